This is an optimization exercise on Yosys and OpenROAD, whose aim is small area, a short achievable clock period and few clock cycles, not a production implementation.
Only simulation tests tie the RTL to the original design; equivalence was not proved.
Order is by start time. A run may have started before the one above it ended, and the first run may already hold edits.
Not every run is shown, and edits may drop behaviour that the tests do not exercise.

### flow/config.mk
export PLATFORM = sky130hd
export DESIGN_NAME = riscv_core_top
export DESIGN_NICKNAME = riscv_core_top
export VERILOG_FILES = /design/flow/design.v
export SDC_FILE = /design/flow/constraint.sdc
export NUM_CORES = 4
export LEC_CHECK = 0
export CAP_MARGIN = 20
export CORE_MARGIN = 2
export CORE_UTILIZATION = 45
export PLACE_DENSITY = 0.6
export SLEW_MARGIN = 20
### flow/constraint.sdc
create_clock -name core_clock -period 8.0 [get_ports {clk}]
set_input_delay 1.6000 -clock core_clock [delete_from_list [all_inputs] [get_ports {clk}]]
set_output_delay 1.6000 -clock core_clock [all_outputs]
set_load 0.01 [all_outputs]
### flow/design.v
`timescale 1ns/1ps
module alu (
    input      [31:0] op_a,
    input      [31:0] op_b,
    input      [3:0]  alu_ctrl,
    output reg [31:0] result,
    output            zero
);
    localparam ALU_ADD  = 4'b0000;
    localparam ALU_SUB  = 4'b0001;
    localparam ALU_AND  = 4'b0010;
    localparam ALU_OR   = 4'b0011;
    localparam ALU_XOR  = 4'b0100;
    localparam ALU_SLT  = 4'b0101;
    localparam ALU_SLTU = 4'b0110;
    localparam ALU_SLL  = 4'b0111;
    localparam ALU_SRL  = 4'b1000;
    localparam ALU_SRA  = 4'b1001;
    always @(*) begin
        case (alu_ctrl)
            ALU_ADD:  result = op_a + op_b;
            ALU_SUB:  result = op_a - op_b;
            ALU_AND:  result = op_a & op_b;
            ALU_OR:   result = op_a | op_b;
            ALU_XOR:  result = op_a ^ op_b;
            ALU_SLT:  result = ($signed(op_a) < $signed(op_b)) ? 32'h1 : 32'h0;
            ALU_SLTU: result = (op_a < op_b) ? 32'h1 : 32'h0;
            ALU_SLL:  result = op_a << op_b[4:0];
            ALU_SRL:  result = op_a >> op_b[4:0];
            ALU_SRA:  result = $signed(op_a) >>> op_b[4:0];
            default:  result = 32'h0;
        endcase
    end
    assign zero = (result == 32'h0);
endmodule
`timescale 1ns/1ps
module alu_control (
    input      [1:0] alu_op,
    input      [2:0] funct3,
    input      [6:0] funct7,
    output reg [3:0] alu_ctrl
);
    localparam ALU_ADD  = 4'b0000;
    localparam ALU_SUB  = 4'b0001;
    localparam ALU_AND  = 4'b0010;
    localparam ALU_OR   = 4'b0011;
    localparam ALU_XOR  = 4'b0100;
    localparam ALU_SLT  = 4'b0101;
    localparam ALU_SLTU = 4'b0110;
    localparam ALU_SLL  = 4'b0111;
    localparam ALU_SRL  = 4'b1000;
    localparam ALU_SRA  = 4'b1001;
    always @(*) begin
        case (alu_op)
            2'b00: alu_ctrl = ALU_ADD;
            2'b01: alu_ctrl = ALU_SUB;
            2'b10: begin
                case (funct3)
                    3'b000: begin
                        if (funct7[5])
                            alu_ctrl = ALU_SUB;
                        else
                            alu_ctrl = ALU_ADD;
                    end
                    3'b111: alu_ctrl = ALU_AND;
                    3'b110: alu_ctrl = ALU_OR;
                    3'b100: alu_ctrl = ALU_XOR;
                    3'b010: alu_ctrl = ALU_SLT;
                    3'b011: alu_ctrl = ALU_SLTU;
                    3'b001: alu_ctrl = ALU_SLL;
                    3'b101: begin
                        if (funct7[5])
                            alu_ctrl = ALU_SRA;
                        else
                            alu_ctrl = ALU_SRL;
                    end
                    default: alu_ctrl = ALU_ADD;
                endcase
            end
            2'b11: begin
                case (funct3)
                    3'b000: alu_ctrl = ALU_ADD;
                    3'b111: alu_ctrl = ALU_AND;
                    3'b110: alu_ctrl = ALU_OR;
                    3'b100: alu_ctrl = ALU_XOR;
                    3'b010: alu_ctrl = ALU_SLT;
                    3'b011: alu_ctrl = ALU_SLTU;
                    3'b001: alu_ctrl = ALU_SLL;
                    3'b101: begin
                        if (funct7[5])
                            alu_ctrl = ALU_SRA;
                        else
                            alu_ctrl = ALU_SRL;
                    end
                    default: alu_ctrl = ALU_ADD;
                endcase
            end
            default: alu_ctrl = ALU_ADD;
        endcase
    end
endmodule
`timescale 1ns/1ps
module branch_unit (
    input             branch_en,
    input      [2:0]  funct3,
    input      [31:0] op_a,
    input      [31:0] op_b,
    output reg        branch_taken
);
    localparam F3_BEQ = 3'b000;
    localparam F3_BNE = 3'b001;
    localparam F3_BLT = 3'b100;
    localparam F3_BGE = 3'b101;
    localparam F3_BLTU = 3'b110;
    localparam F3_BGEU = 3'b111;
    always @(*) begin
        if (!branch_en) begin
            branch_taken = 1'b0;
        end else begin
            case (funct3)
                F3_BEQ: branch_taken = (op_a == op_b);
                F3_BNE: branch_taken = (op_a != op_b);
                F3_BLT: branch_taken = ($signed(op_a) < $signed(op_b));
                F3_BGE: branch_taken = ($signed(op_a) >= $signed(op_b));
                F3_BLTU: branch_taken = (op_a < op_b);
                F3_BGEU: branch_taken = (op_a >= op_b);
                default: branch_taken = 1'b0;
            endcase
        end
    end
endmodule
`timescale 1ns/1ps
module control_unit (
    input      [6:0] opcode,
    output reg        reg_write,
    output reg        mem_read,
    output reg        mem_write,
    output reg        mem_to_reg,
    output reg        alu_src,
    output reg        branch,
    output reg        jump,
    output reg        jump_reg,
    output reg        lui,
    output reg        auipc,
    output reg [1:0]  alu_op
);
    localparam OPCODE_RTYPE  = 7'b0110011;
    localparam OPCODE_ITYPE  = 7'b0010011;
    localparam OPCODE_LOAD   = 7'b0000011;
    localparam OPCODE_STORE  = 7'b0100011;
    localparam OPCODE_BRANCH = 7'b1100011;
    localparam OPCODE_JAL    = 7'b1101111;
    localparam OPCODE_JALR   = 7'b1100111;
    localparam OPCODE_LUI    = 7'b0110111;
    localparam OPCODE_AUIPC  = 7'b0010111;
    always @(*) begin
        reg_write = 1'b0;
        mem_read  = 1'b0;
        mem_write = 1'b0;
        mem_to_reg = 1'b0;
        alu_src   = 1'b0;
        branch    = 1'b0;
        jump      = 1'b0;
        jump_reg  = 1'b0;
        lui       = 1'b0;
        auipc     = 1'b0;
        alu_op    = 2'b00;
        case (opcode)
            OPCODE_RTYPE: begin
                reg_write = 1'b1;
                alu_src   = 1'b0;
                alu_op    = 2'b10;
            end
            OPCODE_ITYPE: begin
                reg_write = 1'b1;
                alu_src   = 1'b1;
                alu_op    = 2'b11;
            end
            OPCODE_LOAD: begin
                reg_write = 1'b1;
                mem_read  = 1'b1;
                mem_to_reg = 1'b1;
                alu_src   = 1'b1;
                alu_op    = 2'b00;
            end
            OPCODE_STORE: begin
                mem_write = 1'b1;
                alu_src   = 1'b1;
                alu_op    = 2'b00;
            end
            OPCODE_BRANCH: begin
                branch    = 1'b1;
                alu_op    = 2'b01;
            end
            OPCODE_JAL: begin
                reg_write = 1'b1;
                jump      = 1'b1;
                alu_op    = 2'b00;
            end
            OPCODE_JALR: begin
                reg_write = 1'b1;
                jump_reg  = 1'b1;
                alu_src   = 1'b1;
                alu_op    = 2'b00;
            end
            OPCODE_LUI: begin
                reg_write = 1'b1;
                lui       = 1'b1;
                alu_src   = 1'b1;
                alu_op    = 2'b00;
            end
            OPCODE_AUIPC: begin
                reg_write = 1'b1;
                auipc     = 1'b1;
                alu_src   = 1'b1;
                alu_op    = 2'b00;
            end
            default: begin
            end
        endcase
    end
endmodule
`timescale 1ns/1ps
module ex_mem_reg (
    input             clk,
    input             rst_n,
    input             reg_write_in,
    input             mem_read_in,
    input             mem_write_in,
    input             mem_to_reg_in,
    input             jump_in,
    input      [31:0] alu_result_in,
    input      [31:0] rs2_data_in,
    input      [31:0] pc_plus4_in,
    input      [4:0]  rd_in,
    output reg        reg_write_out,
    output reg        mem_read_out,
    output reg        mem_write_out,
    output reg        mem_to_reg_out,
    output reg        jump_out,
    output reg [31:0] alu_result_out,
    output reg [31:0] rs2_data_out,
    output reg [31:0] pc_plus4_out,
    output reg [4:0]  rd_out
);
    always @(posedge clk) begin
        if (!rst_n) begin
            reg_write_out  <= 1'b0;
            mem_read_out   <= 1'b0;
            mem_write_out  <= 1'b0;
            mem_to_reg_out <= 1'b0;
            jump_out       <= 1'b0;
            alu_result_out <= 32'h0000_0000;
            rs2_data_out   <= 32'h0000_0000;
            pc_plus4_out   <= 32'h0000_0000;
            rd_out         <= 5'd0;
        end else begin
            reg_write_out  <= reg_write_in;
            mem_read_out   <= mem_read_in;
            mem_write_out  <= mem_write_in;
            mem_to_reg_out <= mem_to_reg_in;
            jump_out       <= jump_in;
            alu_result_out <= alu_result_in;
            rs2_data_out   <= rs2_data_in;
            pc_plus4_out   <= pc_plus4_in;
            rd_out         <= rd_in;
        end
    end
endmodule
`timescale 1ns/1ps
module forwarding_unit (
    input        ex_mem_reg_write,
    input  [4:0] ex_mem_rd,
    input        mem_wb_reg_write,
    input  [4:0] mem_wb_rd,
    input  [4:0] id_ex_rs1,
    input  [4:0] id_ex_rs2,
    output reg [1:0] forward_a,
    output reg [1:0] forward_b
);
    always @(*) begin
        forward_a = 2'b00;
        forward_b = 2'b00;
        if (ex_mem_reg_write && (ex_mem_rd != 5'd0) && (ex_mem_rd == id_ex_rs1)) begin
            forward_a = 2'b10;
        end else if (mem_wb_reg_write && (mem_wb_rd != 5'd0) && (mem_wb_rd == id_ex_rs1)) begin
            forward_a = 2'b01;
        end
        if (ex_mem_reg_write && (ex_mem_rd != 5'd0) && (ex_mem_rd == id_ex_rs2)) begin
            forward_b = 2'b10;
        end else if (mem_wb_reg_write && (mem_wb_rd != 5'd0) && (mem_wb_rd == id_ex_rs2)) begin
            forward_b = 2'b01;
        end
    end
endmodule
`timescale 1ns/1ps
module hazard_unit (
    input        id_ex_mem_read,
    input  [4:0] id_ex_rd,
    input  [4:0] if_id_rs1,
    input  [4:0] if_id_rs2,
    output reg   pc_write_en,
    output reg   if_id_write_en,
    output reg   id_ex_flush
);
    always @(*) begin
        if (id_ex_mem_read && (id_ex_rd != 5'd0) &&
            ((id_ex_rd == if_id_rs1) || (id_ex_rd == if_id_rs2))) begin
            pc_write_en   = 1'b0;
            if_id_write_en = 1'b0;
            id_ex_flush   = 1'b1;
        end else begin
            pc_write_en   = 1'b1;
            if_id_write_en = 1'b1;
            id_ex_flush   = 1'b0;
        end
    end
endmodule
`timescale 1ns/1ps
module id_ex_reg (
    input             clk,
    input             rst_n,
    input             flush,
    input             reg_write_in,
    input             mem_read_in,
    input             mem_write_in,
    input             mem_to_reg_in,
    input             alu_src_in,
    input             branch_in,
    input             jump_in,
    input             jump_reg_in,
    input             lui_in,
    input             auipc_in,
    input      [1:0]  alu_op_in,
    input      [31:0] pc_in,
    input      [31:0] rs1_data_in,
    input      [31:0] rs2_data_in,
    input      [31:0] imm_i_in,
    input      [31:0] imm_s_in,
    input      [31:0] imm_b_in,
    input      [31:0] imm_u_in,
    input      [31:0] imm_j_in,
    input      [4:0]  rs1_in,
    input      [4:0]  rs2_in,
    input      [4:0]  rd_in,
    input      [2:0]  funct3_in,
    input      [6:0]  funct7_in,
    output reg        reg_write_out,
    output reg        mem_read_out,
    output reg        mem_write_out,
    output reg        mem_to_reg_out,
    output reg        alu_src_out,
    output reg        branch_out,
    output reg        jump_out,
    output reg        jump_reg_out,
    output reg        lui_out,
    output reg        auipc_out,
    output reg [1:0]  alu_op_out,
    output reg [31:0] pc_out,
    output reg [31:0] rs1_data_out,
    output reg [31:0] rs2_data_out,
    output reg [31:0] imm_i_out,
    output reg [31:0] imm_s_out,
    output reg [31:0] imm_b_out,
    output reg [31:0] imm_u_out,
    output reg [31:0] imm_j_out,
    output reg [4:0]  rs1_out,
    output reg [4:0]  rs2_out,
    output reg [4:0]  rd_out,
    output reg [2:0]  funct3_out,
    output reg [6:0]  funct7_out
);
    always @(posedge clk) begin
        if (!rst_n || flush) begin
            reg_write_out <= 1'b0;
            mem_read_out  <= 1'b0;
            mem_write_out <= 1'b0;
            mem_to_reg_out <= 1'b0;
            alu_src_out   <= 1'b0;
            branch_out    <= 1'b0;
            jump_out      <= 1'b0;
            jump_reg_out  <= 1'b0;
            lui_out       <= 1'b0;
            auipc_out     <= 1'b0;
            alu_op_out    <= 2'b00;
            pc_out        <= 32'h0000_0000;
            rs1_data_out  <= 32'h0000_0000;
            rs2_data_out  <= 32'h0000_0000;
            imm_i_out     <= 32'h0000_0000;
            imm_s_out     <= 32'h0000_0000;
            imm_b_out     <= 32'h0000_0000;
            imm_u_out     <= 32'h0000_0000;
            imm_j_out     <= 32'h0000_0000;
            rs1_out       <= 5'd0;
            rs2_out       <= 5'd0;
            rd_out        <= 5'd0;
            funct3_out    <= 3'd0;
            funct7_out    <= 7'd0;
        end else begin
            reg_write_out <= reg_write_in;
            mem_read_out  <= mem_read_in;
            mem_write_out <= mem_write_in;
            mem_to_reg_out <= mem_to_reg_in;
            alu_src_out   <= alu_src_in;
            branch_out    <= branch_in;
            jump_out      <= jump_in;
            jump_reg_out  <= jump_reg_in;
            lui_out       <= lui_in;
            auipc_out     <= auipc_in;
            alu_op_out    <= alu_op_in;
            pc_out        <= pc_in;
            rs1_data_out  <= rs1_data_in;
            rs2_data_out  <= rs2_data_in;
            imm_i_out     <= imm_i_in;
            imm_s_out     <= imm_s_in;
            imm_b_out     <= imm_b_in;
            imm_u_out     <= imm_u_in;
            imm_j_out     <= imm_j_in;
            rs1_out       <= rs1_in;
            rs2_out       <= rs2_in;
            rd_out        <= rd_in;
            funct3_out    <= funct3_in;
            funct7_out    <= funct7_in;
        end
    end
endmodule
`timescale 1ns/1ps
module if_id_reg (
    input             clk,
    input             rst_n,
    input             write_en,
    input             flush,
    input      [31:0] pc_in,
    input      [31:0] instr_in,
    output reg [31:0] pc_out,
    output reg [31:0] instr_out
);
    localparam NOP = 32'h0000_0013;  
    always @(posedge clk) begin
        if (!rst_n) begin
            pc_out    <= 32'h0000_0000;
            instr_out <= NOP;
        end else if (flush) begin
            pc_out    <= 32'h0000_0000;
            instr_out <= NOP;
        end else if (write_en) begin
            pc_out    <= pc_in;
            instr_out <= instr_in;
        end
    end
endmodule
`timescale 1ns/1ps
module immediate_generator (
    input      [31:0] instr,
    output reg [31:0] imm_i,
    output reg [31:0] imm_s,
    output reg [31:0] imm_b,
    output reg [31:0] imm_u,
    output reg [31:0] imm_j
);
    always @(*) begin
        imm_i = {{20{instr[31]}}, instr[31:20]};
        imm_s = {{20{instr[31]}}, instr[31:25], instr[11:7]};
        imm_b = {{19{instr[31]}}, instr[31], instr[7], instr[30:25], instr[11:8], 1'b0};
        imm_u = {instr[31:12], 12'b0};
        imm_j = {{11{instr[31]}}, instr[31], instr[19:12], instr[20], instr[30:21], 1'b0};
    end
endmodule
`timescale 1ns/1ps
module mem_wb_reg (
    input             clk,
    input             rst_n,
    input             reg_write_in,
    input             mem_to_reg_in,
    input             jump_in,
    input      [31:0] alu_result_in,
    input      [31:0] mem_data_in,
    input      [31:0] pc_plus4_in,
    input      [4:0]  rd_in,
    output reg        reg_write_out,
    output reg        mem_to_reg_out,
    output reg        jump_out,
    output reg [31:0] alu_result_out,
    output reg [31:0] mem_data_out,
    output reg [31:0] pc_plus4_out,
    output reg [4:0]  rd_out
);
    always @(posedge clk) begin
        if (!rst_n) begin
            reg_write_out  <= 1'b0;
            mem_to_reg_out <= 1'b0;
            jump_out       <= 1'b0;
            alu_result_out <= 32'h0000_0000;
            mem_data_out   <= 32'h0000_0000;
            pc_plus4_out   <= 32'h0000_0000;
            rd_out         <= 5'd0;
        end else begin
            reg_write_out  <= reg_write_in;
            mem_to_reg_out <= mem_to_reg_in;
            jump_out       <= jump_in;
            alu_result_out <= alu_result_in;
            mem_data_out   <= mem_data_in;
            pc_plus4_out   <= pc_plus4_in;
            rd_out         <= rd_in;
        end
    end
endmodule
`timescale 1ns/1ps
module program_counter (
    input              clk,
    input              rst_n,
    input              pc_write_en,
    input      [31:0]  pc_next,
    output reg [31:0]  pc_current
);
    always @(posedge clk) begin
        if (!rst_n) begin
            pc_current <= 32'h0000_0000;
        end else if (pc_write_en) begin
            pc_current <= pc_next;
        end
    end
endmodule
`timescale 1ns/1ps
module register_file (
    input             clk,
    input             rst_n,
    input             reg_write_en,
    input      [4:0]  rs1_addr,
    input      [4:0]  rs2_addr,
    input      [4:0]  rd_addr,
    input      [31:0] rd_data,
    output     [31:0] rs1_data,
    output     [31:0] rs2_data
);
    reg [31:0] regs [0:31];
    integer i;
    always @(posedge clk) begin
        if (!rst_n) begin
            for (i = 0; i < 32; i = i + 1) begin
                regs[i] <= 32'h0000_0000;
            end
        end else if (reg_write_en && (rd_addr != 5'd0)) begin
            regs[rd_addr] <= rd_data;
        end
    end
    assign rs1_data = (rs1_addr == 5'd0) ? 32'h0000_0000 :
                      (reg_write_en && (rd_addr == rs1_addr)) ? rd_data : regs[rs1_addr];
    assign rs2_data = (rs2_addr == 5'd0) ? 32'h0000_0000 :
                      (reg_write_en && (rd_addr == rs2_addr)) ? rd_data : regs[rs2_addr];
endmodule
`timescale 1ns/1ps
module riscv_core_top (
    input         clk,
    input         rst_n,
    output [31:0] imem_addr,
    input  [31:0] imem_rdata,
    output        dmem_read,
    output        dmem_write,
    output [31:0] dmem_addr,
    output [31:0] dmem_wdata,
    input  [31:0] dmem_rdata
);
    wire [31:0] pc_current;
    wire [31:0] pc_next;
    wire [31:0] pc_plus4 = pc_current + 32'd4;
    wire [31:0] instr;
    wire [31:0] if_id_pc;
    wire [31:0] if_id_instr;
    wire [6:0] opcode = if_id_instr[6:0];
    wire [4:0] rs1 = if_id_instr[19:15];
    wire [4:0] rs2 = if_id_instr[24:20];
    wire [4:0] rd  = if_id_instr[11:7];
    wire [2:0] funct3 = if_id_instr[14:12];
    wire [6:0] funct7 = if_id_instr[31:25];
    wire [31:0] rs1_data;
    wire [31:0] rs2_data;
    wire [31:0] imm_i;
    wire [31:0] imm_s;
    wire [31:0] imm_b;
    wire [31:0] imm_u;
    wire [31:0] imm_j;
    wire        reg_write;
    wire        mem_read;
    wire        mem_write;
    wire        mem_to_reg;
    wire        alu_src;
    wire        branch;
    wire        jump;
    wire        jump_reg;
    wire        lui;
    wire        auipc;
    wire [1:0]  alu_op;
    wire pc_write_en;
    wire if_id_write_en;
    wire id_ex_flush;
    wire        id_ex_reg_write;
    wire        id_ex_mem_read;
    wire        id_ex_mem_write;
    wire        id_ex_mem_to_reg;
    wire        id_ex_alu_src;
    wire        id_ex_branch;
    wire        id_ex_jump;
    wire        id_ex_jump_reg;
    wire        id_ex_lui;
    wire        id_ex_auipc;
    wire [1:0]  id_ex_alu_op;
    wire [31:0] id_ex_pc;
    wire [31:0] id_ex_rs1_data;
    wire [31:0] id_ex_rs2_data;
    wire [31:0] id_ex_imm_i;
    wire [31:0] id_ex_imm_s;
    wire [31:0] id_ex_imm_b;
    wire [31:0] id_ex_imm_u;
    wire [31:0] id_ex_imm_j;
    wire [4:0]  id_ex_rs1;
    wire [4:0]  id_ex_rs2;
    wire [4:0]  id_ex_rd;
    wire [2:0]  id_ex_funct3;
    wire [6:0]  id_ex_funct7;
    wire [1:0] forward_a;
    wire [1:0] forward_b;
    wire [3:0] alu_ctrl;
    wire [31:0] alu_result;
    wire alu_zero;
    wire [31:0] wb_write_data;
    wire [31:0] ex_rs1_forward = (forward_a == 2'b10) ? ex_mem_alu_result :
                                 (forward_a == 2'b01) ? wb_write_data :
                                 id_ex_rs1_data;
    wire [31:0] ex_rs2_forward = (forward_b == 2'b10) ? ex_mem_alu_result :
                                 (forward_b == 2'b01) ? wb_write_data :
                                 id_ex_rs2_data;
    wire [31:0] imm_alu = (id_ex_lui || id_ex_auipc) ? id_ex_imm_u :
                          (id_ex_mem_write) ? id_ex_imm_s :
                          id_ex_imm_i;
    wire [31:0] alu_in1 = (id_ex_auipc) ? id_ex_pc :
                          (id_ex_lui)   ? 32'h0000_0000 :
                          ex_rs1_forward;
    wire [31:0] alu_in2 = (id_ex_alu_src) ? imm_alu : ex_rs2_forward;
    wire [31:0] ex_pc_plus4 = id_ex_pc + 32'd4;
    wire branch_taken;
    wire [31:0] branch_target = id_ex_pc + id_ex_imm_b;
    wire [31:0] jal_target    = id_ex_pc + id_ex_imm_j;
    wire [31:0] jalr_target   = (ex_rs1_forward + id_ex_imm_i) & 32'hFFFF_FFFE;
    wire take_branch = (id_ex_branch && branch_taken) || id_ex_jump || id_ex_jump_reg;
    wire [31:0] pc_target = id_ex_jump_reg ? jalr_target :
                            id_ex_jump     ? jal_target  :
                            branch_target;
    wire        ex_mem_reg_write;
    wire        ex_mem_mem_read;
    wire        ex_mem_mem_write;
    wire        ex_mem_mem_to_reg;
    wire        ex_mem_jump;
    wire [31:0] ex_mem_alu_result;
    wire [31:0] ex_mem_rs2_data;
    wire [31:0] ex_mem_pc_plus4;
    wire [4:0]  ex_mem_rd;
    wire [31:0] mem_read_data;
    wire        mem_wb_reg_write;
    wire        mem_wb_mem_to_reg;
    wire        mem_wb_jump;
    wire [31:0] mem_wb_alu_result;
    wire [31:0] mem_wb_mem_data;
    wire [31:0] mem_wb_pc_plus4;
    wire [4:0]  mem_wb_rd;
    wire if_id_flush = take_branch;
    wire id_ex_flush_ctl = take_branch;
    program_counter pc_u (
        .clk(clk),
        .rst_n(rst_n),
        .pc_write_en(pc_write_en),
        .pc_next(pc_next),
        .pc_current(pc_current)
    );
    assign imem_addr = pc_current;
    assign instr     = imem_rdata;
    if_id_reg if_id_u (
        .clk(clk),
        .rst_n(rst_n),
        .write_en(if_id_write_en),
        .flush(if_id_flush),
        .pc_in(pc_current),
        .instr_in(instr),
        .pc_out(if_id_pc),
        .instr_out(if_id_instr)
    );
    register_file rf_u (
        .clk(clk),
        .rst_n(rst_n),
        .reg_write_en(mem_wb_reg_write),
        .rs1_addr(rs1),
        .rs2_addr(rs2),
        .rd_addr(mem_wb_rd),
        .rd_data(wb_write_data),
        .rs1_data(rs1_data),
        .rs2_data(rs2_data)
    );
    immediate_generator imm_gen_u (
        .instr(if_id_instr),
        .imm_i(imm_i),
        .imm_s(imm_s),
        .imm_b(imm_b),
        .imm_u(imm_u),
        .imm_j(imm_j)
    );
    control_unit ctrl_u (
        .opcode(opcode),
        .reg_write(reg_write),
        .mem_read(mem_read),
        .mem_write(mem_write),
        .mem_to_reg(mem_to_reg),
        .alu_src(alu_src),
        .branch(branch),
        .jump(jump),
        .jump_reg(jump_reg),
        .lui(lui),
        .auipc(auipc),
        .alu_op(alu_op)
    );
    hazard_unit hazard_u (
        .id_ex_mem_read(id_ex_mem_read),
        .id_ex_rd(id_ex_rd),
        .if_id_rs1(rs1),
        .if_id_rs2(rs2),
        .pc_write_en(pc_write_en),
        .if_id_write_en(if_id_write_en),
        .id_ex_flush(id_ex_flush)
    );
    id_ex_reg id_ex_u (
        .clk(clk),
        .rst_n(rst_n),
        .flush(id_ex_flush || id_ex_flush_ctl),
        .reg_write_in(reg_write),
        .mem_read_in(mem_read),
        .mem_write_in(mem_write),
        .mem_to_reg_in(mem_to_reg),
        .alu_src_in(alu_src),
        .branch_in(branch),
        .jump_in(jump),
        .jump_reg_in(jump_reg),
        .lui_in(lui),
        .auipc_in(auipc),
        .alu_op_in(alu_op),
        .pc_in(if_id_pc),
        .rs1_data_in(rs1_data),
        .rs2_data_in(rs2_data),
        .imm_i_in(imm_i),
        .imm_s_in(imm_s),
        .imm_b_in(imm_b),
        .imm_u_in(imm_u),
        .imm_j_in(imm_j),
        .rs1_in(rs1),
        .rs2_in(rs2),
        .rd_in(rd),
        .funct3_in(funct3),
        .funct7_in(funct7),
        .reg_write_out(id_ex_reg_write),
        .mem_read_out(id_ex_mem_read),
        .mem_write_out(id_ex_mem_write),
        .mem_to_reg_out(id_ex_mem_to_reg),
        .alu_src_out(id_ex_alu_src),
        .branch_out(id_ex_branch),
        .jump_out(id_ex_jump),
        .jump_reg_out(id_ex_jump_reg),
        .lui_out(id_ex_lui),
        .auipc_out(id_ex_auipc),
        .alu_op_out(id_ex_alu_op),
        .pc_out(id_ex_pc),
        .rs1_data_out(id_ex_rs1_data),
        .rs2_data_out(id_ex_rs2_data),
        .imm_i_out(id_ex_imm_i),
        .imm_s_out(id_ex_imm_s),
        .imm_b_out(id_ex_imm_b),
        .imm_u_out(id_ex_imm_u),
        .imm_j_out(id_ex_imm_j),
        .rs1_out(id_ex_rs1),
        .rs2_out(id_ex_rs2),
        .rd_out(id_ex_rd),
        .funct3_out(id_ex_funct3),
        .funct7_out(id_ex_funct7)
    );
    forwarding_unit fwd_u (
        .ex_mem_reg_write(ex_mem_reg_write),
        .ex_mem_rd(ex_mem_rd),
        .mem_wb_reg_write(mem_wb_reg_write),
        .mem_wb_rd(mem_wb_rd),
        .id_ex_rs1(id_ex_rs1),
        .id_ex_rs2(id_ex_rs2),
        .forward_a(forward_a),
        .forward_b(forward_b)
    );
    alu_control alu_ctrl_u (
        .alu_op(id_ex_alu_op),
        .funct3(id_ex_funct3),
        .funct7(id_ex_funct7),
        .alu_ctrl(alu_ctrl)
    );
    alu alu_u (
        .op_a(alu_in1),
        .op_b(alu_in2),
        .alu_ctrl(alu_ctrl),
        .result(alu_result),
        .zero(alu_zero)
    );
    branch_unit br_u (
        .branch_en(id_ex_branch),
        .funct3(id_ex_funct3),
        .op_a(ex_rs1_forward),
        .op_b(ex_rs2_forward),
        .branch_taken(branch_taken)
    );
    assign pc_next = take_branch ? pc_target : pc_plus4;
    ex_mem_reg ex_mem_u (
        .clk(clk),
        .rst_n(rst_n),
        .reg_write_in(id_ex_reg_write),
        .mem_read_in(id_ex_mem_read),
        .mem_write_in(id_ex_mem_write),
        .mem_to_reg_in(id_ex_mem_to_reg),
        .jump_in(id_ex_jump || id_ex_jump_reg),
        .alu_result_in(alu_result),
        .rs2_data_in(ex_rs2_forward),
        .pc_plus4_in(ex_pc_plus4),
        .rd_in(id_ex_rd),
        .reg_write_out(ex_mem_reg_write),
        .mem_read_out(ex_mem_mem_read),
        .mem_write_out(ex_mem_mem_write),
        .mem_to_reg_out(ex_mem_mem_to_reg),
        .jump_out(ex_mem_jump),
        .alu_result_out(ex_mem_alu_result),
        .rs2_data_out(ex_mem_rs2_data),
        .pc_plus4_out(ex_mem_pc_plus4),
        .rd_out(ex_mem_rd)
    );
    assign dmem_read     = ex_mem_mem_read;
    assign dmem_write    = ex_mem_mem_write;
    assign dmem_addr     = ex_mem_alu_result;
    assign dmem_wdata    = ex_mem_rs2_data;
    assign mem_read_data = ex_mem_mem_read ? dmem_rdata : 32'h0000_0000;
    mem_wb_reg mem_wb_u (
        .clk(clk),
        .rst_n(rst_n),
        .reg_write_in(ex_mem_reg_write),
        .mem_to_reg_in(ex_mem_mem_to_reg),
        .jump_in(ex_mem_jump),
        .alu_result_in(ex_mem_alu_result),
        .mem_data_in(mem_read_data),
        .pc_plus4_in(ex_mem_pc_plus4),
        .rd_in(ex_mem_rd),
        .reg_write_out(mem_wb_reg_write),
        .mem_to_reg_out(mem_wb_mem_to_reg),
        .jump_out(mem_wb_jump),
        .alu_result_out(mem_wb_alu_result),
        .mem_data_out(mem_wb_mem_data),
        .pc_plus4_out(mem_wb_pc_plus4),
        .rd_out(mem_wb_rd)
    );
    assign wb_write_data = mem_wb_jump ? mem_wb_pc_plus4 :
                           mem_wb_mem_to_reg ? mem_wb_mem_data :
                           mem_wb_alu_result;
endmodule
### flow/run.sh
#!/bin/bash
# synth_recipe.tcl (not shown) runs the flow's synth.tcl, then flattens the netlist and writes it again
# the make line also repeats each setting of config.mk as NAME=value (left out here)
make -C /OpenROAD-flow-scripts/flow DESIGN_CONFIG=/design/flow/config.mk WORK_HOME=/design/flow/orfs CLKGATE_MAP_FILE= SYNTH_SCRIPT=/design/flow/synth_recipe.tcl finish
==> results.yml, run 1 <==
outcome:
  status: "complete, no violations"
synth:
  yosys.area_share.xor_xnor_pct: 1.477
  synth_seq_cells: 1461
  synth_cells: 7344
  synth_compound_area_share_pct: 10.47
  synth_mux_area_share_pct: 19.97
  synth_flop_cell: "edfxtp_1"
  synth_edf_count: 1024
  synth-simple-area-share_pct: 13.34
  synth_fa_ha_area_share_pct: 2.997
  yosys_warnings: 13
  synth_top_family_by_area: "multiplexers"
  async_flop_share_pct: 0
  syn_area_per_cell_sq_um: 11.22
  synth.cell_area_sq_um: 82420
  yosysUniqueCellTypes: 99
  ys_seq_area_share_pct: 47.92
drt:
  ant_nets: 0
  dr.pass1.iters: 8
  vias: 65380
  avgRoutedWirePerCell_um: 34.68
  viasPerCell: 6.668
  wirelength_um: 340100
  post-route-drc-count: 0
  drtIter0Drc: 9894
clock_network:
  cts_setup_buffers: 0
  cts_resized: 0
  root_buffer: "clkbuf_16"
  cts_buffer_depth: 3
  worstSkewPairLatency_ns: 0.83
  cts_hold_buf: 0
  cts_buffers: 158
  cts_tree: "yes"
  htreeDepth: 4
  clock_sinks: 1461
  clk_pin_slew_ns: 0.06
cells_and_area:
  area_delta_synth_final_pct: 12.00
  final_common_cell: "nor2_1"
  nets: 7546
  layout_common_cells: "1,421 x nor2_1, 1,024 x edfxtp_1, 558 x mux4_2"
  drive_gt1_share_pct: 17.64
sta:
  final_hold_viol_count: 0
  fin_worst_skew_ns: 0.05362
  finalCritPeriodShare_pct: 91.55
  slew_headroom_pct: 16.83
  tightestPinTransition_ns: 1.248
  max_freq_ghz: 0.1365
  period_needed_ns: 7.324
  setup_tns_ns: 0
  setup_violations: 0
  rsz0062_at_grt: "no"
  report.final.slew_viol_count: 0
global_route:
  track_usage_pct: 35.87
  gr-usage-met2_pct: 54.51
  grt_pass1_wl_um: 472800
  gr-usage-met1_pct: 45.66
  antenna_found_initial: 14
  grt_max_degree: 143
  grt_overflow_total: 0
  met3_usage_pct: 8.314
  busiest_layer: "met2"
  grt_pass1_vias: 62560
floorplanning:
  num_rows: 157
  dieArea_sq_um: 186600
  start_util_pct: 45.16
  io_pins: 164
  die_h_um: 432.0
  core_area_sq_um: 182500
  fp.dieW_um: 432.0
worst_setup_path:
  cp_max_fo: 39
  cp-start-kind: "flip-flop"
  crit_path_end_kind: "flip-flop"
  worstPathRequired_ns: 8.62
  crit_type: "flip-flop to flip-flop"
  worstPathArrival_ns: 7.95
run:
  max-cap-violations: 0
worst_hold_path:
  min_path_type: "flip-flop to flip-flop"
placement:
  io_buffers: 163
  gp_congestion: 1.041
  dp_hpwl_um: 224400
## logic make-up (layout without fill, tap and decap cells)
group	Yosys count	after routing
AOI/OAI and AO/OA	1287	1287
other	1	37
adders and majority gates	195	195
xor gates and xnor gates	139	139
and+or+nand+nor	2534	2534
muxes	936	936
DFF	1461	1461
buffers and inverters	791	831
## registers in the layout, summed over array words and instances, names as in the netlist, 32 cells and up
register                 cells
rf_u.regs                 1024
ex_mem_u.alu_result_out     32
ex_mem_u.pc_plus4_out       32
ex_mem_u.rs2_data_out       32
id_ex_u.pc_out              32
id_ex_u.rs1_data_out        32
id_ex_u.rs2_data_out        32
if_id_u.instr_out           32
if_id_u.pc_out              32
mem_wb_u.alu_result_out     32
mem_wb_u.mem_data_out       32
mem_wb_u.pc_plus4_out       32
pc_u.pc_current             32
## critical path, stage by stage (launching register included)
cell,delay [ns]
dfxtp_1,0.47
or3_4,0.49
o311ai_2,0.27
or2_2,0.73
buf_4,0.38
nor2_1,0.08
a21oi_1,0.15
nor2_1,0.05
a21oi_1,0.28
ha_1,0.33
nand4_1,0.23
nor4_1,0.68
nand2_1,0.12
a31oi_1,0.23
nor4_1,0.08
a311oi_1,0.31
a22o_2,0.64
and3_2,0.52
o21ai_2,0.09
buf_4,0.28
a211oi_1,0.68
## routing by layer
| metal | vias to the layer above | wire length [um] |
|---|---|---|
| met5 | - | 113 |
| met4 | 4 | 28120 |
| met3 | 1006 | 38510 |
| met2 | 4680 | 150600 |
| met1 | 32600 | 122800 |
| li1 | 27090 | - |
## Yosys cell counts (139+ instances only)
master / number / area [sq um]
a21oi_1: 434 / 2172
and2_1: 155 / 969.7
clkbuf_1: 497 / 1866
dfxtp_1: 437 / 8748
edfxtp_1: 1024 / 30750
ha_1: 191 / 2390
inv_1: 139 / 521.8
mux2i_1: 289 / 2893
mux4_2: 558 / 12570
nand2_1: 543 / 2038
nor2_1: 1421 / 5334
o21ai_0: 187 / 935.9
## stage by stage
stage                     hold slack, ns  utilization [%]  area, sq um  instances  setup slack (ns)
after floorplan                   0.4119                -        82540       7375             2.943
after global placement            0.4125            47.68        87020       9505             1.105
after detailed placement          0.4178            47.71        87070       9509            0.9228
after CTS                         0.4236            50.57        92280       9799            0.9128
after global routing              0.4455            50.58        92300       9801            0.4437
final                             0.4147            50.59        92310       9805            0.6762
## worst paths after layout
kind	cells past startpoint	slack, ns	end	from
setup / recovery	20	0.68	id_ex_u.rs2_data_out[16]$_SDFF_PP0_	mem_wb_u.rd_out[4]$_SDFF_PN0_
hold / removal	1	0.41	mem_wb_u.pc_plus4_out[16]$_SDFF_PN0_	ex_mem_u.pc_plus4_out[16]$_SDFF_PN0_
setup reg to reg	20	0.68	id_ex_u.rs2_data_out[16]$_SDFF_PP0_	mem_wb_u.rd_out[4]$_SDFF_PN0_
hold reg to reg	1	0.41	mem_wb_u.pc_plus4_out[16]$_SDFF_PN0_	ex_mem_u.pc_plus4_out[16]$_SDFF_PN0_
## area by class of cell
class                      instances  area [sq um]
inverter                         143         546.8
antenna                            5         12.51
clock buffer                     202          4264
clock inverter                    88         944.7
fill                           15990         90180
tap                             2385          2984
multi-input combinational       5123         40470
sequential                      1461         39540
timing repair buffer             398          3551
Testbench counts, summed over its fixed seeds: cycles 158,676.
Power of run 1 is not shown: the default activity estimate is doubtful for this run.
==> inputs of run 2 (changes only) <==
==> flow/design.v (replaced) <==
`timescale 1ns/1ps
module register_file (
    input             clk,
    input             rst_n,
    input             we,
    input      [4:0]  waddr,
    input      [31:0] wdata,
    input      [4:0]  raddr1,
    input      [4:0]  raddr2,
    output     [31:0] rdata1,
    output     [31:0] rdata2
);
    reg [31:0] regs [1:31];
    reg [31:1] valid;
    always @(posedge clk) begin
        if (we && waddr != 5'd0)
            regs[waddr] <= wdata;
    end
    always @(posedge clk) begin
        if (!rst_n)
            valid <= 31'd0;
        else if (we && waddr != 5'd0)
            valid[waddr] <= 1'b1;
    end
    wire [31:0] v = {valid, 1'b0};
    wire [31:0] r1 = regs[raddr1];
    wire [31:0] r2 = regs[raddr2];
    assign rdata1 = r1 & {32{v[raddr1]}};
    assign rdata2 = r2 & {32{v[raddr2]}};
endmodule
`timescale 1ns/1ps
module riscv_core_top (
    input         clk,
    input         rst_n,
    output [31:0] imem_addr,
    input  [31:0] imem_rdata,
    output        dmem_read,
    output        dmem_write,
    output [31:0] dmem_addr,
    output [31:0] dmem_wdata,
    input  [31:0] dmem_rdata
);
    reg [31:0] e_pc;       
    reg [31:0] e_a;        
    reg [31:0] e_b;        
    reg [31:0] e_x;        
    reg [4:0]  e_rd;
    reg        e_cin;      
    reg        e_wen;      
    reg        e_load;
    reg        e_store;
    reg        e_br;       
    reg        e_br_lt;    
    reg        e_br_inv;   
    reg        e_jal;
    reg        e_jalr;
    reg        e_r_sum, e_r_lt, e_r_and, e_r_or, e_r_xor, e_r_sll, e_r_sr, e_r_pc4, e_r_tgt;
    reg        e_sra;
    wire [32:0] sum_full = {1'b0, e_a} + {1'b0, e_b} + {32'd0, e_cin};
    wire [31:0] sum = sum_full[31:0];
    wire        lt  = ~sum_full[32];           
    wire        eq  = &(e_a ^ e_b);            
    wire [31:0] pc4 = e_pc + 32'd4;
    wire [31:0] tgt = e_pc + e_x;
    wire cond  = (e_br_lt ? lt : eq) ^ e_br_inv;
    wire taken = e_jal | (e_br & cond);
    wire [31:0] npc = e_jalr ? {sum[31:1], 1'b0} :
                      taken  ? tgt : pc4;
    wire [4:0]  shamt = e_b[4:0];
    wire [31:0] sll = e_a << shamt;
    wire [31:0] sr  = $signed({e_sra & e_a[31], e_a}) >>> shamt;
    wire [31:0] alu_res = ({32{e_r_sum}} & sum) |
                          ({32{e_r_lt}}  & {31'd0, lt}) |
                          ({32{e_r_and}} & (e_a & e_b)) |
                          ({32{e_r_or}}  & (e_a | e_b)) |
                          ({32{e_r_xor}} & (e_a ^ e_b)) |
                          ({32{e_r_sll}} & sll) |
                          ({32{e_r_sr}}  & sr) |
                          ({32{e_r_pc4}} & pc4) |
                          ({32{e_r_tgt}} & tgt);
    wire [31:0] result = e_load ? dmem_rdata : alu_res;
    assign imem_addr  = npc;
    assign dmem_read  = e_load;
    assign dmem_write = e_store;
    assign dmem_addr  = sum;
    assign dmem_wdata = e_x;
    wire [31:0] ins    = imem_rdata;
    wire [6:0]  opcode = ins[6:0];
    wire [4:0]  rd     = ins[11:7];
    wire [2:0]  f3     = ins[14:12];
    wire [4:0]  rs1    = ins[19:15];
    wire [4:0]  rs2    = ins[24:20];
    wire op_r     = (opcode == 7'b0110011);
    wire op_i     = (opcode == 7'b0010011);
    wire op_load  = (opcode == 7'b0000011);
    wire op_store = (opcode == 7'b0100011);
    wire op_br    = (opcode == 7'b1100011);
    wire op_jal   = (opcode == 7'b1101111);
    wire op_jalr  = (opcode == 7'b1100111);
    wire op_lui   = (opcode == 7'b0110111);
    wire op_auipc = (opcode == 7'b0010111);
    wire [31:0] imm_i = {{20{ins[31]}}, ins[31:20]};
    wire [31:0] imm_s = {{20{ins[31]}}, ins[31:25], ins[11:7]};
    wire [31:0] imm_b = {{19{ins[31]}}, ins[31], ins[7], ins[30:25], ins[11:8], 1'b0};
    wire [31:0] imm_u = {ins[31:12], 12'b0};
    wire [31:0] imm_j = {{11{ins[31]}}, ins[31], ins[19:12], ins[20], ins[30:21], 1'b0};
    wire alu_op = op_r | op_i;
    wire f_sub  = op_r & (f3 == 3'b000) & ins[30];
    wire f_slt  = alu_op & (f3 == 3'b010);
    wire f_sltu = alu_op & (f3 == 3'b011);
    wire f_br   = op_br & (f3[2:1] != 2'b01);
    wire f_cmp_signed = f_slt | (f_br & f3[2] & ~f3[1]);
    wire f_inv_b = f_sub | f_slt | f_sltu | f_br;
    wire [31:0] rf1, rf2;
    register_file rf_u (
        .clk(clk), .rst_n(rst_n),
        .we(e_wen), .waddr(e_rd), .wdata(result),
        .raddr1(rs1), .raddr2(rs2),
        .rdata1(rf1), .rdata2(rf2)
    );
    wire [31:0] rs1_val = (e_wen && e_rd == rs1) ? result : rf1;
    wire [31:0] rs2_val = (e_wen && e_rd == rs2) ? result : rf2;
    wire        b_imm = op_i | op_load | op_store | op_jalr | op_lui;
    wire [31:0] b_imm_val = op_store ? imm_s : op_lui ? imm_u : imm_i;
    wire [31:0] b_val = b_imm ? b_imm_val : rs2_val;
    wire [31:0] a_next = (op_lui ? 32'd0 : rs1_val) ^ {f_cmp_signed, 31'd0};
    wire [31:0] b_next = (b_val ^ {f_cmp_signed, 31'd0}) ^ {32{f_inv_b}};
    wire [31:0] x_next = op_store ? rs2_val :
                         op_jal   ? imm_j :
                         op_auipc ? imm_u : imm_b;
    wire f_wen = (rd != 5'd0) & (alu_op | op_load | op_jal | op_jalr | op_lui | op_auipc);
    always @(posedge clk) begin
        e_a  <= a_next;
        e_b  <= b_next;
        e_x  <= x_next;
        e_rd <= rd;
        e_cin <= f_inv_b;
        e_br_lt  <= f3[2];
        e_br_inv <= f3[0];
        e_sra    <= ins[30];
        e_r_sum <= (alu_op & (f3 == 3'b000)) | op_lui;
        e_r_lt  <= f_slt | f_sltu;
        e_r_and <= alu_op & (f3 == 3'b111);
        e_r_or  <= alu_op & (f3 == 3'b110);
        e_r_xor <= alu_op & (f3 == 3'b100);
        e_r_sll <= alu_op & (f3 == 3'b001);
        e_r_sr  <= alu_op & (f3 == 3'b101);
        e_r_pc4 <= op_jal | op_jalr;
        e_r_tgt <= op_auipc;
        if (!rst_n) begin
            e_pc    <= 32'hFFFF_FFFC;
            e_wen   <= 1'b0;
            e_load  <= 1'b0;
            e_store <= 1'b0;
            e_br    <= 1'b0;
            e_jal   <= 1'b0;
            e_jalr  <= 1'b0;
        end else begin
            e_pc    <= npc;
            e_wen   <= f_wen;
            e_load  <= op_load;
            e_store <= op_store;
            e_br    <= f_br;
            e_jal   <= op_jal;
            e_jalr  <= op_jalr;
        end
    end
endmodule
==> run 2 against run 1 <==
- register-to-register slack better by 1.6 ns
- synthesized cell count is 39% lower
- utilization is 0.39 points higher
- die area is 21% lower
- first-iteration DRC count is 35% lower
- critical path depth is 7 lower
- maximum frequency is 1.4% lower
- design area is 21% lower
- highest routed layer unchanged
==> results.yml, run 2 <==
clock_network:
  cts_buffer_depth: 3
  cts_buffers: 132
  cts_resized: 0
  clk_pin_slew_ns: 0.06
  clock_sinks: 1175
  cts_hold_buf: 0
  worstSkewPairLatency_ns: 0.80
  cts_setup_buffers: 0
  htreeDepth: 4
  root_buffer: "clkbuf_16"
  cts_tree: "yes"
global_route:
  grt_pass1_vias: 43280
  track_usage_pct: 33.01
  antenna_found_initial: 13
  grt_overflow_total: 0
  grt_max_degree: 103
  grt_pass1_wl_um: 340000
drt:
  viasPerCell: 6.864
  avgRoutedWirePerCell_um: 36.88
  drtIter0Drc: 6464
  post-route-drc-count: 0
  vias: 45300
  ant_nets: 0
  dr.pass1.iters: 6
  wirelength_um: 243400
synth:
  ys_seq_area_share_pct: 51.57
  yosysTopAreaCellShare_pct: 45.92
  async_flop_share_pct: 0
  yosysUniqueCellTypes: 97
  yosys-top-cells-count: "992 x edfxtp_1, 658 x mux4_2, 401 x nor2_1"
  synth_seq_cells: 1175
  synth_flop_cell: "edfxtp_1"
  synth_cells: 4508
  synth_edf_count: 992
  yosys_warnings: 2
  synth_area_leaders: "edfxtp_1 46%, mux4_2 23%, dfxtp_1 5.6%"
  synth_most_common_cell: "edfxtp_1"
  yosys.area.top_type: "edfxtp_1"
  synth.cell_area_sq_um: 64870
  syn_area_per_cell_sq_um: 14.39
cells_and_area:
  nFillCells: 11910
  drive_gt1_share_pct: 24.12
  seq_area_sq_um: 33460
  area_delta_synth_final_pct: 12.62
  largest_register_ffs: 992
  layout_common_cells: "992 x edfxtp_1, 658 x mux4_2, 369 x nor2_1"
  nets: 4762
  fin_cells: 6600
  final_common_cell: "edfxtp_1"
  largest_register: "rf_u.regs"
  design_area_sq_um: 73050
  multiInputGateArea_sq_um: 29720
sta:
  setup_violations: 0
  rsz0062_at_grt: "no"
  slew_headroom_pct: 8.403
  max_freq_ghz: 0.1347
  finalCritPeriodShare_pct: 92.83
  setup_tns_ns: 0
  period_needed_ns: 7.426
  final_hold_viol_count: 0
  report.final.slew_viol_count: 0
  fin_worst_skew_ns: 0.02733
  tightestPinTransition_ns: 1.362
  timing.final.ws_setup_ns: 0.5740
worst_setup_path:
  cp-start-kind: "flip-flop"
  worstPathArrival_ns: 5.83
  crit_type: "flip-flop to output pin"
  cp_max_fo: 26
  crit_path_end_kind: "output pin"
  worstPathRequired_ns: 6.40
floorplanning:
  start_util_pct: 45.26
  num_rows: 139
  die_h_um: 383.7
  dieArea_sq_um: 147200
  fp.dieW_um: 383.7
  io_pins: 164
  core_area_sq_um: 143300
placement:
  dp_hpwl_um: 159700
  dpl_cell_area_sq_um: 68720
  io_buffers: 163
  place_ws_ns: 1.497
  gp_congestion: 1.058
  dp_cells: 6353
worst_hold_path:
  min_path_type: "flip-flop to flip-flop"
outcome:
  status: "complete, no violations"
run:
  max-cap-violations: 0
run 2: cell count changes in the layout (fill, tap and decap cells not counted), moves of 95 or more:
cell,previous run,this run
and2_1,155,23
nor2_1,1421,369
dfxtp_1,421,177
nand2_1,486,220
mux2i_1,289,184
mux4_2,558,658
buf_4,221,126
a21oi_1,405,226
run 2: layout make-up:
class                           count  area share, %
Antenna cell                        7        0.02398
Timing Repair Buffer              293          3.712
Tap cell                         1903          3.259
Multi-Input combinational cell   2860          40.69
Clock buffer                      160          4.753
Clock inverter                     80          1.130
Sequential cell                  1175          45.81
Inverter                          122         0.6269
run 2: cells by family (layout without fill, tap and decap cells):
group | Yosys count | after routing | share of synthesized area [%]
AOI/OAI and AO/OA | 819 | 819 | 8.757
xor gates and xnor gates | 122 | 122 | 1.647
adders and majority gates | 112 | 112 | 2.195
buffers and inverters | 473 | 655 | 3.198
DFF | 1175 | 1175 | 51.57
muxes | 862 | 862 | 26.03
other | 0 | 7 | 0
and+or+nand+nor | 945 | 945 | 6.601
run 2: worst max-delay path, stage by stage (launching register included):
cell and delay (ns):
dfxtp_2 0.71, inv_1 0.29, fa_1 0.49, nor2b_1 0.18
o2111ai_1 0.19, and3_1 0.29, o21ai_1 0.28, a211oi_1 0.14
o21ba_2 0.25, a211oi_4 0.91, buf_4 0.42, mux2i_1 0.12
a21oi_1 0.19, clkdlybuf4s50_1 0.56
run 2: path summary, 6_finish.rpt:
kind                               startpoint                          end  slack, ns  cells after the start
setup / recovery               e_b[1]$_DFF_P_                imem_addr[27]       0.57                     13
hold / removal    rf_u.valid[26]$_SDFFE_PN0P_  rf_u.valid[26]$_SDFFE_PN0P_       0.49                      1
setup reg to reg               e_b[1]$_DFF_P_  rf_u.regs[29][17]$_DFFE_PP_       2.32                     11
hold reg to reg   rf_u.valid[26]$_SDFFE_PN0P_  rf_u.valid[26]$_SDFFE_PN0P_       0.49                      1
run 2: per-stage QoR:
stage / util (%) / hold WS (ns)
6_report: 50.98 / 0.4882
5_1_grt: 50.96 / 0.5133
4_1_cts: 50.96 / 0.4910
3_5_place_dp: 47.96 / 0.4775
3_3_place_gp: 47.94 / 0.4594
2_1_floorplan: - / 0.4516
run 2: metal layers:
metal | wire length (um) | share of wire (%) | up-vias | GRT usage, %
li1 | - | - | 18360 | -
met1 | 92030 | 38 | 23370 | 44.09
met2 | 111300 | 46 | 2942 | 50.90
met3 | 24970 | 10 | 618 | 7.012
met4 | 15040 | 6.2 | 12 | 17.49
met5 | 72 | 0.030 | - | 0
Testbench counts for the RTL of run 2, summed over its fixed seeds: cycles 126,435.
Power of run 2 is not shown: the default activity estimate is doubtful for this run.
==> inputs of run 3 (changes only) <==
==> flow/design.v (replaced) <==
`timescale 1ns/1ps
module adder32 (
    input  [31:0] a,
    input  [31:0] b,
    input         cin,
    output [31:0] sum
);
    assign sum = a + b + {31'd0, cin};
endmodule
module agu (
    input  [31:0] a,
    input  [11:0] imm,
    output [31:0] addr
);
    wire [11:0] x = a[11:0];
    wire [11:0] y = imm;
    wire [11:0] g = x & y;
    wire [11:0] p = x | y;
    wire [5:0]  G1, P1;
    genvar i;
    generate
        for (i = 0; i < 6; i = i + 1) begin : pair
            assign G1[i] = g[2*i+1] | ((p[2*i+1] & x[2*i]) & y[2*i]);
            assign P1[i] = p[2*i+1] & p[2*i];
        end
    endgenerate
    wire [5:0] GG;
    assign GG[0] = G1[0];
    assign GG[1] = G1[1] | (P1[1] & G1[0]);
    assign GG[2] = G1[2] | (P1[2] & GG[1]);
    wire   G32   = G1[3] | (P1[3] & G1[2]);
    wire   P32   = P1[3] & P1[2];
    assign GG[3] = G32 | (P32 & GG[1]);
    assign GG[4] = G1[4] | (P1[4] & GG[3]);
    wire   G54   = G1[5] | (P1[5] & G1[4]);
    wire   P54   = P1[5] & P1[4];
    assign GG[5] = G54 | (P54 & GG[3]);
    wire [12:0] c;
    assign c[0] = 1'b0;
    assign c[1] = g[0];
    generate
        for (i = 0; i < 6; i = i + 1) begin : cin
            assign c[2*i+2] = GG[i];
            if (i < 5) begin : odd
                assign c[2*i+3] = g[2*i+2] | (p[2*i+2] & GG[i]);
            end
        end
    endgenerate
    wire [19:0] ah  = a[31:12];
    wire [19:0] inc = ah + 20'd1;
    wire [19:0] dec = ah - 20'd1;
    wire        s   = imm[11];
    wire [19:0] hi_c1 = s ? ah : inc;
    wire [19:0] hi_c0 = s ? dec : ah;
    assign addr[11:0]  = (x ^ y) ^ c[11:0];
    assign addr[31:12] = c[12] ? hi_c1 : hi_c0;
endmodule
`timescale 1ns/1ps
module branch_unit (
    input  [31:0] a,         
    input  [31:0] b,         
    input         br,        
    input         br_lt,     
    input         br_inv,    
    input         jal,
    input  [31:0] pc4,
    input  [31:0] tgt,
    output        taken,
    output        lt,
    output [31:0] npc
);
    wire eq = &(a ^ b);
    wire [31:0] l0 = ~a & ~b;
    wire [31:0] q0 = a ^ b;
    wire [15:0] l1, q1;
    wire [7:0]  l2, q2;
    wire [3:0]  l3, q3;
    wire [1:0]  l4, q4;
    genvar gi;
    generate
        for (gi = 0; gi < 16; gi = gi + 1) begin : cmp1
            assign l1[gi] = l0[2*gi+1] | (q0[2*gi+1] & l0[2*gi]);
            assign q1[gi] = q0[2*gi+1] & q0[2*gi];
        end
        for (gi = 0; gi < 8; gi = gi + 1) begin : cmp2
            assign l2[gi] = l1[2*gi+1] | (q1[2*gi+1] & l1[2*gi]);
            assign q2[gi] = q1[2*gi+1] & q1[2*gi];
        end
        for (gi = 0; gi < 4; gi = gi + 1) begin : cmp3
            assign l3[gi] = l2[2*gi+1] | (q2[2*gi+1] & l2[2*gi]);
            assign q3[gi] = q2[2*gi+1] & q2[2*gi];
        end
        for (gi = 0; gi < 2; gi = gi + 1) begin : cmp4
            assign l4[gi] = l3[2*gi+1] | (q3[2*gi+1] & l3[2*gi]);
            assign q4[gi] = q3[2*gi+1] & q3[2*gi];
        end
    endgenerate
    assign lt = l4[1] | (q4[1] & l4[0]);
    wire cond = (br_lt ? lt : eq) ^ br_inv;
    assign taken = jal | (br & cond);
    assign npc = taken ? tgt : pc4;
endmodule
`timescale 1ns/1ps
module riscv_core_top (
    input         clk,
    input         rst_n,
    output [31:0] imem_addr,
    input  [31:0] imem_rdata,
    output        dmem_read,
    output        dmem_write,
    output [31:0] dmem_addr,
    output [31:0] dmem_wdata,
    input  [31:0] dmem_rdata
);
    reg [31:0] e_pc4;      
    reg [31:0] e_tgt;      
    reg [31:0] e_a;        
    reg [31:0] e_a2;       
    reg [31:0] e_b;        
    reg [11:0] e_imm;      
    reg [4:0]  e_rd;
    reg        e_cin;      
    reg        e_wen;      
    reg        e_load;
    reg        e_store;
    reg        e_br;       
    reg        e_br_lt;    
    reg        e_br_inv;   
    reg        e_jal;
    reg        e_jalr;
    reg        e_r_sum, e_r_lt, e_r_and, e_r_or, e_r_xor, e_r_sll, e_r_sr, e_r_pc4, e_r_tgt;
    reg        e_sra;
    reg [4:0]  e_sh;       
    reg [31:0] regs [1:31];
    reg [31:1] valid;
    wire [31:0] sum, addr, npc;
    wire        lt, taken;
    adder32 add_u (.a(e_a), .b(e_b), .cin(e_cin), .sum(sum));
    agu agu_u (.a(e_a2), .imm(e_imm), .addr(addr));
    branch_unit br_u (
        .a(e_a2), .b(e_b), .br(e_br), .br_lt(e_br_lt), .br_inv(e_br_inv), .jal(e_jal),
        .pc4(e_pc4), .tgt(e_tgt), .taken(taken), .lt(lt), .npc(npc)
    );
    wire [31:0] a_rev;
    genvar gr;
    generate
        for (gr = 0; gr < 32; gr = gr + 1) begin : rev_in
            assign a_rev[gr] = e_a[31-gr];
        end
    endgenerate
    wire [31:0] sh_in = e_r_sll ? a_rev : e_a;
    wire [31:0] sr  = $signed({e_sra & ~e_r_sll & e_a[31], sh_in}) >>> e_sh;
    wire [31:0] sll;
    generate
        for (gr = 0; gr < 32; gr = gr + 1) begin : rev_out
            assign sll[gr] = sr[31-gr];
        end
    endgenerate
    wire [31:0] alu_res = ({32{e_r_sum}} & sum) |
                          ({32{e_r_lt}}  & {31'd0, lt}) |
                          ({32{e_r_and}} & (e_a & e_b)) |
                          ({32{e_r_or}}  & (e_a | e_b)) |
                          ({32{e_r_xor}} & (e_a ^ e_b)) |
                          ({32{e_r_sll}} & sll) |
                          ({32{e_r_sr}}  & sr) |
                          ({32{e_r_pc4}} & e_pc4) |
                          ({32{e_r_tgt}} & e_tgt);
    wire [31:0] result = e_load ? dmem_rdata : alu_res;
    assign imem_addr  = npc;
    assign dmem_read  = e_load;
    assign dmem_write = e_store;
    assign dmem_addr  = addr;
    assign dmem_wdata = e_b;
    always @(posedge clk) begin
        if (e_wen)
            regs[e_rd] <= result;
    end
    always @(posedge clk) begin
        if (!rst_n)
            valid <= 31'd0;
        else if (e_wen)
            valid[e_rd] <= 1'b1;
    end
    wire [31:0] ins    = imem_rdata;
    wire [6:0]  opcode = ins[6:0];
    wire [4:0]  rd     = ins[11:7];
    wire [2:0]  f3     = ins[14:12];
    wire [4:0]  rs1    = ins[19:15];
    wire [4:0]  rs2    = ins[24:20];
    wire op_r     = (opcode == 7'b0110011);
    wire op_i     = (opcode == 7'b0010011);
    wire op_load  = (opcode == 7'b0000011);
    wire op_store = (opcode == 7'b0100011);
    wire op_br    = (opcode == 7'b1100011);
    wire op_jal   = (opcode == 7'b1101111);
    wire op_jalr  = (opcode == 7'b1100111);
    wire op_lui   = (opcode == 7'b0110111);
    wire op_auipc = (opcode == 7'b0010111);
    wire [31:0] imm_i = {{20{ins[31]}}, ins[31:20]};
    wire [31:0] imm_s = {{20{ins[31]}}, ins[31:25], ins[11:7]};
    wire [31:0] imm_b = {{19{ins[31]}}, ins[31], ins[7], ins[30:25], ins[11:8], 1'b0};
    wire [31:0] imm_u = {ins[31:12], 12'b0};
    wire [31:0] imm_j = {{11{ins[31]}}, ins[31], ins[19:12], ins[20], ins[30:21], 1'b0};
    wire alu_op = op_r | op_i;
    wire f_sub  = op_r & (f3 == 3'b000) & ins[30];
    wire f_slt  = alu_op & (f3 == 3'b010);
    wire f_sltu = alu_op & (f3 == 3'b011);
    wire f_br   = op_br & (f3[2:1] != 2'b01);
    wire f_cmp_signed = f_slt | (f_br & f3[2] & ~f3[1]);
    wire f_inv_b = f_sub | f_slt | f_sltu | f_br;
    wire [31:0] vmask = {valid, 1'b0};
    wire [31:0] sel1 = (32'd1 << rs1) & vmask;
    wire [31:0] sel2 = (32'd1 << rs2) & vmask;
    reg  [31:0] rf1, rf2;
    integer k;
    always @(*) begin
        rf1 = 32'd0;
        rf2 = 32'd0;
        for (k = 1; k < 32; k = k + 1) begin
            rf1 = rf1 | (regs[k] & {32{sel1[k]}});
            rf2 = rf2 | (regs[k] & {32{sel2[k]}});
        end
    end
    wire [31:0] rs1_val = (e_wen && e_rd == rs1) ? result : rf1;
    wire [31:0] rs2_val = (e_wen && e_rd == rs2) ? result : rf2;
    wire        b_imm = op_i | op_lui;
    wire [31:0] b_imm_val = op_lui ? imm_u : imm_i;
    wire [31:0] b_val = b_imm ? b_imm_val : rs2_val;
    wire [31:0] a2_next = rs1_val ^ {f_cmp_signed, 31'd0};
    wire [31:0] a_next = op_lui ? 32'd0 : a2_next;
    wire [31:0] b_next = (b_val ^ {f_cmp_signed, 31'd0}) ^ {32{f_inv_b}};
    wire [31:0] imm_n = ins[3] ? imm_j : ins[2] ? imm_u : imm_b;
    wire [31:0] f_pc4 = npc + 32'd4;
    wire [31:0] f_tgt = npc + imm_n;
    wire f_wen = (rd != 5'd0) & (alu_op | op_load | op_jal | op_jalr | op_lui | op_auipc);
    always @(posedge clk) begin
        e_tgt <= f_tgt;
        e_a  <= a_next;
        e_a2 <= a2_next;
        e_b  <= b_next;
        e_imm <= op_store ? imm_s[11:0] : imm_i[11:0];
        e_rd <= rd;
        e_cin <= f_inv_b;
        e_br_lt  <= f3[2];
        e_br_inv <= f3[0];
        e_sra    <= ins[30];
        e_sh     <= b_val[4:0];
        e_r_sum <= (alu_op & (f3 == 3'b000)) | op_lui;
        e_r_lt  <= f_slt | f_sltu;
        e_r_and <= alu_op & (f3 == 3'b111);
        e_r_or  <= alu_op & (f3 == 3'b110);
        e_r_xor <= alu_op & (f3 == 3'b100);
        e_r_sll <= alu_op & (f3 == 3'b001);
        e_r_sr  <= alu_op & (f3 == 3'b101);
        e_r_pc4 <= op_jal | op_jalr;
        e_r_tgt <= op_auipc;
        if (!rst_n)
            e_pc4 <= 32'd0;
        else if (e_jalr)
            e_pc4 <= {addr[31:1], 1'b0};
        else
            e_pc4 <= f_pc4;
        if (!rst_n || e_jalr) begin
            e_wen   <= 1'b0;
            e_load  <= 1'b0;
            e_store <= 1'b0;
            e_br    <= 1'b0;
            e_jal   <= 1'b0;
            e_jalr  <= 1'b0;
        end else begin
            e_wen   <= f_wen;
            e_load  <= op_load;
            e_store <= op_store;
            e_br    <= f_br;
            e_jal   <= op_jal;
            e_jalr  <= op_jalr;
        end
    end
endmodule
--- a/flow/config.mk
+++ b/flow/config.mk
@@ -7,6 +7,9 @@
 export LEC_CHECK = 0
 export CAP_MARGIN = 20
 export CORE_MARGIN = 2
-export CORE_UTILIZATION = 45
-export PLACE_DENSITY = 0.6
+export CORE_UTILIZATION = 40
+export CTS_CLUSTER_SIZE = 20
+export PLACE_DENSITY = 0.55
+export SETUP_SLACK_MARGIN = 3
 export SLEW_MARGIN = 20
+export SYNTH_HIERARCHICAL = 1
==> run 3 against run 2 <==
- hold slack improved by 0.018 ns
- clock skew rose by 0.025 ns
- critical endpoint is now e_b[7]$_DFF_P_
- sequential cell count increased by 48
- clock-buffer cell count rose by 12
- still clean
- final cell count grew 29%
- largest cell class unchanged
- highest routed layer unchanged
==> results.yml, run 3 <==
sta:
  report.final.slew_viol_count: 0
  max_freq_ghz: 0.1877
  setup_tns_ns: 0
  fin_worst_skew_ns: 0.05186
  rsz0062_at_grt: "yes"
  setup_violations: 0
  tightestPinTransition_ns: 1.259
  slew_headroom_pct: 15.89
  finalCritPeriodShare_pct: 66.60
  period_needed_ns: 5.328
  final_hold_viol_count: 0
drt:
  post-route-drc-count: 0
  viasPerCell: 7.543
  ant_nets: 0
  dr.pass1.iters: 11
  avgRoutedWirePerCell_um: 44.32
  vias: 64270
  wirelength_um: 377700
  drtIter0Drc: 14150
clock_network:
  cts_tree: "yes"
  cts_hold_buf: 0
  clk_pin_slew_ns: 0.06
  cts_buffer_depth: 3
  cts_buffers: 137
  worstSkewPairLatency_ns: 0.83
  root_buffer: "clkbuf_16"
  clock_sinks: 1223
  htreeDepth: 4
floorplanning:
  dieArea_sq_um: 167300
  core_area_sq_um: 162800
  die_h_um: 409.1
  fp.dieW_um: 409.1
  start_util_pct: 40.32
  num_rows: 148
  io_pins: 164
worst_setup_path:
  crit_type: "input port to flip-flop"
  slowest_delay_ns: 0.84
  cp_max_fo: 27
  critPathSlowestCell: "and3b_1"
  rr_endpoint: "e_a[29]$_SDFF_PP0_"
  regToRegSetupSlack_ns: 2.97
  worstPathArrival_ns: 5.91
  timing.rr.start: "e_a[2]$_SDFF_PP0_"
  cpMostUsedCell: "buf_4"
  path_cells: "clkdlybuf4s50_1 -> buf_4 -> and3b_1 -> and2_4 -> buf_4 -> buf_4 -> a22oi_1 -> nand4_1 -> and4b_1 -> a311oi_1 -> nand3_1"
  worstPathRequired_ns: 8.58
  cp-start-kind: "input port"
  setup.worst_path.end: "e_b[7]$_DFF_P_"
  crit_path_start: "imem_rdata[21]"
  crit_path_end_kind: "flip-flop"
  reg2reg_depth: 15
placement:
  gp_congestion: 1.051
  dp_hpwl_um: 234700
  io_buffers: 163
cells_and_area:
  largest_register: "regs"
  nets: 6463
  layout_common_cells: "992 x edfxtp_1, 821 x a22oi_1, 378 x buf_4"
  drive_gt1_share_pct: 21.17
  final_common_cell: "edfxtp_1"
  nFillCells: 14370
  area_delta_synth_final_pct: 21.43
  largest_register_ffs: 992
run:
  max-cap-violations: 0
global_route:
  grt_max_degree: 50
  grt_pass1_wl_um: 499900
  track_usage_pct: 43.26
  gr-usage-met2_pct: 62.08
  met3_usage_pct: 18.02
  busiest_layer: "met2"
  gr-usage-met1_pct: 50.38
  antenna_found_initial: 31
  grt_pass1_vias: 59290
  grt_overflow_total: 0
worst_hold_path:
  min_path_type: "flip-flop to flip-flop"
synth:
  synth_cells: 5885
  synth.cell_area_sq_um: 65630
  yosys_warnings: 7
  syn_area_per_cell_sq_um: 11.15
outcome:
  status: "complete, no violations"
## run 3: cell types whose count changed in the layout (fill, tap and decap cells not counted), sizes merged, moves of 82 or more
cell | previous run | this run
nor3 | 64 | 179
and3 | 22 | 208
a31oi | 15 | 100
mux2i | 184 | 80
nor2 | 402 | 247
buf | 139 | 505
a22oi | 17 | 826
mux4 | 658 | 55
nand4 | 23 | 116
nand3 | 65 | 303
ha | 109 | 191
nand2 | 222 | 362
## run 3: worst max-delay path: cells and delay by family
| family | cells | cell delay, ns |
|---|---|---|
| simple gates | 5 | 2.34 |
| compound gates | 2 | 0.44 |
| buf+inv | 4 | 1.40 |
## run 3: timing repair
item	CTS	global route
endpoints found under the hold margin	0	0
gates cloned	18	2
pin swaps	76	74
gates resized for setup	532	263
setup buffers	119	72
endpoints found under the setup margin	278	179
## run 3: worst min-delay path by stage
stage | from | to | slack [ns] | depth (start not counted)
2_1_floorplan | valid[20]$_SDFFE_PN0P_ | valid[20]$_SDFFE_PN0P_ | 0.43 | 2
3_3_place_gp | valid[24]$_SDFFE_PN0P_ | valid[24]$_SDFFE_PN0P_ | 0.48 | 2
3_5_place_dp | valid[24]$_SDFFE_PN0P_ | valid[24]$_SDFFE_PN0P_ | 0.48 | 2
4_1_cts | valid[24]$_SDFFE_PN0P_ | valid[24]$_SDFFE_PN0P_ | 0.50 | 2
5_1_grt | valid[24]$_SDFFE_PN0P_ | valid[24]$_SDFFE_PN0P_ | 0.52 | 2
6_report | valid[28]$_SDFFE_PN0P_ | valid[28]$_SDFFE_PN0P_ | 0.51 | 2
## run 3: routing by layer
layer	vias up	wire [um]
li1	24010	-
met1	31030	124600
met2	6946	153500
met3	2259	57970
met4	26	40710
met5	-	867
## run 3: through the flow
stage                     setup slack, ns  instance area (sq um)  hold slack [ns]  cells  util [%]
after floorplan                     3.248                  65630           0.4309   5885         -
after global placement              1.676                  70460           0.4835   8017     43.29
after detailed placement            1.556                  70550           0.4844   8021     43.34
after CTS                           2.798                  77820           0.4991   8410     47.81
after global routing                2.723                  79630           0.5230   8493     48.92
final                               2.672                  79700           0.5057   8521     48.96
## run 3: final cells by class
cell class / instances / area, sq um / share of cell area [%]
well taps: 2175 / 2721 / 3.415
flip-flops and latches: 1223 / 34650 / 43.48
clock buffers: 172 / 3623 / 4.546
clock inverters: 80 / 1055 / 1.323
diodes: 35 / 87.58 / 0.1099
repair buffers: 626 / 5886 / 7.385
multi-input cells: 4003 / 30890 / 38.76
inverters: 207 / 783.3 / 0.9828
Testbench counts for the RTL of run 3, summed over its fixed seeds: cycles 127,654.
Power of run 3 is not shown: the default activity estimate is doubtful for this run.
==> inputs of run 4 (changes only) <==
--- a/flow/design.v
+++ b/flow/design.v
@@ -12,48 +12,13 @@
     input  [11:0] imm,
     output [31:0] addr
 );
-    wire [11:0] x = a[11:0];
-    wire [11:0] y = imm;
-    wire [11:0] g = x & y;
-    wire [11:0] p = x | y;
-    wire [5:0]  G1, P1;
-    genvar i;
-    generate
-        for (i = 0; i < 6; i = i + 1) begin : pair
-            assign G1[i] = g[2*i+1] | ((p[2*i+1] & x[2*i]) & y[2*i]);
-            assign P1[i] = p[2*i+1] & p[2*i];
-        end
-    endgenerate
-    wire [5:0] GG;
-    assign GG[0] = G1[0];
-    assign GG[1] = G1[1] | (P1[1] & G1[0]);
-    assign GG[2] = G1[2] | (P1[2] & GG[1]);
-    wire   G32   = G1[3] | (P1[3] & G1[2]);
-    wire   P32   = P1[3] & P1[2];
-    assign GG[3] = G32 | (P32 & GG[1]);
-    assign GG[4] = G1[4] | (P1[4] & GG[3]);
-    wire   G54   = G1[5] | (P1[5] & G1[4]);
-    wire   P54   = P1[5] & P1[4];
-    assign GG[5] = G54 | (P54 & GG[3]);
-    wire [12:0] c;
-    assign c[0] = 1'b0;
-    assign c[1] = g[0];
-    generate
-        for (i = 0; i < 6; i = i + 1) begin : cin
-            assign c[2*i+2] = GG[i];
-            if (i < 5) begin : odd
-                assign c[2*i+3] = g[2*i+2] | (p[2*i+2] & GG[i]);
-            end
-        end
-    endgenerate
-    wire [19:0] ah  = a[31:12];
-    wire [19:0] inc = ah + 20'd1;
-    wire [19:0] dec = ah - 20'd1;
+    wire [12:0] lo  = {1'b0, a[11:0]} + {1'b0, imm};
+    wire [19:0] inc = a[31:12] + 20'd1;
+    wire [19:0] dec = a[31:12] - 20'd1;
     wire        s   = imm[11];
-    wire [19:0] hi_c1 = s ? ah : inc;
-    wire [19:0] hi_c0 = s ? dec : ah;
-    assign addr[11:0]  = (x ^ y) ^ c[11:0];
-    assign addr[31:12] = c[12] ? hi_c1 : hi_c0;
+    wire        c   = lo[12];
+    assign addr[11:0]  = lo[11:0];
+    assign addr[31:12] = (c & ~s) ? inc : (~c & s) ? dec : a[31:12];
 endmodule
 `timescale 1ns/1ps
 module branch_unit (
@@ -115,7 +80,6 @@
     reg [31:0] e_pc4;      
     reg [31:0] e_tgt;      
     reg [31:0] e_a;        
-    reg [31:0] e_a2;       
     reg [31:0] e_b;        
     reg [11:0] e_imm;      
     reg [4:0]  e_rd;
@@ -136,9 +100,9 @@
     wire [31:0] sum, addr, npc;
     wire        lt, taken;
     adder32 add_u (.a(e_a), .b(e_b), .cin(e_cin), .sum(sum));
-    agu agu_u (.a(e_a2), .imm(e_imm), .addr(addr));
+    agu agu_u (.a(e_a), .imm(e_imm), .addr(addr));
     branch_unit br_u (
-        .a(e_a2), .b(e_b), .br(e_br), .br_lt(e_br_lt), .br_inv(e_br_inv), .jal(e_jal),
+        .a(e_a), .b(e_b), .br(e_br), .br_lt(e_br_lt), .br_inv(e_br_inv), .jal(e_jal),
         .pc4(e_pc4), .tgt(e_tgt), .taken(taken), .lt(lt), .npc(npc)
     );
     wire [31:0] a_rev;
@@ -226,8 +190,7 @@
     wire        b_imm = op_i | op_lui;
     wire [31:0] b_imm_val = op_lui ? imm_u : imm_i;
     wire [31:0] b_val = b_imm ? b_imm_val : rs2_val;
-    wire [31:0] a2_next = rs1_val ^ {f_cmp_signed, 31'd0};
-    wire [31:0] a_next = op_lui ? 32'd0 : a2_next;
+    wire [31:0] a_next = (op_lui ? 32'd0 : rs1_val) ^ {f_cmp_signed, 31'd0};
     wire [31:0] b_next = (b_val ^ {f_cmp_signed, 31'd0}) ^ {32{f_inv_b}};
     wire [31:0] imm_n = ins[3] ? imm_j : ins[2] ? imm_u : imm_b;
     wire [31:0] f_pc4 = npc + 32'd4;
@@ -236,7 +199,6 @@
     always @(posedge clk) begin
         e_tgt <= f_tgt;
         e_a  <= a_next;
-        e_a2 <= a2_next;
         e_b  <= b_next;
         e_imm <= op_store ? imm_s[11:0] : imm_i[11:0];
         e_rd <= rd;
--- a/flow/config.mk
+++ b/flow/config.mk
@@ -8,7 +8,6 @@
 export CAP_MARGIN = 20
 export CORE_MARGIN = 2
 export CORE_UTILIZATION = 40
-export CTS_CLUSTER_SIZE = 20
 export PLACE_DENSITY = 0.55
 export SETUP_SLACK_MARGIN = 3
 export SLEW_MARGIN = 20
==> run 4 against run 3 <==
- clock skew rose by 0.0065 ns
- final cell count fell by 4.1%
- worst setup slack better by 0.081 ns
- largest cell class unchanged
- maximum frequency up 1.5%
- sequential share of layout area up 0.086 points
- first-iteration DRC count is 6.6% lower
- wire length decreased by 4.0%
- critical path type is now flip-flop to output pin
==> results.yml, run 4 <==
outcome:
  status: "complete, no violations"
floorplanning:
  io_pins: 164
  num_rows: 146
  dieArea_sq_um: 163100
  start_util_pct: 40.33
  fp.dieW_um: 403.9
  die_h_um: 403.9
  core_area_sq_um: 158600
global_route:
  grt_max_degree: 57
  grt_pass1_wl_um: 481900
  grt_pass1_vias: 58110
  track_usage_pct: 42.85
  grt_overflow_total: 0
  antenna_found_initial: 28
worst_setup_path:
  reg2reg_depth: 24
  rr_endpoint: "e_tgt[29]$_DFF_P_"
  worstPathRequired_ns: 6.40
  critPathSlowestCell: "dfxtp_4"
  crit_path_end_kind: "output pin"
  slowest_delay_ns: 0.49
  worstPathArrival_ns: 3.65
  cp_max_fo: 8
  timing.rr.start: "e_b[24]$_DFF_P_"
  crit_type: "flip-flop to output pin"
  cp-start-kind: "flip-flop"
  regToRegSetupSlack_ns: 2.95
  path_cells: "inv_2 -> ha_4 -> nand4_4 -> nor4_4 -> buf_6 -> nand2_4 -> a21oi_4 -> buf_12 -> buf_12 -> buf_16 -> nor3_1 -> a31oi_1 -> nand3_2 -> buf_6"
clock_network:
  cts_tree: "yes"
  cts_buffers: 132
  clock_sinks: 1191
  clk_pin_slew_ns: 0.07
  cts_buffer_depth: 3
  worstSkewPairLatency_ns: 0.82
  htreeDepth: 4
  root_buffer: "clkbuf_16"
worst_hold_path:
  holdPathStages: 2
  min_path_type: "flip-flop to flip-flop"
  min_to: "valid[28]$_SDFFE_PN0P_"
  min-delay-start: "valid[28]$_SDFFE_PN0P_"
sta:
  slew_headroom_pct: 11.25
  final_hold_viol_count: 0
  setup_tns_ns: 0
  fin_worst_skew_ns: 0.05839
  tightestPinTransition_ns: 1.331
  finalCritPeriodShare_pct: 65.59
  period_needed_ns: 5.247
  setup_violations: 0
  timing.final.ws_setup_ns: 2.753
  rsz0062_at_grt: "yes"
  max_freq_ghz: 0.1906
  report.final.slew_viol_count: 0
synth:
  syn_area_per_cell_sq_um: 11.30
  yosys_warnings: 7
  synth_cells: 5660
  synth.cell_area_sq_um: 63950
cells_and_area:
  nFillCells: 14050
  final_core_util_pct: 49.18
  multiInputGateArea_sq_um: 30180
  largest_register_ffs: 992
  nets: 6244
  largest_register: "regs"
  seq_area_sq_um: 33970
  area_delta_synth_final_pct: 21.94
  layout_common_cells: "992 x edfxtp_1, 774 x a22oi_1, 410 x buf_4"
  drive_gt1_share_pct: 22.39
  final_common_cell: "edfxtp_1"
run:
  max-cap-violations: 0
drt:
  vias: 62550
  wirelength_um: 362700
  drtIter0Drc: 13220
  post-route-drc-count: 0
  avgRoutedWirePerCell_um: 44.38
  viasPerCell: 7.652
  dr.pass1.iters: 13
  ant_nets: 0
placement:
  io_buffers: 163
  place_ws_ns: 1.709
  dp_hpwl_um: 226500
  gp_congestion: 1.079
==> run 4: worst max-delay path, delay by kind of cell (launching register included) <==
kind	cells	cell delay, ns
and+or+nand+nor	5	0.70
adders and majority gates	1	0.28
AOI/OAI and AO/OA	2	0.46
DFF	1	0.49
buffers and inverters	6	0.88
==> run 4: timing repair <==
| item | 4_1_cts | 5_1_grt |
|---|---|---|
| hold buffers | 0 | 0 |
| cloned | 19 | 6 |
| setup buffers | 132 | 72 |
| pin swaps | 86 | 108 |
| setup endpoints to repair | 245 | 193 |
| resized for setup | 598 | 231 |
==> run 4: routing by layer <==
metal | share of wire, % | vias up | GRT usage [%]
li1 | - | 23370 | -
met3 | 16 | 2176 | 18.82
met5 | 0.19 | - | 2.111
met4 | 11 | 43 | 35.00
met1 | 32 | 30300 | 49.28
met2 | 41 | 6654 | 61.38
==> run 4: final cells by class <==
| class | instances | share of cell area, % |
|---|---|---|
| antenna | 11 | 0.03530 |
| clock buffer | 173 | 4.634 |
| clock inverter | 63 | 0.6755 |
| inverter | 189 | 0.9258 |
| multi-input combinational | 3816 | 38.70 |
| sequential | 1191 | 43.56 |
| tap | 2072 | 3.324 |
| timing repair buffer | 657 | 8.127 |
| timing repair inverter | 2 | 0.01925 |
==> run 4: per-stage QoR <==
step | cell area [sq um] | hold WS [ns] | cells
final | 77980 | 0.5179 | 8174
after CTS | 76210 | 0.5180 | 8085
after global placement | 68880 | 0.4927 | 7697
after floorplan | 63950 | 0.4309 | 5660
after global routing | 77960 | 0.5381 | 8165
after detailed placement | 68890 | 0.5021 | 7698
==> run 4: worst max path at each step <==
stage	cells after the start	slack, ns	endpoint	from
2_1_floorplan	20	3.27	e_tgt[30]$_DFF_P_	e_a[27]$_SDFF_PP0_
3_5_place_dp	19	1.71	e_tgt[30]$_DFF_P_	e_b[23]$_DFF_P_
4_1_cts	14	2.79	imem_addr[22]	e_b[23]$_DFF_P_
5_1_grt	16	2.73	imem_addr[4]	e_a[29]$_SDFF_PP0_
6_report	14	2.75	imem_addr[4]	e_b[24]$_DFF_P_
3_3_place_gp	18	1.76	e_tgt[29]$_DFF_P_	e_b[23]$_DFF_P_
Testbench counts for the RTL of run 4, summed over its fixed seeds: cycles 127,654.
Power of run 4 is not shown: the default activity estimate is doubtful for this run.
==> inputs of run 5 (changes only) <==
--- a/flow/config.mk
+++ b/flow/config.mk
@@ -9,6 +9,6 @@
 export CORE_MARGIN = 2
 export CORE_UTILIZATION = 40
 export PLACE_DENSITY = 0.55
-export SETUP_SLACK_MARGIN = 3
+export SETUP_SLACK_MARGIN = 2.6
 export SLEW_MARGIN = 20
 export SYNTH_HIERARCHICAL = 1
==> run 5 against run 4 <==
- global-route usage decreased by 0.47 points
- clock skew increased by 0.0055 ns
- sequential cell count unchanged
- hold slack got worse by 0.0011 ns
- via count decreased by 1.3%
- non-clock buffer count decreased by 120
- design area decreased by 4.0%
- final cell count decreased by 1.4%
- die area unchanged
==> results.yml, run 5 <==
synth:
  synth_cells: 5660
  yosys_warnings: 7
  synth.cell_area_sq_um: 63950
  syn_area_per_cell_sq_um: 11.30
cells_and_area:
  layout_common_cells: "992 x edfxtp_1, 774 x a22oi_1, 335 x buf_4"
  area_delta_synth_final_pct: 17.10
  drive_gt1_share_pct: 17.40
  largest_register_ffs: 992
  nets: 6123
  largest_register: "regs"
  final_common_cell: "edfxtp_1"
clock_network:
  cts_buffer_depth: 3
  cts_buffers: 132
  clock_sinks: 1191
  root_buffer: "clkbuf_16"
  cts_hold_buf: 0
  cts_tree: "yes"
  worstSkewPairLatency_ns: 0.82
  htreeDepth: 4
  clk_pin_slew_ns: 0.06
worst_setup_path:
  worstPathRequired_ns: 8.65
  crit_type: "flip-flop to flip-flop"
  worstPathArrival_ns: 6.17
  crit_path_end_kind: "flip-flop"
  cp-start-kind: "flip-flop"
  cp_max_fo: 33
sta:
  fin_worst_skew_ns: 0.06392
  rsz0062_at_grt: "yes"
  final_hold_viol_count: 0
  setup_tns_ns: 0
  period_needed_ns: 5.518
  max_freq_ghz: 0.1812
  report.final.slew_viol_count: 0
  finalCritPeriodShare_pct: 68.97
  tightestPinTransition_ns: 1.342
  setup_violations: 0
  slew_headroom_pct: 10.54
floorplanning:
  core_area_sq_um: 158600
  start_util_pct: 40.33
  num_rows: 146
  die_h_um: 403.9
  io_pins: 164
  dieArea_sq_um: 163100
  fp.dieW_um: 403.9
outcome:
  status: "complete, no violations"
worst_hold_path:
  min_path_type: "flip-flop to flip-flop"
global_route:
  grt_pass1_wl_um: 476000
  track_usage_pct: 42.37
  grt_pass1_vias: 57040
  antenna_found_initial: 25
  grt_max_degree: 57
  grt_overflow_total: 0
drt:
  wirelength_um: 357700
  vias: 61720
  viasPerCell: 7.656
  drtIter0Drc: 13530
  avgRoutedWirePerCell_um: 44.37
  dr.pass1.iters: 13
  ant_nets: 0
  post-route-drc-count: 0
placement:
  dp_hpwl_um: 226500
  gp_congestion: 1.079
  io_buffers: 163
run:
  max-cap-violations: 0
[run 5: layer usage]
| metal | part of all wire [%] | wire (um) | vias up | GRT usage, % |
|---|---|---|---|---|
| met3 | 16 | 56110 | 2096 | 18.28 |
| met2 | 41 | 145900 | 6708 | 60.86 |
| met1 | 33 | 117600 | 29770 | 49.05 |
| met4 | 11 | 37650 | 20 | 34.07 |
| met5 | 0.12 | 433 | - | 1.814 |
| li1 | - | - | 23120 | - |
[run 5: worst paths after layout]
check,startpoint,to,slack (ns),cells past startpoint
worst max-delay path,e_a[0]$_SDFF_PP0_,e_b[12]$_DFF_P_,2.48,15
worst min-delay path,valid[28]$_SDFFE_PN0P_,valid[28]$_SDFFE_PN0P_,0.52,2
worst max register to register,e_a[0]$_SDFF_PP0_,e_b[12]$_DFF_P_,2.48,15
worst min register to register,valid[28]$_SDFFE_PN0P_,valid[28]$_SDFFE_PN0P_,0.52,2
[run 5: repair_timing]
item / in CTS / in global routing
endpoints found under the setup margin: 153 / 89
pin swaps: 28 / 23
gates cloned: 9 / 3
setup buffers: 54 / 42
endpoints found under the hold margin: 0 / 0
gates resized for setup: 234 / 87
[run 5: critical path, cell delays in order, from the launching register on]
cell,delay (ns)
dfxtp_1,0.31
buf_8,0.15
fa_1,0.49
fa_1,0.43
a21o_1,0.24
a221o_1,0.37
a21o_1,0.23
a21oi_1,0.23
xnor2_1,0.12
a22oi_1,0.21
nand4_1,0.41
a221oi_2,0.42
a21oi_2,0.06
buf_4,0.25
o21ai_1,0.99
mux2_2,0.43
[run 5: layout make-up]
class	instances	area [sq um]
repair buffers	537	4856
multi-input cells	3816	28640
flip-flops and latches	1191	33900
inverters	189	713.2
clock inverters	63	526.8
diodes	19	47.55
well taps	2072	2592
repair inverters	1	5.005
fillers	14340	83670
clock buffers	173	3613
[run 5: through the flow]
stage | area, sq um | setup slack, ns | hold WS, ns | utilization, % | std cells
2_1_floorplan | 63950 | 3.266 | 0.4309 | - | 5660
3_3_place_gp | 68880 | 1.758 | 0.4927 | 43.44 | 7697
3_5_place_dp | 68890 | 1.709 | 0.5021 | 43.45 | 7698
4_1_cts | 74260 | 2.277 | 0.5180 | 46.83 | 7997
5_1_grt | 74850 | 2.530 | 0.5381 | 47.21 | 8044
6_report | 74890 | 2.482 | 0.5168 | 47.23 | 8061
Power of run 5 is not shown: the default activity estimate is doubtful for this run.

[static timing again, ports no longer ideal]
How much do the figures lean on ideal ports? The routed layouts below were timed once more, with nothing changed but the port constraints. Step 1 (the two cells are an assumption about what drives the block):
set clk [get_ports {clk}]
set_driving_cell -lib_cell sky130_fd_sc_hd__clkbuf_16 $clk
set_driving_cell -lib_cell sky130_fd_sc_hd__buf_2 [delete_from_list [all_inputs] $clk]
Step 2 also shifts input and output timing later by t, the mid clock arrival at the registers, as if the neighbouring blocks saw the same clock. Slacks: ideal ports / drivers / drivers and shift; pairs: ideal ports / drivers.
run | t (ns) | slack for setup (ns) | latest minus earliest clock arrival (ns) | worst register clock-pin slew, ns | worst data-port slew with drivers (ns)
run 1 | 0.886 | 0.676 / 0.676 / 0.676 | 0.056 / 0.056 | 0.09 / 0.09 | 0.07
run 2 | 0.859 | 0.574 / 0.499 / 1.357 | 0.028 / 0.029 | 0.07 / 0.07 | 0.17
run 3 | 0.885 | 2.672 / 2.703 / 1.842 | 0.055 / 0.055 | 0.07 / 0.07 | 0.11
run 4 | 0.871 | 2.753 / 2.675 / 2.043 | 0.058 / 0.058 | 0.07 / 0.07 | 0.18
run 5 | 0.864 | 2.482 / 2.482 / 1.697 | 0.066 / 0.066 | 0.07 / 0.07 | 0.17
After both steps setup and hold are still met in every run listed. The setup slack of run 3, which loses most, moves by +0.031 ns with the drivers and by -0.830 ns with both steps.
